Context: an optimization exercise on an open-source flow, tuned for small area. The choices shown serve that exercise and are no tape-out recipe.
In this exercise RTL edits were held to simulation tests only and were not proved equivalent to the original.
Runs are listed by start time; runs that overlapped did not see each other's results, and the first one shown may already differ from the original design.
The series may have gaps, and a smaller design here may also do less where the tests do not look.
Power and IR drop assume default switching activity.

## config.mk

```make
export PLATFORM = sky130hd
export DESIGN_NAME = FFE_top
export DESIGN_NICKNAME = FFE_top
export VERILOG_FILES = /design/flow/design.v
export SDC_FILE = /design/flow/constraint.sdc
export NUM_CORES = 4
export LEC_CHECK = 0
export CAP_MARGIN = 20
export CORE_MARGIN = 2
export CORE_UTILIZATION = 40
export SLEW_MARGIN = 20
```

## constraint.sdc

```tcl
create_clock -name core_clock -period 10.0 [get_ports {clk}]
set_input_delay 2.0000 -clock core_clock [delete_from_list [all_inputs] [get_ports {clk}]]
set_output_delay 2.0000 -clock core_clock [all_outputs]
set_load 0.01 [all_outputs]
```

## design.v

```verilog
module load_sync #(
    parameter NUM_STAGES = 2
) (
    input                                      clk,
    input                                      rst_n,
    input                                      load_in,
    output                                     load_in_sync
);
integer i;
reg [NUM_STAGES-1:0] Q;
    always @(posedge clk, negedge rst_n ) 
        begin
            if (!rst_n) 
                begin
                    Q <=0;
                end 
            else 
                begin
                    Q[0] <= load_in;
                    for (i = 1;i<NUM_STAGES ;i=i+1 ) 
                        begin
                            Q[i]<=Q[i-1];
                        end 
                end
        end
    assign load_in_sync = Q[NUM_STAGES-1];
endmodule
module counter #(
) (
    input                           clk,
    input                           rst_n,
    input                           load_in_sync,
    output      reg     [1:0]       count    
);  
    reg     flag ;   
    always @(posedge clk , negedge rst_n) 
        begin
            if (!rst_n) 
                begin
                    flag    <=  'd0 ;
                end 
            else 
                begin
                    if (load_in_sync) 
                        begin
                            flag    <=  'd1;
                        end
                    else if (count == 'd3) 
                        begin
                            flag    <=  'd0;
                        end
                end
        end 
    always @(posedge clk , negedge rst_n) 
        begin
            if (!rst_n) 
                begin
                    count   <=  'd0 ;
                end 
            else 
                begin
                    if (flag) 
                        begin
                            count <= count +'d1;
                        end 
                    else 
                        begin
                            count <=    'd0;
                        end
                end
        end
endmodule
module shift_reg #(
    parameter      DATA_WIDTH = 12
) (
    input                                           clk,
    input                                           rst_n,
    input                                           load_in_sync,
    input         signed        [DATA_WIDTH-1:0]    data_in,
    input                       [1:0]               fifo_r_address,
    output  wire                [DATA_WIDTH-1:0]    fifo_r_data                
);
    reg [DATA_WIDTH-1:0] shift_reg [0:3];
    integer  i;
    assign  fifo_r_data = shift_reg[fifo_r_address];
always @(posedge clk ,negedge rst_n) 
    begin
        if (!rst_n) 
            begin
                shift_reg[0] <= 'd0;
                shift_reg[1] <= 'd0;
                shift_reg[2] <= 'd0;
                shift_reg[3] <= 'd0;
            end 
        else 
            begin
                if (load_in_sync) 
                    begin
                        shift_reg[0] <= data_in ;
                        shift_reg[1] <= shift_reg[0];
                        shift_reg[2] <= shift_reg[1];
                        shift_reg[3] <= shift_reg[2];
                    end 
            end
    end
endmodule
module ROM #(
    parameter DATA_WIDTH    = 12
) (
    input     [1:0]                     rom_r_address,
    output    [DATA_WIDTH-1:0]          rom_r_data
);
    reg     [DATA_WIDTH-1:0] ROM [0:3];
    initial 
        begin
            ROM[0] = 'b0_10000000000;
            ROM[1] = 'b1_11000000000;
            ROM[2] = 'b0_00101000000;
            ROM[3] = 'b1_11110000000;
        end
    assign  rom_r_data = ROM[rom_r_address];
endmodule
module FFE_top #(
    parameter DATA_WIDTH =12,
    parameter NUM_STAGES =2
) (
    input   wire                                    clk,
    input   wire                                    rst_n,
    input   wire                                    load_in,
    input   wire    signed  [DATA_WIDTH - 1 : 0]    data_in,
    output  reg     signed  [DATA_WIDTH - 1 : 0]    data_out,
    output  reg                                     data_valid
);
    reg                                          sel              ;
    reg                                          enable           ;
    reg       signed    [DATA_WIDTH-1:0]         acc              ;
    wire      signed    [DATA_WIDTH-1:0]         mux_out          ;
    wire      signed    [2*DATA_WIDTH-1:0]       mul_out_long     ;
    wire      signed    [DATA_WIDTH-1:0]         mul_out          ;
    wire                                            load_in_sync;
    wire                        [1:0]               count       ;
    wire        signed          [DATA_WIDTH-1:0]    fifo_r_data ;  
    wire        signed          [DATA_WIDTH-1:0]    rom_r_data  ;
    assign mux_out      = sel ? 'd0 : acc          ;
    assign mul_out_long = rom_r_data * fifo_r_data ;
    assign mul_out      = mul_out_long >> 11       ;
    always @(posedge clk , negedge rst_n) begin
        if(!rst_n)
            begin
                enable  <= 1'b0;
            end
        else
            if (count == 'd3) begin
                enable  <= 1'b1;
            end else begin
                enable  <= 1'b0;
            end
    end
    always @(posedge clk , negedge rst_n) begin
        if(!rst_n)
            begin
                sel     <= 1'b0;
            end
        else
            if (load_in_sync) begin
                sel     <= 1'b1;
            end else begin
                sel     <= 1'b0;
            end
    end
    always @(posedge clk , negedge rst_n) 
        begin
            if (!rst_n) 
                begin
                    acc <= 'd0;
                end 
            else 
                begin
                    acc <= mul_out + mux_out ;
                end
        end
    always @(posedge clk , negedge rst_n) 
        begin
            if (!rst_n) 
                begin
                    data_out <= 'd0;
                    data_valid <= 1'b0;
                end 
            else 
                begin
                    if (enable) 
                        begin
                            data_out <= acc;
                            data_valid <= 1'b1;
                        end
                    else
                        data_valid <= 1'b0;
                end
        end
    load_sync #(.NUM_STAGES(NUM_STAGES)) load_sync0
    (
        .clk(clk),
        .rst_n(rst_n),
        .load_in(load_in),
        .load_in_sync(load_in_sync)
    );
    counter counter0 
    (
        .clk(clk),
        .rst_n(rst_n),
        .load_in_sync(load_in_sync),
        .count(count)
    );
    shift_reg #(.DATA_WIDTH(DATA_WIDTH)) shift_reg0
    (
        .clk(clk),
        .rst_n(rst_n),
        .load_in_sync(load_in_sync),
        .data_in(data_in),
        .fifo_r_address(count),
        .fifo_r_data(fifo_r_data)
    );
    ROM #(.DATA_WIDTH(DATA_WIDTH)) ROM0
    (
        .rom_r_address(count),
        .rom_r_data(rom_r_data)
    );
endmodule
```

## run.sh

```bash
#!/bin/bash
# synth_recipe.tcl (not shown) runs the flow's synth.tcl, then flattens the netlist and writes it again
# the make line also repeats each setting of config.mk as NAME=value (left out here)
make -C /OpenROAD-flow-scripts/flow DESIGN_CONFIG=/design/flow/config.mk WORK_HOME=/design/flow/orfs CLKGATE_MAP_FILE= SYNTH_SCRIPT=/design/flow/synth_recipe.tcl finish
```

==> impl_metrics.toml, run 1 <==
[status]
status = "complete, no violations"

[placed_design]
hpwl_microns = 9840
place.gp.congestion = 0.805
numPortBuffers = 27

[floorplanning]
die_w_microns = 135
core_sq_um = 16600
boundaryPins = 28
fp.dieH_microns = 135
initial_core_util_pct = 41.2
dieArea_sq_um = 18200
fp-row-count = 47

[drt]
viasPerCell = 4.77
antenna_left = 0
drcViolationCount = 0
routedWlPerCell_microns = 13.7
drtIter0Drc = 263
wirelength_microns = 12200
dr.pass1.iters = 5
vias = 4234

[critical_path]
slowest_delay_ns = 0.70
start_kind = "flop"
worstSetupPathType = "reg2reg"
arrival_ns = 8.16
worstPathMaxFanout = 23
cp_slowest_cell = "ha_1"
worstPathRequired_ns = 10.23
end_kind = "flop"
cpMostUsedCell = "inv_1"

[clocking]
cts.sinks = 80
h-tree-depth = 3
root_buffer = "clkbuf_16"
clock_latency_ns = 0.35
hold_buffers = 0
clock_path_buffers = 2
cts_setup_buffers = 0
ctsResizeCount = 0
numCtsBuffers = 9
cts_tree = "built"
path_clk_slew_ns = 0.07

[sta]
setup_tns_ns = 0
drv_slew = 0
skew_ns = 0.0156
rsz0062_at_grt = "no"
fmax_mhz = 126
finalCritPeriodShare_pct = 79.3
setup_viol = 0
min_period_ns = 7.93
hold_violations = 0
slew_headroom_pct = 45.4
tightestPinTransition_ns = 0.819

[cells_and_area]
area_growth_pct = 11.2
drive_gt1_share_pct = 5.25
finish.utilization_pct = 45.8
diodes = 0
final_nets = 807
largest_reg_flops = 48

[global_route]
grt_usage_pct = 14.9
antenna_found_initial = 0
grt_pass1_wl_microns = 21700
grt_pass1_vias = 4552
grt_max_degree = 81
overflow = 0

[flow_run]
maxCapViolations = 0

[yosys]
synth_flop_cell = "dfrtp_1"
synth_most_common_cell = "inv_1"
synth_area_sq_um = 6850
ys_top_cells_by_area = "dfrtp_1 29%, fa_1 22%, ha_1 9.9%, inv_1 7.2%, mux2_1 6.1%"
async_flop_share_pct = 100
synthCells = 642
ys.warnings.count = 6
ys_top_cells_by_count = "132 x inv_1, 80 x dfrtp_1, 76 x fa_1, 54 x ha_1"
synth-edff-count = 0
ys_seq_area_share_pct = 29.2
synth_top_area_cell = "dfrtp_1"
synth_cell_types = 47
syn_nets = 787
synth.avg_cell_area_sq_um = 10.7
ys_ff_latch = 80
synth_top_area_share_pct = 29.2

[hold_path]
hold_class = "reg2reg"
==> path summary, 6_finish.rpt <==
| kind | endpoint | cells past startpoint | startpoint | slack, ns |
|---|---|---|---|---|
| worst max register to register | acc[11] | 31 | counter0.count[0] | 2.07 |
| max in group asynchronous | load_sync0.Q[1] | 1 | rst_n | 7.81 |
| worst min-delay path | load_sync0.Q[1] | 0 | load_sync0.Q[0] | 0.35 |
| worst min register to register | load_sync0.Q[1] | 0 | load_sync0.Q[0] | 0.35 |
| min in group asynchronous | data_out[1] | 1 | rst_n | 1.67 |
| worst max-delay path | acc[11] | 31 | counter0.count[0] | 2.07 |
==> layout make-up <==
cell class,instances,area (sq um)
Clock inverter,7,77.6
Sequential cell,80,2010
Tap cell,220,275
Clock buffer,9,225
Inverter,133,502
Multi-Input combinational cell,411,4270
Timing Repair Buffer,27,272
Fill cell,1563,9020
==> kinds of logic after synthesis <==
family	share of synthesized area [%]
xor+xnor	4.09
compound gates	6.61
simple gates	9.33
buf+inv	8.53
mux	10.2
fa+ha+maj	32.1
flops	29.2
==> routing by layer <==
metal  wire (microns)  track usage [%]  vias to the layer above
met4              203             4.44                        0
met3              360             3.15                       15
met1             5740             19.4                     2078
met5                0                0                        -
met2             5860             25.0                       57
li1                 -                -                     2084
==> per-stage QoR <==
step	cell area (sq um)	hold slack [ns]	setup WS [ns]	instances
final	7620	0.353	2.07	887
after floorplan	6850	0.331	2.91	642
after global placement	7320	0.335	2.33	871
after CTS	7620	0.354	2.05	887
after detailed placement	7320	0.338	2.07	871
after global routing	7620	0.373	1.39	887
==> cell usage in the layout, fill, tap and decap left out, types with 13 or more instances in the layout <==
master	n
inv_1	132
dfrtp_1	79
fa_1	76
ha_1	54
nand2_1	37
mux2_1	37
clkdlybuf4s50_1	26
xnor2_1	25
and2_1	24
nor2b_1	21
o21ai_0	15
nor2_1	13
==> critical path: cells and delay by family (launching register included) <==
kind                       cells  cell delay [ns]
buffers and inverters          7             0.57
DFF                            1             0.59
xor gates and xnor gates       3             0.40
adders and majority gates      8             3.75
muxes                          1             0.39
AOI/OAI and AO/OA              6             1.27
and+or+nand+nor                6             0.85
Power of run 1 is left out: the tool's default activity adds up to more than one toggle a clock period on the data nets, which glitch-free logic cannot reach.
==> run 2, diff against run 1 <==
==> design.v (replaced) <==
module FFE_top #(
    parameter DATA_WIDTH = 12,
    parameter NUM_STAGES = 2
) (
    input   wire                            clk,
    input   wire                            rst_n,
    input   wire                            load_in,
    input   wire signed [DATA_WIDTH-1:0]    data_in,
    output  reg  signed [DATA_WIDTH-1:0]    data_out,
    output  reg                             data_valid
);
    reg         q0, q1, sel, flag, enable;
    reg  [1:0]  count;
    reg  [11:0] s0, s1, s2;
    reg  [7:0]  s3h;             
    reg         s3z;             
    reg  [11:0] acc;
    wire ls = q1;
    always @(posedge clk, negedge rst_n) begin
        if (!rst_n) begin
            q0 <= 1'b0; q1 <= 1'b0; sel <= 1'b0;
            flag <= 1'b0; count <= 2'd0; enable <= 1'b0;
            data_valid <= 1'b0; data_out <= 12'd0;
            s0 <= 12'd0; s1 <= 12'd0; s2 <= 12'd0; s3h <= 8'd0; s3z <= 1'b0;
        end else begin
            q0 <= load_in;
            q1 <= q0;
            sel <= ls;
            if (ls) flag <= 1'b1;
            else if (count == 2'd3) flag <= 1'b0;
            count <= flag ? count + 2'd1 : 2'd0;
            enable <= (count == 2'd3);
            data_valid <= enable;
            if (enable) data_out <= acc;
            if (ls) begin
                s0 <= data_in;
                s1 <= s0;
                s2 <= s1;
                s3h <= s2[11:4];
                s3z <= (s2[3:0] == 4'd0);
            end
        end
    end
    reg  [11:0] b;
    reg         cin;
    always @(*) begin
        case (count)
            2'd0: begin b = {s0[11], s0[11:1]};           cin = 1'b0; end
            2'd1: begin b = ~{{2{s1[11]}}, s1[11:2]};     cin = (s1[1:0] == 2'd0); end
            2'd2: begin b = {{3{s2[11]}}, s2[11:3]};      cin = ({1'b0, s2[2:0]} + {1'b0, s2[4:2]}) >= 4'd8; end
            default: begin b = ~{{4{s3h[7]}}, s3h};       cin = s3z; end
        endcase
    end
    wire [11:0] a = sel ? ((count != 2'd3) ? {{5{s2[11]}}, s2[11:5]} : 12'd0) : acc;
    always @(posedge clk)
        acc <= a + b + {11'd0, cin};
endmodule
==> impl_metrics.toml, run 2 <==
[status]
status = "complete, no violations"

[yosys]
ys_top_cells_by_count = "65 x dfrtp_1, 47 x mux2_1, 29 x inv_1, 21 x nand2_1, 21 x o21ai_1"
ys.warnings.count = 1
synth.avg_cell_area_sq_um = 11.6
synth-edff-count = 0
ys_ff_latch = 77
synth_area_sq_um = 3660
async_flop_share_pct = 84.4
ys_top_cells_by_area = "dfrtp_1 44%, mux2_1 14%, dfxtp_1 6.6%, ha_1 5.8%, inv_1 3.0%"
synthCells = 315
synth_flop_cell = "dfrtp_1"
syn_nets = 349
synth_most_common_cell = "dfrtp_1"
ys_seq_area_share_pct = 50.9
synth_top_area_cell = "dfrtp_1"
synth_cell_types = 47
synth_top_area_share_pct = 44.4

[cells_and_area]
area_growth_pct = 14.6
layout_commonest_cell = "dfrtp_1"
most-common-layout-cells = "64 x dfrtp_1, 47 x mux2_1, 29 x inv_1"
drive_gt1_share_pct = 8.65
final_nets = 376
diodes = 0
fill_cells = 800
finish.utilization_pct = 47.7

[sta]
min_period_ns = 3.23
skew_ns = 0.00834
drv_slew = 0
finalCritPeriodShare_pct = 32.3
tightestPinTransition_ns = 0.822
rsz0062_at_grt = "no"
setup_tns_ns = 0
fmax_mhz = 310
hold_violations = 0
slew_headroom_pct = 45.2
setup_viol = 0

[drt]
antenna_left = 0
viasPerCell = 5.13
vias = 2336
highest_layer = "met4"
wl_met2_microns = 3090
dr.pass1.iters = 5
wl_met1_microns = 3280
wirelength_microns = 6680
drcViolationCount = 0
routedWlPerCell_microns = 14.7
wl_met3_microns = 182
drtIter0Drc = 107

[floorplanning]
initial_core_util_pct = 41.6
fp.dieH_microns = 99.7
die_w_microns = 99.7
boundaryPins = 28
dieArea_sq_um = 9940
core_sq_um = 8810
fp-row-count = 34

[global_route]
grt_usage_pct = 14.9
overflow = 0
grt_pass1_wl_microns = 11700
grt_pass1_vias = 2326
grt_max_degree = 66
antenna_found_initial = 0

[hold_path]
hold_class = "reg2reg"

[clocking]
clock_path_buffers = 2
cts_setup_buffers = 0
ctsResizeCount = 0
numCtsBuffers = 9
hold_buffers = 0
cts.sinks = 77
path_clk_slew_ns = 0.08
cts_tree = "built"
h-tree-depth = 3
clock_latency_ns = 0.34
root_buffer = "clkbuf_8"

[placed_design]
numPortBuffers = 27
place.gp.congestion = 0.819
hpwl_microns = 4720

[critical_path]
start_kind = "flop"
cp_slowest_cell = "clkdlybuf4s50_1"
worstPathMaxFanout = 2
crit_buf_inv = 1
slowest_delay_ns = 0.54
worstPathRequired_ns = 8.00
end_kind = "output pin"
cp_cell_sequence = "clkdlybuf4s50_1"
worstSetupPathType = "reg2out"
arrival_ns = 1.23
crit_family = "buffers and inverters"

[power_and_ir_drop]
p_per_area_nw_per_um2 = 320
vdd_drop_max_mv = 0.103
leakage_uw = 0.00189

[flow_run]
maxCapViolations = 0
run 2: final cells by class:
type,instances,area [sq um],share of cell area [%]
tap,108,135,3.22
clock inverter,6,63.8,1.52
timing repair buffer,28,273,6.49
multi-input combinational,196,1620,38.5
sequential,77,1870,44.5
inverter,30,113,2.68
clock buffer,10,128,3.04
run 2: logic make-up (layout without fill, tap and decap cells):
group | count (synthesis) | count (layout) | share of synthesized area (%)
adder cells (fa/ha/maj) | 19 | 19 | 6.90
multiplexers | 54 | 54 | 16.4
flip-flops | 77 | 77 | 50.9
buffers and inverters | 42 | 74 | 4.88
AND/OR/NAND/NOR | 49 | 49 | 6.66
AO/OA/AOI/OAI | 66 | 66 | 12.3
XOR/XNOR | 8 | 8 | 1.91
run 2: final timing paths:
path | from | slack (ns) | cells after the start | end
worst max-delay path | data_out[3] | 6.77 | 1 | data_out[3]
worst min-delay path | q0 | 0.35 | 0 | q1
worst max register to register | count[1] | 6.91 | 11 | acc[10]
worst min register to register | q0 | 0.35 | 0 | q1
max in group asynchronous | rst_n | 7.55 | 2 | q1
min in group asynchronous | rst_n | 1.82 | 2 | data_out[7]
run 2: power by group:
group          total [uW]  switching [uW]  internal [uW]
logic                 642             324            318
clock network         228             113            115
registers             473            64.8            408
total                1340             502            841
run 2: through the flow:
step                worst slack [ns]  hold WS [ns]  power (uW)  instance area (sq um)  cells
global placement                7.04         0.333        1110                   4010    439
CTS                             6.74         0.354        1360                   4200    455
finish                          6.77         0.353        1340                   4200    455
detailed placement              6.94         0.335        1130                   4010    439
floorplan                       7.11         0.331         952                   3660    315
global route                    6.67         0.381        1450                   4200    455
run 2: metal layers:
metal / GRT usage, % / up-vias
met5: 0 / -
met4: 5.90 / 0
met3: 3.02 / 12
met2: 22.8 / 40
met1: 20.9 / 1130
li1: - / 1154
==> run 3, diff against run 2 <==
==> design.v (replaced) <==
module FFE_top #(
    parameter DATA_WIDTH = 12,
    parameter NUM_STAGES = 2
) (
    input   wire                            clk,
    input   wire                            rst_n,
    input   wire                            load_in,
    input   wire signed [DATA_WIDTH-1:0]    data_in,
    output  reg  signed [DATA_WIDTH-1:0]    data_out,
    output  reg                             data_valid
);
    reg         q0, q1, sel, enable;
    reg  [1:0]  count;
    reg  [2:0]  nload;
    reg  [11:0] s0, s1, s2;
    reg  [7:0]  s3h;             
    reg         s3z;             
    reg  [11:0] acc;
    wire ls   = q1;
    wire flag = sel | (count != 2'd0);
    always @(posedge clk, negedge rst_n) begin
        if (!rst_n) begin
            q0 <= 1'b0; q1 <= 1'b0; sel <= 1'b0;
            count <= 2'd0; enable <= 1'b0; nload <= 3'd0;
            data_valid <= 1'b0; data_out <= 12'd0;
        end else begin
            q0 <= load_in;
            q1 <= q0;
            sel <= ls;
            count <= flag ? count + 2'd1 : 2'd0;
            enable <= (count == 2'd3);
            data_valid <= enable;
            if (enable) data_out <= acc;
            if (ls && !nload[2]) nload <= nload + 3'd1;
        end
    end
    always @(posedge clk)
        if (ls) begin
            s0 <= data_in;
            s1 <= s0;
            s2 <= s1;
            s3h <= s2[11:4];
            s3z <= (s2[3:0] == 4'd0);
        end
    wire v1 = nload[2] | nload[1];
    wire v2 = nload[2] | (nload[1] & nload[0]);
    wire v3 = nload[2];
    wire d0 = (count == 2'd0);
    wire d1 = (count == 2'd1) & v1;
    wire d2 = (count == 2'd2) & v2;
    wire d3 = (count == 2'd3) & v3;
    wire [11:0] b = ({12{d0}} &  {s0[11], s0[11:1]})
                  | ({12{d1}} & ~{{2{s1[11]}}, s1[11:2]})
                  | ({12{d2}} &  {{3{s2[11]}}, s2[11:3]})
                  | ({12{d3}} & ~{{4{s3h[7]}}, s3h});
    wire cin = (d1 & (s1[1:0] == 2'd0))
             | (d2 & (({1'b0, s2[2:0]} + {1'b0, s2[4:2]}) >= 4'd8))
             | (d3 & s3z);
    wire g = sel & (count != 2'd3) & v2;
    wire [11:0] a = ({12{g}} & {{5{s2[11]}}, s2[11:5]}) | ({12{~sel}} & acc);
    wire [12:0] c;
    wire [11:0] sum;
    assign c[0] = cin;
    genvar i;
    generate
        for (i = 0; i < 12; i = i + 1) begin : rca
            assign sum[i]  = a[i] ^ b[i] ^ c[i];
            assign c[i+1]  = (a[i] & b[i]) | (c[i] & (a[i] ^ b[i]));
        end
    endgenerate
    always @(posedge clk)
        acc <= sum;
endmodule
==> impl_metrics.toml, run 3 <==
[status]
status = "complete, no violations"

[yosys]
synth.avg_cell_area_sq_um = 15.5
syn_nets = 238
synth_cell_types = 31
ys_top_cells_by_count = "45 x edfxtp_1, 22 x dfrtp_1, 17 x inv_1, 13 x mux2_2"
ys_top_cells_by_area = "edfxtp_1 43%, dfrtp_1 17%, dfxtp_1 7.6%, fa_1 7.0%, mux2_2 4.6%"
ys_ff_latch = 79
ys_seq_area_share_pct = 67.9
synth_area_sq_um = 3160
ys.warnings.count = 1
synthCells = 203
synth-edff-count = 45
synth_most_common_cell = "edfxtp_1"
synth_top_area_cell = "edfxtp_1"
async_flop_share_pct = 27.8
synth_flop_cell = "edfxtp_1"
synth_top_area_share_pct = 42.8

[critical_path]
r2r_end = "acc[11]"
cp_num_cells = 18
crit_buf_inv = 1
reg2regPathDepth = 18
cpMostUsedCell = "fa_1"
startpoint = "nload[0]"
worstSetupPathType = "reg2reg"
cp_slowest_cell = "fa_1"
end_kind = "flop"
rrSetupSlack_ns = 3.83
arrival_ns = 6.39
rr_startpoint = "nload[0]"
worstPathRequired_ns = 10.22
cp_cell_sequence = "ha_1 > inv_1 > ha_1 > nor2b_1 > a2bb2oi_1 > o211ai_1 > fa_1 > fa_1 > fa_1 > fa_1 > fa_1 > fa_1 > fa_1 > fa_1 > fa_1 > fa_1 > fa_1 > xor3_1"
slowest_delay_ns = 0.46
crit_family = "adder cells"
endpoint = "acc[11]"
start_kind = "flop"
worstPathMaxFanout = 8

[flow_run]
maxCapViolations = 0

[cells_and_area]
multi_input_area_sq_um = 923
most-common-layout-cells = "45 x edfxtp_1, 26 x clkdlybuf4s50_1, 21 x dfrtp_1"
fin_area_sq_um = 3700
regArea_sq_um = 2140
drive_gt1_share_pct = 12.6
diodes = 0
area_growth_pct = 17.3
fill_cells = 705
final_nets = 270
layout_commonest_cell = "edfxtp_1"

[sta]
worst_slack_ns = 3.83
fmax_mhz = 162
hold_violations = 0
setup_tns_ns = 0
slew_headroom_pct = 33.7
drv_slew = 0
rsz0062_at_grt = "no"
setup_viol = 0
skew_ns = 0.00933
finalCritPeriodShare_pct = 61.7
tightestPinTransition_ns = 0.995
min_period_ns = 6.17

[hold_path]
hold_class = "reg2reg"
hold_depth = 0

[placed_design]
place_area_sq_um = 3530
place.gp.congestion = 0.862
numPortBuffers = 27
hpwl_microns = 3430
pre_cts_slack_ns = 3.87

[floorplanning]
fp-row-count = 32
fp.dieH_microns = 92.8
initial_core_util_pct = 41.0
core_sq_um = 7690
dieArea_sq_um = 8620
boundaryPins = 28
die_w_microns = 92.8

[power_and_ir_drop]
vdd_drop_max_mv = 0.117
p_sw_share_pct = 30.7
p_per_area_nw_per_um2 = 287
power.switching_uw = 326
internal-power_uw = 735
power_frac_clock_pct = 20.6
power.total_uw = 1060
seqPwrFrac_pct = 45.2
combPwrFrac_pct = 34.2
leakage_uw = 0.00147

[global_route]
antenna_found_initial = 0
grt_max_degree = 49
grt_pass1_wl_microns = 8460
overflow = 0
grt_pass1_vias = 1710
grt_usage_pct = 13.1

[clocking]
ctsResizeCount = 0
root_buffer = "clkbuf_8"
numCtsBuffers = 9
h-tree-depth = 3
hold_buffers = 0
path_clk_slew_ns = 0.07
cts_tree = "built"
cts_setup_buffers = 0
clock_latency_ns = 0.34
cts.sinks = 79
clock_path_buffers = 2

[drt]
drcViolationCount = 0
routedWlPerCell_microns = 14.5
dr.pass1.iters = 4
wirelength_microns = 4950
vias = 1642
antenna_left = 0
viasPerCell = 4.82
drtIter0Drc = 126
[run 3: cell types whose count changed after synthesis, sizes merged, moves of 8 or more]
cell,before,now
a21oi,15,1
dfrtp,65,22
edfxtp,0,45
fa,2,11
ha,17,9
inv,30,17
mux2,48,13
nand2,22,11
o211ai,0,8
o21ai,27,13
[run 3: metrics by stage]
stage          instances  util [%]  hold slack, ns
4_1_cts              341      48.2           0.352
6_report             341      48.1           0.351
2_1_floorplan        203         -           0.331
5_1_grt              341      48.1           0.359
3_5_place_dp         326      45.9           0.335
3_3_place_gp         326      45.9           0.331
[run 3: power groups by stage]
stage	Combinational, uW	Clock (uW)	Sequential, uW
floorplan	246	0	483
global placement	361	0	486
detailed placement	368	0	489
CTS	370	226	482
global route	425	241	492
finish	363	219	480
[run 3: area by class of cell]
class / instances / share of cell area (%)
Timing Repair Buffer: 27 / 7.17
Clock buffer: 10 / 3.45
Clock inverter: 5 / 1.35
Inverter: 17 / 1.72
Tap cell: 102 / 3.45
Sequential cell: 79 / 57.9
Multi-Input combinational cell: 101 / 24.9
[run 3: cells by family after synthesis]
logic type / Yosys count / synth area share [%]
XOR/XNOR: 2 / 1.03
flip-flops: 79 / 67.9
buffers and inverters: 23 / 2.85
AO/OA/AOI/OAI: 37 / 8.29
adder cells (fa/ha/maj): 20 / 10.5
AND/OR/NAND/NOR: 29 / 4.76
multiplexers: 13 / 4.64
[run 3: worst min path at each step]
stage,startpoint,endpoint
floorplan,q0,q1
global placement,q0,q1
detailed placement,q0,q1
CTS,q0,q1
global route,q0,q1
finish,q0,q1
[run 3: routing by layer]
metal	global-route usage, %	vias to the layer above	share of wire (%)
li1	-	794	-
met1	19.2	791	49
met2	17.3	47	43
met3	3.17	10	5.4
met4	8.46	0	2.4
met5	0	-	0
==> run 4, diff against run 3 <==
==> flow/run.sh (new file) <==
#!/bin/bash
# Standard layout, with the smallest buffer on the ports and a clock tree
# without dummy loads. Each tool's output goes to a log file in this folder.
set -euo pipefail
export BUFFER_PORTS_ARGS="-buffer_cell sky130_fd_sc_hd__buf_1"
export CTS_ARGS="-sink_clustering_enable -repair_clock_nets -dont_use_dummy_load -sink_clustering_size 40 -sink_clustering_max_diameter 200 -buf_list sky130_fd_sc_hd__clkbuf_4"
bash standard.sh synth > synth.log 2>&1
bash standard.sh finish > layout.log 2>&1
==> standard.sh (new file) <==
#!/bin/bash
# synth_recipe.tcl (not shown) runs the flow's synth.tcl, then flattens the netlist and writes it again
# the make line also repeats each setting of config.mk as NAME=value (left out here)
make -C /OpenROAD-flow-scripts/flow DESIGN_CONFIG=/design/flow/config.mk WORK_HOME=/design/flow/orfs CLKGATE_MAP_FILE= SYNTH_SCRIPT=/design/flow/synth_recipe.tcl "${@:-finish}"
removed: run.sh
==> impl_metrics.toml, run 4 <==
[yosys]
synth_flop_cell = "edfxtp_1"
async_flop_share_pct = 27.8
synth_cell_types = 31
ys_ff_latch = 79
ys_top_cells_by_count = "45 x edfxtp_1, 22 x dfrtp_1, 17 x inv_1, 13 x mux2_2"
ys.warnings.count = 1
synth_top_area_cell = "edfxtp_1"
ys_seq_area_share_pct = 67.9
synth_area_sq_um = 3160
synth_most_common_cell = "edfxtp_1"
synth-edff-count = 45
synthCells = 203
synth_top_area_share_pct = 42.8
ys_top_cells_by_area = "edfxtp_1 43%, dfrtp_1 17%, dfxtp_1 7.6%, fa_1 7.0%, mux2_2 4.6%"
syn_nets = 238
synth.avg_cell_area_sq_um = 15.5

[clocking]
numCtsBuffers = 9
cts_tree = "built"
cts.sinks = 79
path_clk_slew_ns = 0.10
root_buffer = "clkbuf_4"
clock_path_buffers = 2
clock_latency_ns = 0.41
hold_buffers = 0
cts_setup_buffers = 0
h-tree-depth = 3
ctsResizeCount = 0

[placed_design]
dp_cells = 327
numPortBuffers = 27
place.gp.congestion = 0.830
hpwl_microns = 3460
place_area_sq_um = 3370

[global_route]
overflow = 0
grt.met1_usage_pct = 19.2
grt_pass1_vias = 1716
grt_max_degree = 49
busiest_layer = "met1"
gr-usage-met2_pct = 18.0
antenna_found_initial = 0
grt_usage_pct = 13.0
grt_pass1_wl_microns = 8560
met3_usage_pct = 2.44

[sta]
rsz0062_at_grt = "no"
hold_violations = 0
finalCritPeriodShare_pct = 61.7
slew_headroom_pct = 33.3
timing.hold.ws_ns = 0.357
setup_viol = 0
setup_tns_ns = 0
tightestPinTransition_ns = 1.00
min_period_ns = 6.17
drv_slew = 0
skew_ns = 0.0209
fmax_mhz = 162

[critical_path]
arrival_ns = 6.47
worstPathRequired_ns = 10.30
slowest_delay_ns = 0.41
cpMostUsedCell = "fa_1"
cp_slowest_cell = "dfrtp_1"
worstPathMaxFanout = 8
end_kind = "flop"
worstSetupPathType = "reg2reg"
cp_cell_sequence = "ha_1 > inv_1 > ha_1 > nor2b_1 > a221o_1 > fa_1 > fa_1 > fa_1 > fa_1 > fa_1 > fa_1 > fa_1 > fa_1 > fa_1 > fa_1 > fa_1 > xor3_1"
start_kind = "flop"

[floorplanning]
initial_core_util_pct = 41.0
fp-row-count = 32
core_sq_um = 7690
boundaryPins = 28
die_w_microns = 92.8
dieArea_sq_um = 8620
fp.dieH_microns = 92.8

[power_and_ir_drop]
leakage_uw = 0.00136
power.total_uw = 942
vdd_drop_max_mv = 0.0704
p_per_area_nw_per_um2 = 274

[drt]
drcViolationCount = 0
routedWlPerCell_microns = 14.7
vias = 1632
antenna_left = 0
wirelength_microns = 4930
dr.pass1.iters = 4
viasPerCell = 4.86
drtIter0Drc = 79

[cells_and_area]
fin_area_sq_um = 3430
layout_commonest_cell = "edfxtp_1"
final_cells = 336
drive_gt1_share_pct = 11.5
fill_cells = 719
diodes = 0
most-common-layout-cells = "45 x edfxtp_1, 27 x buf_1, 21 x dfrtp_1"
area_growth_pct = 8.84
final_nets = 271

[status]
status = "complete, no violations"

[flow_run]
maxCapViolations = 0

[hold_path]
hold_class = "reg2reg"
[run 4: cell counts after synthesis]
Identical to the previous run, type by type.
[run 4: metal layers]
metal  wire length, microns  share of wire (%)
met5                      0                  0
met2                   2100                 43
met1                   2550                 52
met3                    202                4.1
met4                     75                1.5
[run 4: worst max-delay path: cells and delay by family (launching register included)]
kind | cells | cell delay, ns
adder cells (fa/ha/maj) | 13 | 4.73
flip-flops | 1 | 0.41
AO/OA/AOI/OAI | 1 | 0.36
XOR/XNOR | 1 | 0.36
AND/OR/NAND/NOR | 1 | 0.15
buffers and inverters | 1 | 0.05
[run 4: logic make-up (layout without fill, tap and decap cells)]
kind of cell / Yosys count / in the layout / synth area share (%)
AOI/OAI and AO/OA: 37 / 37 / 8.29
buffers and inverters: 23 / 54 / 2.85
xor gates and xnor gates: 2 / 2 / 1.03
adders and majority gates: 20 / 20 / 10.5
DFF: 79 / 79 / 67.9
and+or+nand+nor: 29 / 29 / 4.76
muxes: 13 / 13 / 4.64
[run 4: layout make-up]
| cell class | count | area [sq um] | area share [%] |
|---|---|---|---|
| well taps | 102 | 128 | 3.72 |
| repair buffers | 28 | 109 | 3.17 |
| flip-flops and latches | 79 | 2140 | 62.4 |
| inverters | 17 | 63.8 | 1.86 |
| multi-input cells | 101 | 923 | 26.9 |
| clock buffers | 9 | 67.6 | 1.97 |
[run 4: through the flow]
stage               utilization, %  setup slack (ns)
CTS                           44.7              3.82
global route                  44.7              3.55
detailed placement            43.8              3.86
finish                        44.7              3.83
floorplan                        -              4.04
global placement              43.8              3.92
[run 4: worst paths after layout]
path | start | end | slack (ns) | cells past startpoint
max | nload[0] | acc[11] | 3.83 | 17
min | q0 | q1 | 0.36 | 0
max reg2reg | nload[0] | acc[11] | 3.83 | 17
min reg2reg | q0 | q1 | 0.36 | 0
max in group asynchronous | rst_n | q1 | 8.22 | 2
min in group asynchronous | rst_n | data_out[9] | 1.54 | 2
[run 4: report_power, final]
part           switching [uW]  internal (uW)
Clock                    92.2           41.9
Combinational             170            157
Sequential               51.7            429
Total                     314            628
==> run 5, diff against run 4 <==
==> run.sh (new file) <==
#!/bin/bash
# synth_recipe.tcl (not shown) runs the flow's synth.tcl, then flattens the netlist and writes it again
# the make line also repeats each setting of config.mk as NAME=value (left out here)
make -C /OpenROAD-flow-scripts/flow DESIGN_CONFIG=/design/flow/config.mk WORK_HOME=/design/flow/orfs CLKGATE_MAP_FILE= SYNTH_SCRIPT=/design/flow/synth_recipe.tcl finish
--- a/config.mk
+++ b/config.mk
@@ -8,4 +8,7 @@
 export CAP_MARGIN = 20
 export CORE_MARGIN = 2
 export CORE_UTILIZATION = 40
+export CTS_BUF_LIST = sky130_fd_sc_hd__clkbuf_4
+export CTS_CLUSTER_DIAMETER = 200
+export CTS_CLUSTER_SIZE = 40
 export SLEW_MARGIN = 20
removed: flow/run.sh
removed: standard.sh
==> impl_metrics.toml, run 5 <==
[sta]
tightestPinTransition_ns = 0.991
rsz0062_at_grt = "no"
hold_violations = 0
skew_ns = 0.0110
setup_viol = 0
fmax_mhz = 162
worst_slack_ns = 3.82
min_period_ns = 6.18
slew_headroom_pct = 33.9
drv_slew = 0
finalCritPeriodShare_pct = 61.8
setup_tns_ns = 0

[yosys]
synthCells = 203
ys_top_cells_by_count = "45 x edfxtp_1, 22 x dfrtp_1, 17 x inv_1, 13 x mux2_2"
synth-edff-count = 45
synthSimpleGateAreaFrac_pct = 4.76
ys_top_cells_by_area = "edfxtp_1 43%, dfrtp_1 17%, dfxtp_1 7.6%, fa_1 7.0%, mux2_2 4.6%"
synth_mux_area_share_pct = 4.64
synth_flop_cell = "edfxtp_1"
synth_most_common_cell = "edfxtp_1"
ys_seq_area_share_pct = 67.9
synth_cell_types = 31
syn_nets = 238
synth-xor-area-share_pct = 1.03
synth_compound_area_share_pct = 8.29
synth_area_sq_um = 3160
synth_top_area_share_pct = 42.8
ys.warnings.count = 1
async_flop_share_pct = 27.8
synth_top_family_by_area = "adder cells"
synthAdderAreaFrac_pct = 10.5
ys_ff_latch = 79
synth_top_area_cell = "edfxtp_1"
synth.avg_cell_area_sq_um = 15.5

[global_route]
antenna_found_initial = 0
grt_pass1_wl_microns = 8450
grt_pass1_vias = 1715
overflow = 0
grt_max_degree = 49
grt_usage_pct = 13.0

[floorplanning]
die_w_microns = 92.8
core_sq_um = 7690
initial_core_util_pct = 41.0
dieArea_sq_um = 8620
fp-row-count = 32
boundaryPins = 28
fp.dieH_microns = 92.8

[power_and_ir_drop]
p_sw_share_pct = 31.7
seqPwrFrac_pct = 46.9
combPwrFrac_pct = 35.6
p_per_area_nw_per_um2 = 280
power.switching_uw = 324
power_frac_clock_pct = 17.5
internal-power_uw = 699
vdd_drop_max_mv = 0.115
leakage_uw = 0.00145

[hold_path]
hold_end = "q1"
worstHoldStart = "q0"
hold_class = "reg2reg"
hold_depth = 0

[drt]
dr.pass1.iters = 4
wirelength_microns = 4970
viasPerCell = 4.83
antenna_left = 0
drcViolationCount = 0
vias = 1646
drtIter0Drc = 123
routedWlPerCell_microns = 14.6

[placed_design]
hpwl_microns = 3430
pre_cts_slack_ns = 3.87
place.gp.congestion = 0.862
numPortBuffers = 27
place_area_sq_um = 3530

[cells_and_area]
layout_commonest_cell = "edfxtp_1"
diodes = 0
most-common-layout-cells = "45 x edfxtp_1, 26 x clkdlybuf4s50_1, 21 x dfrtp_1"
area_growth_pct = 15.6
fill_cells = 712
fin_area_sq_um = 3650
drive_gt1_share_pct = 13.0
final_nets = 270

[clocking]
clock_latency_ns = 0.41
numCtsBuffers = 9
ctsResizeCount = 0
cts_tree = "built"
cts_setup_buffers = 0
root_buffer = "clkbuf_4"
path_clk_slew_ns = 0.12
clock_path_buffers = 2
h-tree-depth = 3
hold_buffers = 0
cts.sinks = 79

[critical_path]
cp_slowest_cell = "fa_1"
worstSetupPathType = "reg2reg"
reg2regPathDepth = 18
slowest_delay_ns = 0.46
cpMostUsedCell = "fa_1"
worstPathMaxFanout = 8
crit_family = "adder cells"
worstPathRequired_ns = 10.31
rrSetupSlack_ns = 3.82
rr_startpoint = "nload[1]"
end_kind = "flop"
r2r_end = "acc[11]"
cp_cell_sequence = "ha_1 > inv_1 > ha_1 > nor2b_1 > a2bb2oi_1 > o211ai_1 > fa_1 > fa_1 > fa_1 > fa_1 > fa_1 > fa_1 > fa_1 > fa_1 > fa_1 > fa_1 > fa_1 > xor3_1"
arrival_ns = 6.49
crit_buf_inv = 1
start_kind = "flop"

[flow_run]
maxCapViolations = 0

[status]
status = "complete, no violations"
==> run 5: cell count changes in the layout (fill, tap and decap cells not counted), sizes merged <==
cell,change
clkinv,+3
buf,-27
clkbuf,+1
clkdlybuf4s50,+26
clkinvlp,+1
bufinv,+1
==> run 5: cell type report <==
cell class                 count  area, sq um  share of cell area [%]
clock inverter                 5         50.0                    1.37
multi-input combinational    101          923                    25.3
sequential                    79         2140                    58.7
tap                          102          128                    3.50
clock buffer                  10         75.1                    2.06
timing repair buffer          27          265                    7.27
inverter                      17         63.8                    1.75
==> run 5: worst register-to-register path, cell delays in order (launching register included) <==
cell       delay [ns]
dfrtp_1          0.43
ha_1             0.19
inv_1            0.05
ha_1             0.21
nor2b_1          0.15
a2bb2oi_1        0.18
o211ai_1         0.13
fa_1             0.46
fa_1             0.40
fa_1             0.40
fa_1             0.39
fa_1             0.40
fa_1             0.40
fa_1             0.40
fa_1             0.39
fa_1             0.40
fa_1             0.39
fa_1             0.36
xor3_1           0.35
==> run 5: cell families after synthesis <==
family / Yosys count
buf+inv: 23
xor+xnor: 2
compound gates: 37
simple gates: 29
flops: 79
mux: 13
fa+ha+maj: 20
==> run 5: how the worst max path moves through the flow <==
stage                   from       to  slack (ns)  depth (start not counted)
global route        nload[1]  acc[11]        3.52                         18
floorplan           nload[0]  acc[11]        4.04                         18
detailed placement  nload[0]  acc[11]        3.87                         18
global placement       s2[3]  acc[11]        3.91                         16
CTS                 nload[1]  acc[11]        3.83                         18
finish              nload[1]  acc[11]        3.82                         18
==> run 5: power groups by stage <==
stage	Sequential [uW]	Combinational (uW)	Clock, uW
finish	480	364	179
global route	491	426	199
CTS	481	370	184
detailed placement	489	368	0
global placement	486	361	0
floorplan	483	246	0
==> run 5: stage by stage <==
step	hold WS, ns	utilization, %	instances	power (uW)
2_1_floorplan	0.331	-	203	729
3_3_place_gp	0.331	45.9	326	848
3_5_place_dp	0.335	45.9	326	857
4_1_cts	0.362	47.5	341	1040
5_1_grt	0.370	47.5	341	1120
6_report	0.361	47.5	341	1020
==> run 5: metal layers <==
layer	vias up	global-route usage [%]	routed length, microns
met2	45	17.5	2070
met1	791	19.0	2510
li1	798	-	-
met5	-	0	0
met3	12	2.93	236
met4	0	8.09	146
==> run 6, diff against run 5 <==
--- a/design.v
+++ b/design.v
@@ -17,7 +17,11 @@
     reg         s3z;             
     reg  [11:0] acc;
     wire ls   = q1;
-    wire flag = sel | (count != 2'd0);
+    wire flag = sel | count[0] | count[1];
+    wire tap0 = ~count[1] & ~count[0];
+    wire tap1 = ~count[1] &  count[0];
+    wire tap2 =  count[1] &  count[0];
+    wire tap3 =  count[1] & ~count[0];
     always @(posedge clk, negedge rst_n) begin
         if (!rst_n) begin
             q0 <= 1'b0; q1 <= 1'b0; sel <= 1'b0;
@@ -27,11 +31,11 @@
             q0 <= load_in;
             q1 <= q0;
             sel <= ls;
-            count <= flag ? count + 2'd1 : 2'd0;
-            enable <= (count == 2'd3);
+            count <= flag ? {count[0], ~count[1]} : 2'd0;
+            enable <= tap3;
             data_valid <= enable;
             if (enable) data_out <= acc;
-            if (ls && !nload[2]) nload <= nload + 3'd1;
+            if (ls) nload <= {nload[1], nload[1] | nload[0], ~nload[2]};
         end
     end
     always @(posedge clk)
@@ -42,21 +46,24 @@
             s3h <= s2[11:4];
             s3z <= (s2[3:0] == 4'd0);
         end
-    wire v1 = nload[2] | nload[1];
-    wire v2 = nload[2] | (nload[1] & nload[0]);
-    wire v3 = nload[2];
-    wire d0 = (count == 2'd0);
-    wire d1 = (count == 2'd1) & v1;
-    wire d2 = (count == 2'd2) & v2;
-    wire d3 = (count == 2'd3) & v3;
+    wire v1 = nload[1];
+    wire v2 = nload[2];
+    wire v3 = nload[2] & ~nload[0];
+    wire d0 = tap0;
+    wire d1 = tap1 & v1;
+    wire d2 = tap2 & v2;
+    wire d3 = tap3 & v3;
+    wire k1 = s2[0] & s2[2];
+    wire k2 = (s2[1] & s2[3]) | (k1 & (s2[1] | s2[3]));
+    wire c2 = (s2[2] & s2[4]) | (k2 & (s2[2] | s2[4]));
     wire [11:0] b = ({12{d0}} &  {s0[11], s0[11:1]})
                   | ({12{d1}} & ~{{2{s1[11]}}, s1[11:2]})
                   | ({12{d2}} &  {{3{s2[11]}}, s2[11:3]})
                   | ({12{d3}} & ~{{4{s3h[7]}}, s3h});
     wire cin = (d1 & (s1[1:0] == 2'd0))
-             | (d2 & (({1'b0, s2[2:0]} + {1'b0, s2[4:2]}) >= 4'd8))
+             | (d2 & c2)
              | (d3 & s3z);
-    wire g = sel & (count != 2'd3) & v2;
+    wire g = sel & ~tap3 & v2;
     wire [11:0] a = ({12{g}} & {{5{s2[11]}}, s2[11:5]}) | ({12{~sel}} & acc);
     wire [12:0] c;
     wire [11:0] sum;
==> flow/run.sh (new file) <==
#!/bin/bash
# Own layout flow: the standard flow (standard.sh) with three changes.
#  1. Synthesis uses an area-oriented ABC script (flow/abc_area_nobuf.script)
#     in place of ORFS's speed script; everything else in synthesis is the
#     standard one (synth_recipe.tcl), so the registers are the same.
#  2. The ports are buffered with the smallest buffer, sky130_fd_sc_hd__buf_1.
#  3. Clock tree synthesis uses fewer, larger clusters and no dummy loads.
# Each tool's output goes to a log file of its own in this folder.
set -euo pipefail
here=$(pwd)
rm -rf "$here/scripts_abc"
cp -r "$FLOW_HOME/scripts" "$here/scripts_abc"
cp "$here/flow/abc_area_nobuf.script" "$here/scripts_abc/abc_speed.script"
export BUFFER_PORTS_ARGS="-buffer_cell sky130_fd_sc_hd__buf_1"
export CTS_ARGS="$(cat "$here/flow/cts_args.txt")"
bash standard.sh SCRIPTS_DIR="$here/scripts_abc" synth > "$here/synth.log" 2>&1
bash standard.sh finish > "$here/layout.log" 2>&1
==> flow/abc_area_nobuf.script (new file) <==
strash
dch
map -a
topo
==> flow/cts_args.txt (new file) <==
-sink_clustering_enable -repair_clock_nets -dont_use_dummy_load -sink_clustering_size 80 -sink_clustering_max_diameter 500 -buf_list sky130_fd_sc_hd__clkbuf_16
==> standard.sh (new file) <==
#!/bin/bash
# synth_recipe.tcl (not shown) runs the flow's synth.tcl, then flattens the netlist and writes it again
# the make line also repeats each setting of config.mk as NAME=value (left out here)
make -C /OpenROAD-flow-scripts/flow DESIGN_CONFIG=/design/flow/config.mk WORK_HOME=/design/flow/orfs CLKGATE_MAP_FILE= SYNTH_SCRIPT=/design/flow/synth_recipe.tcl "${@:-finish}"
--- a/config.mk
+++ b/config.mk
@@ -8,7 +8,4 @@
 export CAP_MARGIN = 20
 export CORE_MARGIN = 2
 export CORE_UTILIZATION = 40
-export CTS_BUF_LIST = sky130_fd_sc_hd__clkbuf_4
-export CTS_CLUSTER_DIAMETER = 200
-export CTS_CLUSTER_SIZE = 40
 export SLEW_MARGIN = 20
removed: run.sh
==> impl_metrics.toml, run 6 <==
[sta]
drv_slew = 0
rsz0062_at_grt = "no"
setup_tns_ns = 0
fmax_mhz = 156
skew_ns = 0.0230
min_period_ns = 6.42
slew_headroom_pct = 41.5
hold_violations = 0
worst_slack_ns = 3.58
tightestPinTransition_ns = 0.874
setup_viol = 0
finalCritPeriodShare_pct = 64.2

[power_and_ir_drop]
leakage_uw = 0.00128
p_per_area_nw_per_um2 = 294
vdd_drop_max_mv = 0.0969

[drt]
wl_met1_microns = 2330
drtIter0Drc = 132
routedWlPerCell_microns = 15.8
dr.pass1.iters = 4
wirelength_microns = 4990
wl_met2_microns = 2380
highest_layer = "met4"
wl_met3_microns = 211
antenna_left = 0
drcViolationCount = 0
vias = 1576
viasPerCell = 4.99

[floorplanning]
fp-row-count = 31
boundaryPins = 28
core_sq_um = 7180
fp.dieH_microns = 89.6
die_w_microns = 89.6
initial_core_util_pct = 40.9
dieArea_sq_um = 8030

[placed_design]
place.gp.congestion = 0.712
hpwl_microns = 3270
numPortBuffers = 27
pre_cts_slack_ns = 3.57

[clocking]
ctsResizeCount = 0
numCtsBuffers = 9
cts_tree = "built"
cts.sinks = 79
h-tree-depth = 3
clock_latency_ns = 0.33
root_buffer = "clkbuf_16"
path_clk_slew_ns = 0.07
clock_path_buffers = 2
cts_setup_buffers = 0
hold_buffers = 0

[critical_path]
slowest_delay_ns = 0.47
cp_slowest_cell = "fa_1"
cpMostUsedCell = "fa_1"
arrival_ns = 6.62
cp_cell_sequence = "clkinv_1 > nor3_1 > clkinv_1 > nor3_1 > a41oi_1 > o21ai_0 > fa_1 > fa_1 > fa_1 > fa_1 > fa_1 > fa_1 > fa_1 > fa_1 > fa_1 > fa_1 > fa_1 > xor2_1 > xor2_1"
worstSetupPathType = "reg2reg"
worstPathRequired_ns = 10.20
crit_buf_inv = 2
end_kind = "flop"
crit_family = "adder cells"
start_kind = "flop"
worstPathMaxFanout = 11

[yosys]
ys.warnings.count = 1
synth_top_area_share_pct = 46.1
synth_cell_types = 20
syn_nets = 205
synthCells = 179
synth.avg_cell_area_sq_um = 16.4
synth_flop_cell = "edfxtp_1"
async_flop_share_pct = 27.8
synth_top_area_cell = "edfxtp_1"
synth_most_common_cell = "edfxtp_1"
ys_seq_area_share_pct = 73.0
synth_area_sq_um = 2930
ys_ff_latch = 79
ys_top_cells_by_area = "edfxtp_1 46%, dfrtp_1 19%, dfxtp_1 8.2%, fa_1 7.5%, mux2_2 4.6%"
ys_top_cells_by_count = "45 x edfxtp_1, 22 x dfrtp_1, 21 x nand2_1, 12 x dfxtp_1, 12 x mux2_2"
synth-edff-count = 45

[cells_and_area]
area_growth_pct = 16.0
drive_gt1_share_pct = 14.3
diodes = 0
final_nets = 245
layout_commonest_cell = "edfxtp_1"
most-common-layout-cells = "45 x edfxtp_1, 27 x buf_1, 21 x nand2_1, 21 x dfrtp_1"

[global_route]
grt_usage_pct = 13.8
grt_max_degree = 52
overflow = 0
grt_pass1_vias = 1560
grt_pass1_wl_microns = 7980
antenna_found_initial = 0

[status]
status = "complete, no violations"

[hold_path]
hold_class = "reg2reg"

[flow_run]
maxCapViolations = 0
==> run 6: cell types whose count changed in the layout (fill, tap and decap cells not counted), sizes merged, moves of 6 or more <==
| cell | previous run | this run |
|---|---|---|
| o21ai | 13 | 4 |
| ha | 9 | 0 |
| clkdlybuf4s50 | 26 | 0 |
| a22oi | 1 | 8 |
| inv | 17 | 0 |
| a22o | 0 | 6 |
| o221ai | 0 | 7 |
| a2bb2oi | 6 | 0 |
| buf | 1 | 30 |
| o211ai | 8 | 2 |
| nand2 | 11 | 21 |
==> run 6: metal layers <==
| layer | global-route usage [%] | vias to the layer above |
|---|---|---|
| li1 | - | 745 |
| met1 | 19.0 | 790 |
| met2 | 19.8 | 33 |
| met3 | 4.39 | 8 |
| met4 | 6.92 | 0 |
| met5 | 0 | - |
==> run 6: worst reg2reg max path, cell delays in order, from the launching register on <==
cell and delay, ns:
dfrtp_1 0.41, clkinv_1 0.08, nor3_1 0.05, clkinv_1 0.22, nor3_1 0.12, a41oi_1 0.21, o21ai_0 0.18, fa_1 0.47
fa_1 0.46, fa_1 0.46, fa_1 0.47, fa_1 0.46, fa_1 0.46, fa_1 0.40, fa_1 0.39, fa_1 0.38
fa_1 0.39, fa_1 0.38, xor2_1 0.18, xor2_1 0.14
==> run 6: layout make-up <==
class	count	area [sq um]
clock buffers	9	225
fillers	620	3770
inverters	8	30.0
multi-input cells	91	757
flip-flops and latches	79	2140
well taps	99	124
repair buffers	30	124
==> run 6: power by group <==
group	leakage (uW)	total [uW]	internal, uW	switching (uW)
sequential	0.000800	473	424	49.6
combinational	0.000367	264	121	143
clock	0.000111	263	157	106
==> run 6: path summary, 6_finish.rpt <==
kind / end / cells past startpoint / from / slack (ns)
worst min register to register: q1 / 0 / q0 / 0.35
worst max-delay path: acc[11] / 19 / count[0] / 3.58
min in group asynchronous: data_valid / 2 / rst_n / 1.63
worst max register to register: acc[11] / 19 / count[0] / 3.58
max in group asynchronous: data_out[11] / 2 / rst_n / 8.13
worst min-delay path: q1 / 0 / q0 / 0.35
==> run 6: logic make-up after synthesis <==
kind of cell    count (synthesis)  synth area share (%)
buf+inv                         9                  1.15
flops                          79                  73.0
mux                            12                  4.61
fa+ha+maj                      11                  7.51
compound gates                 34                  8.70
xor+xnor                        2                 0.597
simple gates                   32                  4.39
==> run 6: stage by stage <==
step	hold WS (ns)	power [uW]	util, %	instance area [sq um]	cells
2_1_floorplan	0.331	656	-	2930	179
3_3_place_gp	0.336	735	44.3	3180	307
6_report	0.353	1000	47.4	3400	316
3_5_place_dp	0.337	747	44.3	3180	307
5_1_grt	0.358	1070	47.4	3400	316
4_1_cts	0.353	1010	47.4	3400	316
==> run 7, diff against run 6 <==
==> flow/cts_args.txt (replaced) <==
-sink_clustering_enable -repair_clock_nets -dont_use_dummy_load -sink_clustering_size 40 -sink_clustering_max_diameter 200 -buf_list sky130_fd_sc_hd__clkbuf_8
==> impl_metrics.toml, run 7 <==
[status]
status = "complete, no violations"

[yosys]
syn_nets = 205
synth_top_area_cell = "edfxtp_1"
async_flop_share_pct = 27.8
ys_top_cells_by_count = "45 x edfxtp_1, 22 x dfrtp_1, 21 x nand2_1, 12 x dfxtp_1, 12 x mux2_2"
synth_area_sq_um = 2930
synth_top_area_share_pct = 46.1
ys.warnings.count = 1
ys_seq_area_share_pct = 73.0
synth_flop_cell = "edfxtp_1"
ys_top_cells_by_area = "edfxtp_1 46%, dfrtp_1 19%, dfxtp_1 8.2%, fa_1 7.5%, mux2_2 4.6%"
synth-edff-count = 45
ys_ff_latch = 79
synth_cell_types = 20
synth.avg_cell_area_sq_um = 16.4
synthCells = 179
synth_most_common_cell = "edfxtp_1"

[floorplanning]
core_sq_um = 7180
fp.dieH_microns = 89.6
initial_core_util_pct = 40.9
die_w_microns = 89.6
boundaryPins = 28
fp-row-count = 31
dieArea_sq_um = 8030

[sta]
setup_tns_ns = 0
worst_slack_ns = 3.57
fmax_mhz = 155
setup_viol = 0
finalCritPeriodShare_pct = 64.3
hold_violations = 0
rsz0062_at_grt = "no"
min_period_ns = 6.43
skew_ns = 0.0329
tightestPinTransition_ns = 0.875
slew_headroom_pct = 41.4
drv_slew = 0

[critical_path]
worstSetupPathType = "reg2reg"
arrival_ns = 6.64
start_kind = "flop"
worstPathRequired_ns = 10.21
rr_startpoint = "count[0]"
slowest_delay_ns = 0.47
rrSetupSlack_ns = 3.57
end_kind = "flop"
r2r_end = "acc[11]"
cpMostUsedCell = "fa_1"
cp_slowest_cell = "fa_1"
cp_cell_sequence = "clkinv_1 > nor3_1 > clkinv_1 > nor3_1 > a41oi_1 > o21ai_0 > fa_1 > fa_1 > fa_1 > fa_1 > fa_1 > fa_1 > fa_1 > fa_1 > fa_1 > fa_1 > fa_1 > xor2_1 > xor2_1"
reg2regPathDepth = 19
worstPathMaxFanout = 11

[clocking]
ctsResizeCount = 0
h-tree-depth = 3
cts_setup_buffers = 0
clock_path_buffers = 2
numCtsBuffers = 9
clock_latency_ns = 0.35
path_clk_slew_ns = 0.09
root_buffer = "clkbuf_8"
cts_tree = "built"
cts.sinks = 79
hold_buffers = 0

[global_route]
grt_usage_pct = 13.6
grt_max_degree = 52
overflow = 0
antenna_found_initial = 0
grt_pass1_wl_microns = 7930
grt_pass1_vias = 1572

[cells_and_area]
layout_commonest_cell = "edfxtp_1"
area_growth_pct = 12.6
diodes = 0
drive_gt1_share_pct = 14.3
most-common-layout-cells = "45 x edfxtp_1, 27 x buf_1, 21 x nand2_1, 21 x dfrtp_1"
final_nets = 245

[hold_path]
hold_end = "q1"
worstHoldStart = "q0"
hold_depth = 0
hold_class = "reg2reg"

[placed_design]
pre_cts_slack_ns = 3.57
hpwl_microns = 3270
place.gp.congestion = 0.712
numPortBuffers = 27

[drt]
vias = 1549
antenna_left = 0
drtIter0Drc = 116
dr.pass1.iters = 4
viasPerCell = 4.90
routedWlPerCell_microns = 15.5
wirelength_microns = 4910
drcViolationCount = 0

[power_and_ir_drop]
vdd_drop_max_mv = 0.0954
p_per_area_nw_per_um2 = 275
leakage_uw = 0.00123

[flow_run]
maxCapViolations = 0
## run 7: cell count changes in the layout (fill, tap and decap cells not counted)
cell,previous run,this run
clkbuf_16,9,0
clkbuf_8,0,9
## run 7: power by group
part / total, uW / switching, uW / internal [uW]
sequential: 472 / 49.1 / 423
clock: 176 / 95.2 / 80.4
combinational: 262 / 142 / 120
total: 909 / 286 / 623
## run 7: cell type report
class | count | area (sq um)
Clock buffer | 9 | 124
Fill cell | 633 | 3870
Sequential cell | 79 | 2140
Timing Repair Buffer | 30 | 124
Multi-Input combinational cell | 91 | 757
Tap cell | 99 | 124
Inverter | 8 | 30.0
## run 7: kinds of logic after synthesis
group,count (synthesis),share of synthesized area (%)
AO/OA/AOI/OAI,34,8.70
XOR/XNOR,2,0.597
adder cells (fa/ha/maj),11,7.51
buffers and inverters,9,1.15
flip-flops,79,73.0
multiplexers,12,4.61
AND/OR/NAND/NOR,32,4.39
## run 7: worst max path at each step
stage	from	to
global placement	count[0]	acc[11]
global route	count[0]	acc[11]
detailed placement	count[0]	acc[11]
finish	count[0]	acc[11]
floorplan	count[0]	acc[11]
CTS	count[0]	acc[11]
## run 7: metrics by stage
stage                     cell area (sq um)  utilization (%)  power [uW]  hold WS (ns)  cells
after floorplan                        2930                -         656         0.331    179
after global routing                   3300             46.0         977         0.366    316
after detailed placement               3180             44.3         747         0.337    307
after global placement                 3180             44.3         735         0.336    307
after CTS                              3300             46.0         925         0.359    316
final                                  3300             46.0         909         0.360    316
## run 7: metal layers
| metal | global-route usage [%] | share of wire (%) | vias to the layer above |
|---|---|---|---|
| met5 | 0 | 0 | - |
| met4 | 7.33 | 2.1 | 0 |
| met3 | 3.56 | 3.4 | 9 |
| met2 | 19.9 | 48 | 30 |
| met1 | 18.7 | 47 | 772 |
| li1 | - | - | 738 |
## run 7: critical path, delay by kind of cell, from the launching register on
family | cells | cell delay, ns
XOR/XNOR | 2 | 0.32
AO/OA/AOI/OAI | 2 | 0.39
buffers and inverters | 2 | 0.30
adder cells (fa/ha/maj) | 11 | 4.72
AND/OR/NAND/NOR | 2 | 0.17
flip-flops | 1 | 0.41
==> run 8, diff against run 7 <==
==> flow/cts_args.txt (replaced) <==
-sink_clustering_enable -repair_clock_nets -dont_use_dummy_load -sink_clustering_size 40 -sink_clustering_max_diameter 200 -buf_list sky130_fd_sc_hd__clkbuf_4
--- a/config.mk
+++ b/config.mk
@@ -7,5 +7,5 @@
 export LEC_CHECK = 0
 export CAP_MARGIN = 20
 export CORE_MARGIN = 2
-export CORE_UTILIZATION = 40
+export CORE_UTILIZATION = 70
 export SLEW_MARGIN = 20
==> impl_metrics.toml, run 8 <==
[status]
status = "complete, no violations"

[critical_path]
end_kind = "flop"
crit_family = "adder cells"
worstSetupPathType = "reg2reg"
worstPathRequired_ns = 10.28
cp_slowest_cell = "fa_1"
r2r_end = "acc[11]"
worstPathMaxFanout = 11
reg2regPathDepth = 19
start_kind = "flop"
rr_startpoint = "count[0]"
slowest_delay_ns = 0.48
arrival_ns = 6.74
cp_cell_sequence = "clkinv_1 > nor3_1 > clkinv_1 > nor3_1 > a41oi_1 > o21ai_0 > fa_1 > fa_1 > fa_1 > fa_1 > fa_1 > fa_1 > fa_1 > fa_1 > fa_1 > fa_1 > fa_1 > xor2_1 > xor2_1"
rrSetupSlack_ns = 3.54
crit_buf_inv = 2
cpMostUsedCell = "fa_1"

[clocking]
path_clk_slew_ns = 0.11
h-tree-depth = 3
clock_path_buffers = 2
cts_tree = "built"
cts.sinks = 79
root_buffer = "clkbuf_4"
hold_buffers = 0
ctsResizeCount = 0
clock_latency_ns = 0.41
cts_setup_buffers = 0
numCtsBuffers = 9

[power_and_ir_drop]
seqPwrFrac_pct = 54.5
leakage_uw = 0.00120
p_sw_share_pct = 33.0
power.switching_uw = 288
p_per_area_nw_per_um2 = 276
power_frac_clock_pct = 15.1
internal-power_uw = 585
vdd_drop_max_mv = 0.196
combPwrFrac_pct = 30.4

[yosys]
ys_top_cells_by_count = "45 x edfxtp_1, 22 x dfrtp_1, 21 x nand2_1, 12 x dfxtp_1, 12 x mux2_2"
synth_top_area_cell = "edfxtp_1"
async_flop_share_pct = 27.8
ys_ff_latch = 79
ys_top_cells_by_area = "edfxtp_1 46%, dfrtp_1 19%, dfxtp_1 8.2%, fa_1 7.5%, mux2_2 4.6%"
synth_area_sq_um = 2930
ys_seq_area_share_pct = 73.0
synth_flop_cell = "edfxtp_1"
synth_most_common_cell = "edfxtp_1"
ys.warnings.count = 1
syn_nets = 205
synth_cell_types = 20
synth_top_area_share_pct = 46.1
synthCells = 179
synth-edff-count = 45
synth.avg_cell_area_sq_um = 16.4

[placed_design]
pre_cts_slack_ns = 3.55
dp_cells = 255
place.gp.congestion = 0.788
numPortBuffers = 27
hpwl_microns = 3570

[floorplanning]
core_sq_um = 4030
boundaryPins = 28
initial_core_util_pct = 72.8
fp-row-count = 23
fp.dieH_microns = 68.7
dieArea_sq_um = 4720
die_w_microns = 68.7

[hold_path]
hold_end = "q1"
worstHoldStart = "q0"
hold_depth = 0
hold_class = "reg2reg"

[sta]
setup_tns_ns = 0
tightestPinTransition_ns = 1.04
worst_slack_ns = 3.54
skew_ns = 0.0197
hold_violations = 0
rsz0062_at_grt = "no"
drv_slew = 0
fmax_mhz = 155
min_period_ns = 6.46
slew_headroom_pct = 30.8
setup_viol = 0
finalCritPeriodShare_pct = 64.6

[cells_and_area]
regArea_sq_um = 2140
area_growth_pct = 8.02
final_nets = 242
layout_commonest_cell = "edfxtp_1"
fill_cells = 253
multi_input_area_sq_um = 762
diodes = 0
drive_gt1_share_pct = 14.0
most-common-layout-cells = "45 x edfxtp_1, 26 x buf_1, 21 x nand2_1, 21 x dfrtp_1"
final_cells = 264

[global_route]
grt_pass1_wl_microns = 7940
grt_pass1_vias = 1604
overflow = 0
grt_max_degree = 52
antenna_found_initial = 0
grt_usage_pct = 24.8

[drt]
wirelength_microns = 5020
antenna_left = 0
drcViolationCount = 0
dr.pass1.iters = 4
drtIter0Drc = 201
viasPerCell = 6.14
routedWlPerCell_microns = 19.0
vias = 1620

[flow_run]
maxCapViolations = 0
[run 8: cell counts after synthesis]
No cell type changed its count.
[run 8: power by group through the flow]
stage	clock (uW)	sequential, uW	combinational (uW)
floorplan	0	480	177
global placement	0	478	244
detailed placement	0	484	270
CTS	132	476	271
global route	146	486	299
finish	132	476	266
[run 8: cell families (layout without fill, tap and decap cells)]
kind of cell    count (synthesis)  in the layout  synth area share [%]
flops                          79             79                  73.0
compound gates                 34             34                  8.70
simple gates                   32             32                  4.39
mux                            12             12                  4.61
fa+ha+maj                      11             11                  7.51
buf+inv                         9             44                  1.15
xor+xnor                        2              2                 0.597
[run 8: stage by stage]
| step | hold WS, ns | total power, uW | area [sq um] | utilization, % |
|---|---|---|---|---|
| 2_1_floorplan | 0.331 | 656 | 2930 | - |
| 3_3_place_gp | 0.339 | 721 | 3090 | 76.8 |
| 3_5_place_dp | 0.355 | 754 | 3100 | 76.9 |
| 4_1_cts | 0.383 | 879 | 3170 | 78.6 |
| 5_1_grt | 0.375 | 931 | 3170 | 78.6 |
| 6_report | 0.379 | 873 | 3170 | 78.6 |
[run 8: layout make-up]
class,count,area share (%)
Clock buffer,9,2.13
Inverter,8,0.948
Multi-Input combinational cell,91,24.1
Sequential cell,79,67.7
Tap cell,50,1.97
Timing Repair Buffer,27,3.24
[run 8: worst max path at each step]
stage	start	endpoint	slack, ns	depth (start not counted)
2_1_floorplan	count[0]	acc[11]	4.01	19
3_3_place_gp	count[0]	acc[11]	3.66	19
3_5_place_dp	count[0]	acc[11]	3.55	19
4_1_cts	count[0]	acc[11]	3.52	19
5_1_grt	count[0]	acc[11]	3.21	19
6_report	count[0]	acc[11]	3.54	19
[run 8: metal layers]
layer / share of wire [%] / vias up / global-route usage (%) / routed length (microns)
met4: 2.1 / 0 / 12.0 / 106
met2: 50 / 58 / 38.6 / 2520
met5: 0 / - / 0 / 0
li1: - / 739 / - / -
met1: 42 / 810 / 33.8 / 2120
met3: 5.4 / 13 / 5.36 / 270
[run 8: worst register-to-register path: cells and delay by family (launching register included)]
kind / cells / cell delay, ns
DFF: 1 / 0.43
AOI/OAI and AO/OA: 2 / 0.33
buffers and inverters: 2 / 0.32
and+or+nand+nor: 2 / 0.14
adders and majority gates: 11 / 4.80
xor gates and xnor gates: 2 / 0.33
==> run 9, diff against run 8 <==
==> flow/cts_args.txt (replaced) <==
-sink_clustering_enable -repair_clock_nets -dont_use_dummy_load -sink_clustering_size 40 -sink_clustering_max_diameter 200 -buf_list sky130_fd_sc_hd__clkbuf_2 sky130_fd_sc_hd__clkbuf_4
==> impl_metrics.toml, run 9 <==
[yosys]
synth_top_area_cell = "edfxtp_1"
synth_top_area_share_pct = 46.1
synth.avg_cell_area_sq_um = 16.4
synth_cell_types = 20
async_flop_share_pct = 27.8
synth_flop_cell = "edfxtp_1"
synth-edff-count = 45
ys_top_cells_by_count = "45 x edfxtp_1, 22 x dfrtp_1, 21 x nand2_1, 12 x dfxtp_1, 12 x mux2_2"
syn_nets = 205
synth_area_sq_um = 2930
synth_most_common_cell = "edfxtp_1"
ys_seq_area_share_pct = 73.0
synthCells = 179
ys_ff_latch = 79
ys.warnings.count = 1
ys_top_cells_by_area = "edfxtp_1 46%, dfrtp_1 19%, dfxtp_1 8.2%, fa_1 7.5%, mux2_2 4.6%"

[placed_design]
hpwl_microns = 3570
numPortBuffers = 27
place.gp.congestion = 0.788
place_area_sq_um = 3100

[status]
haltStage = "clock tree synthesis (4_1_cts)"
stop_error = "[ERROR STA-0564] clock_tree_synthesis positional arguments not supported."
status = "stopped before the end"

[floorplanning]
initial_core_util_pct = 72.8
die_w_microns = 68.7
fp.dieH_microns = 68.7
boundaryPins = 28
fp-row-count = 23
==> run 9: cell families after synthesis <==
kind of cell    synth area share (%)
fa+ha+maj                       7.51
simple gates                    4.39
mux                             4.61
flops                           73.0
xor+xnor                       0.597
buf+inv                         1.15
compound gates                  8.70
==> run 9: how the worst max path moves through the flow <==
stage          cells past startpoint  slack, ns  startpoint  endpoint
2_1_floorplan                     19       4.01    count[0]   acc[11]
3_3_place_gp                      19       3.66    count[0]   acc[11]
3_5_place_dp                      19       3.55    count[0]   acc[11]
==> run 9: per-stage QoR <==
stage	instances	setup WS [ns]	util (%)
after detailed placement	255	3.55	76.9
after global placement	255	3.66	76.8
after floorplan	179	4.01	-
==> run 10, diff against run 9 <==
--- a/flow/run.sh
+++ b/flow/run.sh
@@ -11,6 +11,7 @@
 rm -rf "$here/scripts_abc"
 cp -r "$FLOW_HOME/scripts" "$here/scripts_abc"
 cp "$here/flow/abc_area_nobuf.script" "$here/scripts_abc/abc_speed.script"
+export RECOVER_POWER=100
 export BUFFER_PORTS_ARGS="-buffer_cell sky130_fd_sc_hd__buf_1"
 export CTS_ARGS="$(cat "$here/flow/cts_args.txt")"
 bash standard.sh SCRIPTS_DIR="$here/scripts_abc" synth > "$here/synth.log" 2>&1
==> flow/cts_args.txt (replaced) <==
-sink_clustering_enable -repair_clock_nets -dont_use_dummy_load -sink_clustering_size 40 -sink_clustering_max_diameter 200 -buf_list sky130_fd_sc_hd__clkbuf_4
==> impl_metrics.toml, run 10 <==
[hold_path]
worstHoldStart = "q0"
hold_depth = 0
hold_end = "q1"
hold_class = "reg2reg"

[status]
status = "failed layout checks"
so_faults = "max-capacitance violations, max-slew violations"

[yosys]
ys.warnings.count = 1
synth.avg_cell_area_sq_um = 16.4
synth_top_area_cell = "edfxtp_1"
synth-edff-count = 45
async_flop_share_pct = 27.8
synth_top_area_share_pct = 46.1
synth_flop_cell = "edfxtp_1"
synth_cell_types = 20
synth_area_sq_um = 2930
syn_nets = 205
ys_seq_area_share_pct = 73.0
synth_most_common_cell = "edfxtp_1"
ys_top_cells_by_count = "45 x edfxtp_1, 22 x dfrtp_1, 21 x nand2_1, 12 x dfxtp_1, 12 x mux2_2"
ys_ff_latch = 79
ys_top_cells_by_area = "edfxtp_1 46%, dfrtp_1 19%, dfxtp_1 8.2%, fa_1 7.5%, mux2_2 4.6%"
synthCells = 179

[drt]
antenna_left = 0
vias = 1620
wirelength_microns = 5020
viasPerCell = 6.14
routedWlPerCell_microns = 19.0
dr.pass1.iters = 4
drcViolationCount = 0
drtIter0Drc = 201

[clocking]
cts_setup_buffers = 0
numCtsBuffers = 9
h-tree-depth = 3
hold_buffers = 0
cts_tree = "built"
cts.sinks = 79
path_clk_slew_ns = 0.11
root_buffer = "clkbuf_4"
clock_path_buffers = 2
ctsResizeCount = 0
clock_latency_ns = 0.41

[floorplanning]
die_w_microns = 68.7
initial_core_util_pct = 72.8
fp.dieH_microns = 68.7
core_sq_um = 4030
boundaryPins = 28
fp-row-count = 23
dieArea_sq_um = 4720

[placed_design]
place.gp.congestion = 0.788
numPortBuffers = 27
pre_cts_slack_ns = 3.55
hpwl_microns = 3570

[sta]
setup_tns_ns = 0
min_period_ns = 6.46
timing.hold.ws_ns = 0.380
setup_viol = 0
tightestPinTransition_ns = 1.90
hold_violations = 0
worst_slack_ns = 3.54
drv_slew = 52
finalCritPeriodShare_pct = 64.6
rsz0062_at_grt = "no"
slew_headroom_pct = -26.9
fmax_mhz = 155
skew_ns = 0.0197

[critical_path]
start_kind = "flop"
worstPathRequired_ns = 10.28
arrival_ns = 6.74
rr_startpoint = "count[0]"
end_kind = "flop"
worstPathMaxFanout = 11
r2r_end = "acc[11]"
worstSetupPathType = "reg2reg"
rrSetupSlack_ns = 3.54
reg2regPathDepth = 19

[cells_and_area]
multi_input_area_sq_um = 762
layout_commonest_cell = "edfxtp_1"
diodes = 0
area_growth_pct = 7.94
fill_cells = 255
most-common-layout-cells = "45 x edfxtp_1, 26 x buf_1, 22 x dfrtp_1"
drive_gt1_share_pct = 13.1
final_nets = 242
regArea_sq_um = 2140

[power_and_ir_drop]
p_per_area_nw_per_um2 = 276
vdd_drop_max_mv = 0.196
leakage_uw = 0.00119
power.total_uw = 873

[flow_run]
maxCapViolations = 1

[global_route]
overflow = 0
grt_pass1_wl_microns = 7940
grt_usage_pct = 24.8
antenna_found_initial = 0
grt_max_degree = 52
grt_pass1_vias = 1604
==> run 10: cell counts after synthesis <==
Identical to the previous run, type by type.
==> run 10: kinds of logic (layout without fill, tap and decap cells) <==
group | Yosys count | after routing | synth area share [%]
flops | 79 | 79 | 73.0
compound gates | 34 | 34 | 8.70
simple gates | 32 | 32 | 4.39
mux | 12 | 12 | 4.61
fa+ha+maj | 11 | 11 | 7.51
buf+inv | 9 | 44 | 1.15
xor+xnor | 2 | 2 | 0.597
==> run 10: where the power goes <==
| part | switching, uW | total (uW) | internal, uW |
|---|---|---|---|
| sequential | 53.8 | 476 | 422 |
| combinational | 145 | 266 | 121 |
| clock | 89.6 | 132 | 41.9 |
| total | 288 | 873 | 585 |
==> run 10: how the worst max path moves through the flow <==
stage | startpoint | end | slack, ns
floorplan | count[0] | acc[11] | 4.01
global placement | count[0] | acc[11] | 3.66
detailed placement | count[0] | acc[11] | 3.55
CTS | count[0] | acc[11] | 3.52
global route | count[0] | acc[11] | 3.21
finish | count[0] | acc[11] | 3.54
==> run 10: worst max-delay path, cell delays in order (launching register included) <==
cell,delay (ns)
dfrtp_1,0.43
clkinv_1,0.10
nor3_1,0.05
clkinv_1,0.22
nor3_1,0.08
a41oi_1,0.17
o21ai_0,0.16
fa_1,0.48
fa_1,0.46
fa_1,0.46
fa_1,0.46
fa_1,0.46
fa_1,0.45
fa_1,0.39
fa_1,0.40
fa_1,0.40
fa_1,0.42
fa_1,0.42
xor2_1,0.19
xor2_1,0.14
==> run 10: through the flow <==
step                      area, sq um  utilization [%]  cells
final                            3170             78.6    264
after detailed placement         3100             76.9    255
after global placement           3090             76.8    255
after floorplan                  2930                -    179
after global routing             3170             78.6    264
after CTS                        3170             78.6    264
==> run 10: layout make-up <==
type | count | share of cell area, %
well taps | 50 | 1.98
inverters | 8 | 0.949
clock buffers | 9 | 2.13
multi-input cells | 91 | 24.1
repair buffers | 27 | 3.20
flip-flops and latches | 79 | 67.7
==> run 10: routing by layer <==
metal	global-route usage, %	vias to the layer above	routed length [microns]	share of wire [%]
li1	-	739	-	-
met4	12.0	0	106	2.1
met1	33.8	810	2120	42
met5	0	-	0	0
met3	5.36	13	277	5.5
met2	38.6	58	2520	50
==> run 11, diff against run 10 <==
--- a/flow/run.sh
+++ b/flow/run.sh
@@ -11,7 +11,6 @@
 rm -rf "$here/scripts_abc"
 cp -r "$FLOW_HOME/scripts" "$here/scripts_abc"
 cp "$here/flow/abc_area_nobuf.script" "$here/scripts_abc/abc_speed.script"
-export RECOVER_POWER=100
 export BUFFER_PORTS_ARGS="-buffer_cell sky130_fd_sc_hd__buf_1"
 export CTS_ARGS="$(cat "$here/flow/cts_args.txt")"
 bash standard.sh SCRIPTS_DIR="$here/scripts_abc" synth > "$here/synth.log" 2>&1
==> flow/abc_area_nobuf.script (replaced) <==
strash
&get -n
&st
&dch -f -C 10000
&nf -a -R 10000 -C 20
&put
topo
==> impl_metrics.toml, run 11 <==
[yosys]
ys_top_cells_by_area = "edfxtp_1 46%, dfrtp_1 19%, dfxtp_1 8.2%, fa_1 7.6%, a21oi_1 3.1%"
synth_area_sq_um = 2920
ys_ff_latch = 79
ys_top_cells_by_count = "45 x edfxtp_1, 22 x dfrtp_1, 20 x nor2_1, 18 x a21oi_1, 16 x o21ai_0"
ys_seq_area_share_pct = 73.5
syn_nets = 223
synth_top_area_share_pct = 46.4
synthCells = 197
synth_most_common_cell = "edfxtp_1"
synth_top_area_cell = "edfxtp_1"
async_flop_share_pct = 27.8
ys.warnings.count = 1
synth_flop_cell = "edfxtp_1"
synth_cell_types = 23
synth.avg_cell_area_sq_um = 14.8
synth-edff-count = 45

[cells_and_area]
area_growth_pct = 7.90
diodes = 0
most-common-layout-cells = "45 x edfxtp_1, 26 x buf_1, 21 x dfrtp_1"
layout_commonest_cell = "edfxtp_1"
final_nets = 260
fill_cells = 251
drive_gt1_share_pct = 4.74
fin_area_sq_um = 3150

[floorplanning]
boundaryPins = 28
dieArea_sq_um = 4700
initial_core_util_pct = 72.9
core_sq_um = 4000
fp-row-count = 23
fp.dieH_microns = 68.5
die_w_microns = 68.5

[drt]
routedWlPerCell_microns = 16.7
antenna_left = 0
dr.pass1.iters = 4
wirelength_microns = 4720
vias = 1666
viasPerCell = 5.91
drtIter0Drc = 159
drcViolationCount = 0

[hold_path]
hold_depth = 0
hold_class = "reg2reg"

[clocking]
path_clk_slew_ns = 0.11
clock_path_buffers = 2
hold_buffers = 0
numCtsBuffers = 9
root_buffer = "clkbuf_4"
h-tree-depth = 3
cts_tree = "built"
cts.sinks = 79
cts_setup_buffers = 0
clock_latency_ns = 0.41
ctsResizeCount = 0

[power_and_ir_drop]
power_frac_clock_pct = 14.6
internal-power_uw = 573
seqPwrFrac_pct = 53.8
power.switching_uw = 303
p_per_area_nw_per_um2 = 279
vdd_drop_max_mv = 0.142
p_sw_share_pct = 34.6
combPwrFrac_pct = 31.6
leakage_uw = 0.00115
power.total_uw = 876

[global_route]
grt_pass1_vias = 1609
grt_max_degree = 51
overflow = 0
antenna_found_initial = 0
grt_usage_pct = 24.4
grt_pass1_wl_microns = 7740

[placed_design]
hpwl_microns = 3290
place_area_sq_um = 3080
pre_cts_slack_ns = 3.56
place.gp.congestion = 0.794
numPortBuffers = 27

[sta]
hold_violations = 0
skew_ns = 0.0228
setup_tns_ns = 0
tightestPinTransition_ns = 1.01
rsz0062_at_grt = "no"
slew_headroom_pct = 32.7
fmax_mhz = 156
min_period_ns = 6.43
setup_viol = 0
worst_slack_ns = 3.57
finalCritPeriodShare_pct = 64.3
drv_slew = 0

[status]
status = "complete, no violations"

[critical_path]
cp_slowest_cell = "fa_1"
reg2regPathDepth = 18
slowest_delay_ns = 0.47
cp_cell_sequence = "nor2b_1 > nand3b_1 > clkinv_1 > a21oi_1 > o21ai_0 > fa_1 > fa_1 > fa_1 > fa_1 > fa_1 > fa_1 > fa_1 > fa_1 > fa_1 > fa_1 > fa_1 > xnor2_1 > xnor2_1"
worstSetupPathType = "reg2reg"
end_kind = "flop"
worstPathMaxFanout = 9
arrival_ns = 6.76
cpMostUsedCell = "fa_1"
worstPathRequired_ns = 10.33
start_kind = "flop"

[flow_run]
maxCapViolations = 0
-- run 11: per-stage QoR --
step / util (%) / hold WS [ns] / instances
final: 78.6 / 0.359 / 282
after detailed placement: 76.9 / 0.336 / 273
after global routing: 78.6 / 0.385 / 282
after floorplan: - / 0.331 / 197
after global placement: 76.9 / 0.336 / 273
after CTS: 78.6 / 0.363 / 282
-- run 11: area by class of cell --
class	instances	area [sq um]	share of cell area, %
multi-input cells	104	721	22.9
clock buffers	9	67.6	2.15
repair buffers	27	103	3.26
flip-flops and latches	79	2140	68.1
inverters	13	48.8	1.55
well taps	50	62.6	1.99
-- run 11: final timing paths --
path	startpoint	endpoint	slack, ns
max in group asynchronous	rst_n	q1	8.09
worst min-delay path	q0	q1	0.36
worst min register to register	q0	q1	0.36
min in group asynchronous	rst_n	nload[0]	1.54
worst max register to register	count[1]	acc[11]	3.57
worst max-delay path	count[1]	acc[11]	3.57
-- run 11: power groups by stage --
stage	registers, uW	logic (uW)	clock network [uW]
floorplan	480	187	0
global placement	472	260	0
detailed placement	479	282	0
CTS	471	283	131
global route	481	328	147
finish	471	277	128
-- run 11: logic make-up after synthesis --
| family | after synthesis | synth area share, % |
|---|---|---|
| compound gates | 51 | 10.5 |
| xor+xnor | 2 | 0.601 |
| fa+ha+maj | 11 | 7.55 |
| buf+inv | 14 | 1.80 |
| flops | 79 | 73.5 |
| mux | 1 | 0.386 |
| simple gates | 39 | 5.67 |
-- run 11: layer usage --
layer,global-route usage [%],vias to the layer above,part of all wire [%]
met5,0,-,0
met4,10.8,0,1.6
met3,8.12,9,6.1
met2,37.9,52,51
met1,31.8,820,41
li1,-,785,-
-- run 11: critical path, delay by kind of cell, from the launching register on --
| family | cells | cell delay [ns] |
|---|---|---|
| compound gates | 2 | 0.28 |
| buf+inv | 1 | 0.12 |
| flops | 1 | 0.43 |
| xor+xnor | 2 | 0.32 |
| simple gates | 2 | 0.49 |
| fa+ha+maj | 11 | 4.71 |
==> run 12, diff against run 11 <==
--- a/flow/run.sh
+++ b/flow/run.sh
@@ -4,7 +4,8 @@
 #     in place of ORFS's speed script; everything else in synthesis is the
 #     standard one (synth_recipe.tcl), so the registers are the same.
 #  2. The ports are buffered with the smallest buffer, sky130_fd_sc_hd__buf_1.
-#  3. Clock tree synthesis uses fewer, larger clusters and no dummy loads.
+#  3. Clock tree synthesis builds its tree from sky130_fd_sc_hd__clkbuf_4
+#     only (flow/cts_args.txt) and adds no dummy loads.
 # Each tool's output goes to a log file of its own in this folder.
 set -euo pipefail
 here=$(pwd)
==> impl_metrics.toml, run 12 <==
[clocking]
hold_buffers = 0
cts_setup_buffers = 0
clock_latency_ns = 0.41
ctsResizeCount = 0
numCtsBuffers = 9
cts_tree = "built"
cts.sinks = 79
root_buffer = "clkbuf_4"
h-tree-depth = 3
path_clk_slew_ns = 0.11
clock_path_buffers = 2

[sta]
worst_slack_ns = 3.57
drv_slew = 0
hold_violations = 0
finalCritPeriodShare_pct = 64.3
slew_headroom_pct = 32.7
skew_ns = 0.0228
setup_viol = 0
tightestPinTransition_ns = 1.01
setup_tns_ns = 0
fmax_mhz = 156
rsz0062_at_grt = "no"
min_period_ns = 6.43

[yosys]
ys.warnings.count = 1
ys_top_cells_by_area = "edfxtp_1 46%, dfrtp_1 19%, dfxtp_1 8.2%, fa_1 7.6%, a21oi_1 3.1%"
synth.avg_cell_area_sq_um = 14.8
ys_ff_latch = 79
async_flop_share_pct = 27.8
synth_cell_types = 23
synth_top_area_share_pct = 46.4
synth_most_common_cell = "edfxtp_1"
synth-edff-count = 45
synth_area_sq_um = 2920
ys_top_cells_by_count = "45 x edfxtp_1, 22 x dfrtp_1, 20 x nor2_1, 18 x a21oi_1, 16 x o21ai_0"
syn_nets = 223
synth_flop_cell = "edfxtp_1"
ys_seq_area_share_pct = 73.5
synth_top_area_cell = "edfxtp_1"
synthCells = 197

[floorplanning]
fp.dieH_microns = 68.5
die_w_microns = 68.5
initial_core_util_pct = 72.9
fp-row-count = 23
dieArea_sq_um = 4700
boundaryPins = 28
core_sq_um = 4000

[critical_path]
reg2regPathDepth = 18
worstPathRequired_ns = 10.33
end_kind = "flop"
worstSetupPathType = "reg2reg"
arrival_ns = 6.76
worstPathMaxFanout = 9
start_kind = "flop"

[cells_and_area]
layout_commonest_cell = "edfxtp_1"
multi_input_area_sq_um = 721
drive_gt1_share_pct = 4.74
fill_cells = 251
final_nets = 260
final_cells = 282
area_growth_pct = 7.90
diodes = 0
fin_area_sq_um = 3150
regArea_sq_um = 2140
most-common-layout-cells = "45 x edfxtp_1, 26 x buf_1, 21 x dfrtp_1"

[power_and_ir_drop]
p_per_area_nw_per_um2 = 279
power.total_uw = 876
leakage_uw = 0.00115
vdd_drop_max_mv = 0.142

[global_route]
busiest_layer = "met2"
grt_usage_pct = 24.4
overflow = 0
gr-usage-met2_pct = 37.9
grt_pass1_vias = 1609
grt_max_degree = 51
grt_pass1_wl_microns = 7740
met3_usage_pct = 8.12
grt.met1_usage_pct = 31.8
antenna_found_initial = 0

[drt]
drtIter0Drc = 159
viasPerCell = 5.91
antenna_left = 0
drcViolationCount = 0
routedWlPerCell_microns = 16.7
wirelength_microns = 4720
dr.pass1.iters = 4
vias = 1666

[placed_design]
hpwl_microns = 3290
dp_cells = 273
place.gp.congestion = 0.794
place_area_sq_um = 3080
numPortBuffers = 27
pre_cts_slack_ns = 3.56

[hold_path]
hold_depth = 0
hold_class = "reg2reg"

[status]
status = "complete, no violations"

[flow_run]
maxCapViolations = 0
[run 12: through the flow]
stage	util (%)	hold slack, ns
2_1_floorplan	-	0.331
3_3_place_gp	76.9	0.336
3_5_place_dp	76.9	0.336
4_1_cts	78.6	0.363
5_1_grt	78.6	0.385
6_report	78.6	0.359
[run 12: power by group]
part,switching (uW),leakage (uW),internal (uW)
registers,49.8,0.000788,422
clock network,86.3,0.0000414,41.9
logic,167,0.000319,110
[run 12: critical path: stages, from the launching register on]
cell	delay, ns
dfrtp_1	0.43
nor2b_1	0.17
nand3b_1	0.32
clkinv_1	0.12
a21oi_1	0.14
o21ai_0	0.14
fa_1	0.47
fa_1	0.45
fa_1	0.46
fa_1	0.46
fa_1	0.46
fa_1	0.46
fa_1	0.39
fa_1	0.39
fa_1	0.39
fa_1	0.39
fa_1	0.39
xnor2_1	0.19
xnor2_1	0.13
[run 12: final timing paths]
check | start | endpoint | slack (ns)
max in group asynchronous | rst_n | q1 | 8.09
min in group asynchronous | rst_n | nload[0] | 1.54
worst max-delay path | count[1] | acc[11] | 3.57
worst min register to register | q0 | q1 | 0.36
worst max register to register | count[1] | acc[11] | 3.57
worst min-delay path | q0 | q1 | 0.36
[run 12: layout make-up]
cell class	instances	area share (%)
Inverter	13	1.55
Tap cell	50	1.99
Clock buffer	9	2.15
Timing Repair Buffer	27	3.26
Sequential cell	79	68.1
Multi-Input combinational cell	104	22.9
[run 12: kinds of logic (layout without fill, tap and decap cells)]
logic type | after synthesis | count (layout) | synth area share, %
compound gates | 51 | 51 | 10.5
mux | 1 | 1 | 0.386
xor+xnor | 2 | 2 | 0.601
simple gates | 39 | 39 | 5.67
flops | 79 | 79 | 73.5
fa+ha+maj | 11 | 11 | 7.55
buf+inv | 14 | 49 | 1.80
[run 12: layer usage]
layer	vias to the layer above	part of all wire, %	routed length [microns]
met5	-	0	0
met4	0	1.6	74
met3	9	6.1	287
met2	52	51	2410
met1	820	41	1950
li1	785	-	-

port drivers added, routing unchanged:
The flow's constraints put no driver on any port. The routed layouts listed below were extracted and timed again, unchanged, in two steps. Step 1: set_driving_cell puts a clkbuf_16 on clk and a buf_2 on each other input, an assumption about the parent block. Step 2 adds t to the input delays and takes it off the output delays; t is the mean of the earliest and latest rising clock arrival at the registers after step 1. Input paths then give back, and output paths get back, about the clock's delay inside the block. Slacks: no drivers / after step 1 / after step 2; pairs: no drivers / after step 1.
run	shift t [ns]	slack for setup (ns)	hold WS [ns]	worst setup path after step 2
run 1	0.389	2.069 / 2.069 / 2.069	0.353 / 0.353 / 0.353	register to register
run 2	0.371	6.773 / 6.742 / 6.910	0.353 / 0.353 / 0.353	register to register
run 3	0.367	3.833 / 3.833 / 3.833	0.351 / 0.351 / 0.351	register to register
run 4	0.432	3.828 / 3.828 / 3.828	0.357 / 0.357 / 0.357	register to register
run 5	0.434	3.817 / 3.817 / 3.817	0.361 / 0.361 / 0.361	register to register
run 6	0.357	3.580 / 3.580 / 3.580	0.353 / 0.353 / 0.353	register to register
run 7	0.360	3.566 / 3.566 / 3.566	0.360 / 0.360 / 0.360	register to register
run 8	0.418	3.535 / 3.535 / 3.535	0.379 / 0.379 / 0.379	register to register
run 10	0.418	3.535 / 3.535 / 3.535	0.380 / 0.380 / 0.380	register to register
run 11	0.421	3.573 / 3.573 / 3.573	0.359 / 0.359 / 0.359	register to register
run 12	0.421	3.573 / 3.573 / 3.573	0.359 / 0.359 / 0.359	register to register
